Context: an optimization exercise on an open-source flow, tuned for small area. The choices shown serve that exercise and are no tape-out recipe. In this exercise RTL edits were held to simulation tests only and were not proved equivalent to the original. The runs stand in the order in which they began. Some may have run side by side, so a run need not build on the results above it, and the first need not be the original design. The series may have gaps, and a smaller design here may also do less where the tests do not look. Power is estimated from default activity; no workload was simulated.

==> flow/design.v <==
module cdf5_3 (
input logic clk, resetn, en, dis,
input logic [7:0] in0, in1, in2,
output logic [7:0] out_s, out_d,
output logic result);
	localparam logic ST_IDLE = 1'b0, ST_PROC = 1'b1;
	logic state, next_state;
	logic signed [15:0] x0, x1, x2;
	logic signed [15:0] d_prev;
	logic signed [15:0] s, d;
	always_ff @ (posedge clk or negedge resetn)
	begin
		if (~resetn) state <= ST_IDLE;
		else state <= next_state;
	end
	always_comb
	begin
        next_state = state;
		case (state)
		ST_IDLE:
			if (en) next_state = ST_PROC;
			else next_state = ST_IDLE;
		ST_PROC:
			if (dis) next_state = ST_IDLE;
			else next_state = ST_PROC;
		default:
			next_state = ST_IDLE;
		endcase
	end
	always_ff @ (posedge clk or negedge resetn)
	begin
		if (!resetn)
		begin
			d_prev <= 0;
			result <= 0;
		end
		else	
		case (state)
		ST_IDLE:
			begin				
				result <= 0;
				if (en)
					d_prev <= 0;
			end
		ST_PROC:
			begin				
				result <= 1;
				d_prev <= d;
			end
		endcase
	end
	always_ff @ (posedge clk)
	begin
		if (resetn)
		case (state)
		ST_IDLE:
			if (en)
			begin
				x0 <= in0;
				x1 <= in1;
				x2 <= in2;
			end
		ST_PROC:
			begin
				x0 <= in0;
				x1 <= in1;
				x2 <= in2;
			end
		endcase
	end
	always_ff @ (posedge clk or negedge resetn)
	begin
	if (!resetn)
		begin
			out_s <= 0;
			out_d <= 0;
		end
		else
		begin
			out_s <= s[7:0];
			out_d <= d[7:0];
		end
	end
	always_comb
	begin
		d = x1 - ((x0 + x2) >>> 1);
		s = x0 + ((d + d_prev) >>> 2);
	end
endmodule
module row_to_cdf #(parameter LENGTH = 64)
(
input logic clk, resetn, en,
input logic [LENGTH*8-1:0] in,
output logic [7:0] out0, out1, out2,
output logic result);
	localparam logic ST_IDLE = 1'b0, ST_PROC = 1'b1;
	logic state, next_state;
	logic [7:0] counter;
	always_ff @ (posedge clk or negedge resetn)
	begin
		if (~resetn) state <= ST_IDLE;
		else state <= next_state;
	end
	always_comb
	begin
        next_state = state;
		case (state)
		ST_IDLE:
			if (en) next_state = ST_PROC;
			else next_state = ST_IDLE;
		ST_PROC:
			if (counter == LENGTH - 2) next_state = ST_IDLE;
			else next_state = ST_PROC;
		default:
			next_state = ST_IDLE;
		endcase
	end
	always_ff @ (posedge clk or negedge resetn)
	begin
		if (!resetn)
		begin
			result <= 0;
			counter <= 0;
		end
		else
		case (state)
		ST_IDLE:
			begin				
				if (en)
				begin
					result <= 1;
					counter <= counter + 2;
				end
				else 
				begin
					counter <= 0;
					result <= 0;
				end
			end
		ST_PROC:
			begin
				result <= 1;
				counter <= counter + 2;
			end
	    endcase		
	end
	always_ff @ (posedge clk)
	begin
		if (resetn)
		case (state)
		ST_IDLE:
			if (en)
			begin
				out0 <= in[0*8 +: 8];
				out1 <= in[1*8 +: 8];
				out2 <= in[2*8 +: 8];
			end
		ST_PROC:
			begin
				out0 <= in[counter*8 +: 8];
				out1 <= in[(counter + 1)*8 +: 8];
				if (counter == LENGTH - 2) out2 <= in[(counter + 1)*8 +: 8]; else out2 <= in[(counter + 2)*8 +: 8];
			end
		endcase
	end
endmodule
module coefs_to_row #(parameter LENGTH = 64) (
input logic clk, en, resetn,
input logic [7:0] s, d,
output logic [7:0] out,
output logic result);	
	logic [7:0] counter;
	logic [7:0] d_bank [0:LENGTH/2-1];
	localparam logic [1:0] ST_IDLE = 2'd0, ST_OUT_S = 2'd1, ST_OUT_D = 2'd2;
	logic [1:0] state, next_state;
	always_ff @ (posedge clk or negedge resetn)
	begin
		if (~resetn) state <= ST_IDLE;
		else state <= next_state;
	end
	always_comb
	begin
        next_state = state;
		case (state)
		ST_IDLE:
			if (en) next_state = ST_OUT_S;
			else next_state = ST_IDLE;
		ST_OUT_S:
			if (counter == LENGTH / 2) next_state = ST_OUT_D;
			else next_state = ST_OUT_S;
		ST_OUT_D:
			if (counter == LENGTH / 2) next_state = ST_IDLE;
			else next_state = ST_OUT_D;
		default:
			next_state = ST_IDLE;
		endcase
	end
	always_ff @ (posedge clk or negedge resetn)
	begin
		if (~resetn)
		begin
			counter <= 0;
			result <= 0;
		end
		else
		case (state)
		ST_IDLE:
		begin
			if (en)
			begin
				counter <= 1;
				result <= 1;
			end
			else
			begin
				result <= 0;
				counter <= 0;
			end		
		end
		ST_OUT_S:
			begin		
				if (counter == LENGTH / 2) counter <= 0; else counter <= counter + 1;
				result <= 1;
			end
		ST_OUT_D:
			begin		
				if (counter == LENGTH / 2)
				begin
					counter <= 0;
					result <= 0;
				end
				else 
				begin
					counter <= counter + 1;
					result <= 1;
				end
			end
		endcase		
	end
	always_ff @ (posedge clk)
	begin
		if (resetn)
		case (state)
		ST_IDLE:
			if (en)
			begin
				d_bank[0] <= d;
				out <= s;
			end
		ST_OUT_S:
			begin
				if (counter < LENGTH / 2) d_bank[counter] <= d;
				out <= s;
			end
		ST_OUT_D:
			out <= (counter < LENGTH / 2) ? d_bank[counter] : 8'd0;
		endcase
	end
endmodule
module row_shift_bank #(parameter LENGTH = 64) (
input logic clk, en, resetn,
input logic [7:0] in,
output logic [7:0] out);
	logic [7:0] data[0:LENGTH-1];
	always_ff @ (posedge clk or negedge resetn)
	begin
		if (!resetn)
			for (int i = 0; i < LENGTH; i=i+1)
				data[i] <= 0;
		else
		if (en)
		begin
			for (int i = 1; i < LENGTH; i=i+1)
				data[i] <= data[i-1];
			data[0] <= in;
		end
	end
	always_ff @ (posedge clk)
	begin
		if (resetn && en)
			out <= data[LENGTH-1];
	end
endmodule
module row_processor #(parameter LENGTH = 64) (
input logic clk, resetn, en,
input logic [LENGTH*8-1:0] in,
output logic [7:0] s, d,
output logic result);
	logic [7:0] x0, x1, x2;
	logic tf_en, tf_dis;
	logic df_res;
	logic [9:0] counter;
	localparam logic ST_IDLE = 1'b0, ST_PROC = 1'b1;
	logic state, next_state;
	cdf5_3 transformer(clk, resetn, tf_en, tf_dis, x0, x1, x2, s, d, result);
	row_to_cdf #(.LENGTH(LENGTH)) data_former(clk, resetn, en, in, x0, x1, x2, df_res);
	always_ff @ (posedge clk or negedge resetn)
	begin
		if (~resetn) state <= ST_IDLE;
		else state <= next_state;
	end
	always_comb
	begin
        next_state = state;
		case (state)
		ST_IDLE:
			if (en) next_state = ST_PROC;
			else next_state = ST_IDLE;
		ST_PROC:
			if (counter == LENGTH / 2 + 1) next_state = ST_IDLE;
			else next_state = ST_PROC;
		default:
			next_state = ST_IDLE;
		endcase
	end
	always_ff @ (posedge clk or negedge resetn)
	begin
		if (!resetn)
		begin
			tf_en <= 0;	
			tf_dis <= 0;			
		end
		else
		case (state)
		ST_IDLE:
			begin				
				tf_en <= 0;
				tf_dis <= 0;
				if (en) tf_en <= 1;
			end
		ST_PROC:
			begin
				tf_en <= 0;
				if (counter == LENGTH / 2 - 1) tf_dis <= 1; else tf_dis <= 0;
			end
	    endcase		
	end
	always_ff @ (posedge clk)
	begin
		if (resetn)
		case (state)
		ST_IDLE: counter <= 0;
		ST_PROC: counter <= counter + 1;
		endcase
	end
endmodule
module col_processor #(parameter LENGTH = 64) (
input logic clk, resetn, en,
input logic [7:0] row_0, row_1, row_2,
input logic row_bank_en,
input logic iter_var,
output logic [7:0] s, d,
output logic result);
	logic [7:0] r0_input;
	logic [7:0] bank_out;
	logic tf_en, tf_dis, tf_res;
	logic [8:0] counter;
	localparam logic ST_IDLE = 1'b0, ST_PROC = 1'b1;
	logic state, next_state;
	cdf5_3 transformer(clk, resetn, tf_en, tf_dis, r0_input, row_1, row_2, s, d, tf_res);	
	row_shift_bank #(.LENGTH(LENGTH)) bank(clk, row_bank_en, resetn, row_2, bank_out);
	always_ff @ (posedge clk or negedge resetn)
	begin
		if (~resetn) state <= ST_IDLE;
		else state <= next_state;
	end
	always_comb
	begin
        next_state = state;
		case (state)
		ST_IDLE:
			if (en) next_state = ST_PROC;
			else next_state = ST_IDLE;
		ST_PROC:
			if (counter == LENGTH) next_state = ST_IDLE;
			else next_state = ST_PROC;
		default:
			next_state = ST_IDLE;
		endcase
	end
	always_ff @ (posedge clk or negedge resetn)
	begin
		if (!resetn)
		begin
			counter <= 0;
		end
		else
		case (state)
		ST_IDLE:			
			counter <= 0;
		ST_PROC:
			counter <= counter + 1;		
	    endcase		
	end
	always_comb
	begin
		if (en) tf_en = 1; else tf_en = 0;
		if (counter == LENGTH - 1) tf_dis = 1; else tf_dis = 0;
		if (tf_res == 1) result = 1; else result = 0;
		if (iter_var)
			r0_input = bank_out;
		else
			r0_input = row_0;
	end
endmodule
module block_processor #(parameter LENGTH = 64) (
input logic clk, en, resetn,
input logic [1:0] iter_flag,
input logic [LENGTH*8-1:0] in_row_0, in_row_1, in_row_2,
output logic [7:0] s, d,
output logic result);
	logic [7:0] rp0_s, rp0_d;
	logic [7:0] rp1_s, rp1_d;
	logic [7:0] rp2_s, rp2_d;
	logic rp0_en, rp1_en, rp2_en, rp0_res, rp1_res, rp2_res;
	logic [7:0] cp_in2;
	logic cp_en, cp_res;
	logic cp_rb_en;
	logic iter_var;
	logic cr_en0, cr_en1, cr_en2;
	logic [7:0] cr0_out, cr1_out, cr2_out;
	logic cr_res0, cr_res1, cr_res2;	
	logic [9:0] counter;
	localparam logic [1:0] ST_IDLE = 2'd0, ST_ROW_PROC = 2'd1, ST_COL_PROC = 2'd2;
	logic [1:0] state, next_state;
	row_processor #(.LENGTH(LENGTH)) rp0(clk, resetn, rp0_en, in_row_0, rp0_s, rp0_d, rp0_res);
	row_processor #(.LENGTH(LENGTH)) rp1(clk, resetn, rp1_en, in_row_1, rp1_s, rp1_d, rp1_res);
	row_processor #(.LENGTH(LENGTH)) rp2(clk, resetn, rp2_en, in_row_2, rp2_s, rp2_d, rp2_res);
	coefs_to_row #(.LENGTH(LENGTH)) cr0(clk, cr_en0, resetn, rp0_s, rp0_d, cr0_out, cr_res0);
	coefs_to_row #(.LENGTH(LENGTH)) cr1(clk, cr_en1, resetn, rp1_s, rp1_d, cr1_out, cr_res1);
	coefs_to_row #(.LENGTH(LENGTH)) cr2(clk, cr_en2, resetn, rp2_s, rp2_d, cr2_out, cr_res2);
	col_processor #(.LENGTH(LENGTH)) cp(clk, resetn, cp_en, cr0_out, cr1_out, cp_in2, cr_res1, iter_var, s, d, cp_res);
	always_ff @ (posedge clk or negedge resetn)
	begin
		if (~resetn) state <= ST_IDLE;
		else state <= next_state;
	end
	always_comb
	begin
      next_state = state;
		case (state)
		ST_IDLE:
			if (en) next_state = ST_ROW_PROC;
			else next_state = ST_IDLE;
		ST_ROW_PROC:
			if (rp1_res) next_state = ST_COL_PROC;
			else next_state = ST_ROW_PROC;
		ST_COL_PROC:
			if (counter == LENGTH) next_state = ST_IDLE;
			else next_state = ST_COL_PROC;
		default:
			next_state = ST_IDLE;
		endcase
	end
	always_ff @ (posedge clk or negedge resetn)
	begin
		if (!resetn)
			counter <= 0;
		else
		case (state)
		ST_ROW_PROC:				
				counter <= 0;
		ST_COL_PROC:
				counter <= counter + 1;
		default: ;
	    endcase		
	end
	always_comb
	begin
		if (en && iter_flag == 0) rp0_en = 1; else rp0_en = 0;
		if (en) rp1_en = 1; else rp1_en = 0;
		if (en && iter_flag != 2) rp2_en = 1; else rp2_en = 0;	
		if (state == ST_ROW_PROC && rp0_res) cr_en0 = 1; else cr_en0 = 0;
		if (state == ST_ROW_PROC && rp1_res) cr_en1 = 1; else cr_en1 = 0;
		if (state == ST_ROW_PROC && rp2_res) cr_en2 = 1; else cr_en2 = 0;
		if (state == ST_COL_PROC && counter == 0) 
			cp_en = 1; 
		else 
			cp_en = 0;
		if (iter_flag == 0)
			iter_var = 0; 
		else 
			iter_var = 1;
		if (iter_flag == 2)
			cp_in2 = cr1_out;
		else
			cp_in2 = cr2_out;
		result = cp_res;
	end
endmodule
module input_block #(parameter LENGTH = 64) (
input logic clk, en, resetn,
input logic [1:0] iter_flag,
input logic [7:0] in,
output logic [LENGTH*8-1:0] out_row_0,
output logic [LENGTH*8-1:0] out_row_1,
output logic [LENGTH*8-1:0] out_row_2,
output logic full_flag);	
	logic [9:0] counter;
	logic [1:0] iter;
	logic [7:0] mem [0:(LENGTH*3)-1];
	localparam logic [1:0] ST_IDLE = 2'd0, ST_INPUT = 2'd1, ST_OUTPUT = 2'd2;
	logic [1:0] state, next_state;
	always_ff @ (posedge clk or negedge resetn)
	begin
		if (~resetn) state <= ST_IDLE;
		else state <= next_state;
	end
	always_comb
	begin
        next_state = state;
		case (state)
		ST_IDLE:
			if (en) next_state = ST_INPUT;
			else next_state = ST_IDLE;
		ST_INPUT:
		begin
			if (iter == 0)
				if (counter == (LENGTH*3)-1)
					next_state = ST_OUTPUT;
				else
					next_state = ST_INPUT;
			if (iter == 1)
				if (counter == (LENGTH*2)-1)
					next_state = ST_OUTPUT;
				else
					next_state = ST_INPUT;
			if (iter == 2)
				if (counter == LENGTH-1)
					next_state = ST_OUTPUT;
				else
					next_state = ST_INPUT;
		end
		ST_OUTPUT:
			next_state = ST_IDLE;
		default:
			next_state = ST_IDLE;
		endcase
	end
	always_ff @ (posedge clk or negedge resetn)
	begin
		if (~resetn)
		begin
			counter <= 0;
		end
		else
		case (state)
		ST_IDLE:
			if (en)
				counter <= 1;				
		ST_INPUT:
			counter <= counter + 1;
		default: ;
		endcase
	end
	always_ff @ (posedge clk)
	begin
		if (resetn)
		case (state)
		ST_IDLE:
			if (en)
			begin
				mem[0] <= in;
				iter <= iter_flag;
			end
		ST_INPUT:
			if (counter < LENGTH*3)
				mem[counter] <= in;
		default: ;
		endcase
	end
	assign full_flag = (state == ST_OUTPUT);
	for (genvar i = 0; i < LENGTH; i++)
	begin : g_rows
		assign out_row_0[i*8 +: 8] = mem[i];
		assign out_row_1[i*8 +: 8] = (iter == 0) ? mem[LENGTH + i] : mem[i];
		assign out_row_2[i*8 +: 8] = (iter == 0) ? mem[LENGTH*2 + i] : mem[LENGTH + i];
	end
endmodule
module dwt_module(
input logic clk, en, resetn,
input logic [7:0] in,
output logic [7:0] s, d,
output logic result, rdy);
	localparam LENGTH = 64;
	logic [8:0] result_counter;
	logic [7:0] block_counter;
	logic ip_en, ip_full;
	logic [1:0] iter_flag;
	logic [LENGTH*8-1:0] ip_row_0;
	logic [LENGTH*8-1:0] ip_row_1;
	logic [LENGTH*8-1:0] ip_row_2;
	localparam logic [1:0] ST_IDLE = 2'd0, ST_FIRST_BLOCK = 2'd1, ST_MAIN_BLOCK = 2'd2, ST_LAST_BLOCK = 2'd3;
	logic [1:0] state, next_state;
	input_block #(.LENGTH(LENGTH)) ip(clk, ip_en, resetn, iter_flag, in, ip_row_0, ip_row_1, ip_row_2, ip_full);	
	block_processor #(.LENGTH(LENGTH)) bp(clk, ip_full, resetn, iter_flag, ip_row_0, ip_row_1, ip_row_2, s, d, result);
	always_ff @ (posedge clk or negedge resetn)
	begin
		if (~resetn) state <= ST_IDLE;
		else state <= next_state;
	end
	always_comb
	begin
        next_state = state;
		case (state)
		ST_IDLE:
			if (en) next_state = ST_FIRST_BLOCK;
			else next_state = ST_IDLE;
		ST_FIRST_BLOCK:
			if (block_counter == 1) next_state = ST_MAIN_BLOCK;
			else next_state = ST_FIRST_BLOCK;
		ST_MAIN_BLOCK:
			if (block_counter == LENGTH/2-1) next_state = ST_LAST_BLOCK;
			else next_state = ST_MAIN_BLOCK;
		ST_LAST_BLOCK:
			if (block_counter == LENGTH/2) next_state = ST_IDLE;
			else next_state = ST_LAST_BLOCK;
		default:
			next_state = ST_IDLE;
		endcase
	end
	always_ff @ (posedge clk or negedge resetn)
	begin
		if (!resetn)
		begin
			iter_flag <= 0;
			rdy <= 0;
			ip_en <= 0;
		end
		else
		case (state)
		ST_IDLE:
		begin
			iter_flag <= 0;
			if (en) 
			begin
				ip_en <= 1;				
				rdy <= 0;				
			end
			else 
			begin
				rdy <= 1;
				ip_en <= 0;
			end
		end
		ST_FIRST_BLOCK:
		begin
			ip_en <= 0;
			if (block_counter == 1)	rdy <= 1; else rdy <= 0;
		end
		ST_MAIN_BLOCK:
		begin
			if (block_counter == LENGTH/2-1) iter_flag <= 2; else iter_flag <= 1;
			if (en)
			begin
				ip_en <= 1;
				rdy <= 0;
			end
			else
			begin
				ip_en <= 0;
				if (result_counter == LENGTH) rdy <= 1; else rdy <= 0;
			end
		end
		ST_LAST_BLOCK:
		begin
			iter_flag <= 2;
			if (en)
			begin
				ip_en <= 1;
				rdy <= 0;
			end
			else
			begin
				ip_en <= 0;
				if (result_counter == LENGTH) rdy <= 1; else rdy <= 0;
			end
		end
	    endcase		
	end
	always_ff @ (posedge clk or negedge resetn)
	begin
		if (!resetn)
		begin
			result_counter <= 0;
			block_counter <= 0;
		end
		else
		begin
			if (block_counter == LENGTH/2)
				block_counter <= 0;
			else
			if (result_counter == LENGTH)
			begin
				result_counter <= 0;
				block_counter <= block_counter + 1;
			end
			else
			begin
				if (result) result_counter <= result_counter + 1;
			end
		end
	end
endmodule
==> flow/run.sh <==
#!/bin/bash
# synth_recipe.tcl (not shown) runs the flow's synth.tcl, then flattens the netlist and writes it again
# the make line also repeats each setting of config.mk as NAME=value (left out here)
make -C /OpenROAD-flow-scripts/flow DESIGN_CONFIG=/design/flow/config.mk WORK_HOME=/design/flow/orfs CLKGATE_MAP_FILE= SYNTH_SCRIPT=/design/flow/synth_recipe.tcl finish
==> flow/config.mk <==
export PLATFORM = sky130hd
export DESIGN_NAME = dwt_module
export DESIGN_NICKNAME = dwt_module
export VERILOG_FILES = /design/flow/design.v
export SDC_FILE = /design/flow/constraint.sdc
export NUM_CORES = 4
export LEC_CHECK = 0
export CAP_MARGIN = 20
export CORE_MARGIN = 2
export CORE_UTILIZATION = 40
export PLACE_DENSITY = 0.6
export SLEW_MARGIN = 20
==> flow/constraint.sdc <==
create_clock -name core_clock -period 10.0 [get_ports {clk}]
set_input_delay 2.0000 -clock core_clock [delete_from_list [all_inputs] [get_ports {clk}]]
set_output_delay 2.0000 -clock core_clock [all_outputs]
set_load 0.01 [all_outputs]
==> results of run 1 <==
==> flip-flops by register name (all words and copies together), names as in the netlist, 256 cells and up <==
name             flops
bp.cp.bank.data    512
bp.cr0.d_bank      256
bp.cr1.d_bank      256
bp.cr2.d_bank      256
ip.mem            1536
==> final cells by class <==
cell class,instances,area share
Multi-Input combinational cell,5901,0.3043
Inverter,136,0.003134
Clock buffer,456,0.05847
Tap cell,4972,0.03746
Clock inverter,193,0.01238
Timing Repair Buffer,249,0.01269
Antenna cell,21,0.0003164
Sequential cell,3281,0.5712
==> stage by stage <==
step | area (sq um) | util
2_1_floorplan | 148800 | -
3_3_place_gp | 154100 | 0.4151
3_5_place_dp | 154200 | 0.4152
4_1_cts | 165900 | 0.4469
5_1_grt | 166000 | 0.4471
6_report | 166100 | 0.4472
==> layer usage <==
metal | routed length (um) | part of all wire | track usage | vias up
met5 | 270 | 0.00051 | 0.0006457 | -
met4 | 39090 | 0.074 | 0.1721 | 38
met3 | 56350 | 0.11 | 0.07140 | 1612
met2 | 232700 | 0.44 | 0.4131 | 6344
met1 | 201000 | 0.38 | 0.3579 | 48760
li1 | - | - | - | 38770
==> cell families after synthesis <==
logic type	count (synthesis)	share of synthesized area
DFF	3281	0.6369
muxes	1750	0.1751
xor gates and xnor gates	151	0.008885
and+or+nand+nor	2203	0.06677
adders and majority gates	181	0.01582
AOI/OAI and AO/OA	1616	0.07179
buffers and inverters	791	0.02471
==> power breakdown <==
| part | leakage (nW) | total (mW) | internal (mW) | switching, mW |
|---|---|---|---|---|
| clock network | 5.70 | 13.3 | 7.68 | 5.61 |
| registers | 33.0 | 14.7 | 14.7 | 0.0455 |
| logic | 18.3 | 0.428 | 0.0716 | 0.356 |
==> worst paths after layout <==
path / endpoint / from / cells after the start / slack, ns
worst min-delay path: bp.rp0.transformer.x2[1]$_DFFE_PP_ / bp.rp0.data_former.out2[1]$_DFFE_PP_ / 0 / 0.40
worst max register to register: bp.rp2.transformer.out_s[7]$_DFF_PN0_ / bp.rp2.transformer.x0[1]$_DFFE_PP_ / 24 / 4.63
worst max-delay path: bp.rp2.transformer.out_s[7]$_DFF_PN0_ / bp.rp2.transformer.x0[1]$_DFFE_PP_ / 24 / 4.63
worst min register to register: bp.rp0.transformer.x2[1]$_DFFE_PP_ / bp.rp0.data_former.out2[1]$_DFFE_PP_ / 0 / 0.40
min in group asynchronous: bp.cr2.counter[2]$_DFFE_PN0P_ / resetn / 1 / 0.94
max in group asynchronous: bp.cp.bank.data[38][5]$_DFFE_PN0P_ / resetn / 4 / 6.30
==> critical path, cell delays in order, from the launching register on <==
cell	delay [ns]
sky130_fd_sc_hd__edfxtp_1	0.51
sky130_fd_sc_hd__inv_1	0.10
sky130_fd_sc_hd__fa_1	0.43
sky130_fd_sc_hd__inv_1	0.07
sky130_fd_sc_hd__a21oi_1	0.06
sky130_fd_sc_hd__o21ai_0	0.27
sky130_fd_sc_hd__a21oi_1	0.12
sky130_fd_sc_hd__o21bai_1	0.22
sky130_fd_sc_hd__xnor2_1	0.10
sky130_fd_sc_hd__ha_1	0.32
sky130_fd_sc_hd__o21ai_0	0.09
sky130_fd_sc_hd__a21oi_1	0.26
sky130_fd_sc_hd__o21ai_0	0.16
sky130_fd_sc_hd__nor2b_1	0.18
sky130_fd_sc_hd__xnor2_1	0.23
sky130_fd_sc_hd__ha_1	0.32
sky130_fd_sc_hd__nor4_1	0.09
sky130_fd_sc_hd__a31oi_1	0.14
sky130_fd_sc_hd__nand2_1	0.08
sky130_fd_sc_hd__a211o_1	0.23
sky130_fd_sc_hd__ha_1	0.19
sky130_fd_sc_hd__o41ai_1	0.53
sky130_fd_sc_hd__xnor2_1	0.16
sky130_fd_sc_hd__xnor2_1	0.17
sky130_fd_sc_hd__xnor2_1	0.17
==> cells in the mapped netlist (all sizes together), types with 35 or more instances <==
cell	instances	share of area
edfxtp	2536	0.51
a21oi	438	0.015
o211ai	51	0.0026
o22ai	116	0.0049
o21ai	290	0.0098
xor2	43	0.0025
dfrtp	745	0.13
a22o	35	0.0021
nand3	177	0.0060
xnor2	108	0.0064
inv	128	0.0032
a21o	38	0.0019
nor3	144	0.0048
or3b	56	0.0033
and2	40	0.0017
nand2	881	0.022
buf	345	0.013
mux2	563	0.043
o221ai	59	0.0035
clkbuf	310	0.0078
o21a	39	0.0020
nor2	609	0.015
nand4	35	0.0015
mux2i	560	0.038
a211oi	104	0.0052
a31oi	56	0.0024
nor2b	73	0.0031
mux4	627	0.095
ha	169	0.014
==> run summary, run 1 <==
The flow ran to the end and the layout has no timing, DRC or antenna violations. The number of pins exceeding their max-slew limit in the final report came out at 0. The first TritonRoute pass finished after 9 iterations. The number of clock buffers added by TritonCTS is 353. For this run, the post-layout net count is 10,110. The worst hold slack across all endpoints is 0.3963 ns. The DRC violation count after routing came out at 0. The combined area of the multi-input logic cells came out at 50,540 sq um.

The worst-margin pin slew came out at 1.318 ns. The die is 614.0 um tall. STA classifies the critical path startpoint as a register.

Of all flip-flops after synthesis, the portion carrying an async set or reset was 0.2271. In the layout the commonest cells are 2,536 x sky130_fd_sc_hd__edfxtp_1, 870 x sky130_fd_sc_hd__nand2_1, 714 x sky130_fd_sc_hd__dfrtp_1. The Yosys step of the flow raised 10 warnings. The global-route congestion overflow total is 0. After clock tree synthesis, the clock-pin slew on the worst setup and hold paths is 0.06 ns. The total via count after detailed routing came out at 95,520. The endpoint required time on the critical path came out at 10.82 ns.

The final RePlAce weighted congestion came out at 1.080. In the final layout, flip-flops and latches occupy 94,870 sq um. The filler cell count is 32,560. The critical path is of the reg -> reg type. The tree is rooted in a sky130_fd_sc_hd__clkbuf_16. TritonCTS built the clock tree. The maximum clock frequency came out at 186.3 MHz. The clock insertion delay at the later pin of the skew report is 0.98 ns. The number of global-route vias before repair is 93,300. The clock sink count is 3,281.

The final cell count without fillers came out at 15,210. In the final routed layout, each cell accounts on average for 34.81 um. The synthesized design contains 3,281 register bits. The number of standard-cell rows in the floorplan is 224.

Yosys mapped a number of flops with a built-in enable equal to 2,536. Synthesis produced 9,973 cells. The kind of end point of the critical path is a register. In this run the remaining antenna-violating nets after routing total 0. The cell count after placement came out at 14,540.

The final hold violation count came to 0. The sequential element share of the synthesized area is 0.6369. The ratio of routed vias to standard cells came out at 6.281. The number of antenna violations at the first check in global routing is 46.

The number of buffers added on ports came out at 28. The number of primary I/O pins came out at 29. After synthesis, the netlist uses 91 different library cells. The average cell area after synthesis is 14.92 sq um. The H-tree depth came out at 5. Detailed placement ended at an HPWL of 368.3 mm. The worst setup slack after layout came out at 4.632 ns.

The die covers 377,000 sq um. The total power draw is 28.44 mW. The number of endpoints failing setup at the final stage came out at 0.

The count of maximum capacitance violations is 0. The area of the mapped netlist came out at 148,800 sq um. The power per unit of standard cell area is 171.3 nW/um^2. Counting every net in the synthesized netlist gives 10,170. Compared with the post-synthesis result, the final layout area differs by 11.58%. The most common cell after layout, fill and taps aside is sky130_fd_sc_hd__edfxtp_1. The accumulated negative setup slack is 0 ns. The number of gates resized after CTS was 0. The maximum count of clock buffers along a single path is 4. Setup repair after global routing left no endpoint under its margin. The post-route clock skew is 0.06824 ns. Measured along the x axis, the die boundary spans 614.0 um. The aggregate routed wire length is 529.4 mm. The leakage power is 57.02 nW.

In this run, post-CTS hold repair placed 0 buffers. For this run, the total global-route usage over all layers was measured as 0.2757. Subtracting the final worst setup slack from the clock period gives 5.368 ns. The wire length of the first global-routing pass is 733.7 mm.

The initial utilization of the core area, before any placement, comes to 0.4008. The post-CTS setup buffer count is 0. The path class of the tightest hold or removal check is reg -> reg. The core area came out at 371,400 sq um.

The largest fanout on the critical path came out at 6. The data arrival time of the critical path came out at 6.19 ns. Measured against its own limit, the worst slew margin works out to 0.1212. The share of layout cells above drive strength 1 is 0.2074. VDD sags by at most 0.0002123 V.

The pin count of the biggest net entering global routing came out at 186. The count of routing violations after the opening detailed-route iteration came out at 13,710. The pre-CTS setup slack is 4.390 ns. The most common flop cell mapped by yosys is sky130_fd_sc_hd__edfxtp_1. The final period utilization came out at 0.5368.
==> inputs of run 2 (changes only) <==
==> flow/design.v (replaced) <==
module cdf5_3 (
input logic [7:0] x0, x1, x2,
input logic signed [8:0] d_prev,
output logic [7:0] s,
output logic signed [8:0] d);
	logic [8:0] sum02;
	logic signed [8:0] x1s, hs;
	logic signed [9:0] dd;
	always_comb
	begin
		sum02 = {1'b0, x0} + {1'b0, x2};
		x1s = {1'b0, x1};
		hs = {1'b0, sum02[8:1]};
		d = x1s - hs;
		dd = {d[8], d} + {d_prev[8], d_prev};
		s = x0 + dd[9:2];
	end
endmodule
module coefs_to_row (
input logic clk,
input logic s_en, d_en,
input logic [7:0] s_in, d_in,
output logic [7:0] s_head, d_head);
	row_shift_bank #(.DEPTH(33)) s_chain(clk, s_en, s_in, s_head);
	row_shift_bank #(.DEPTH(31)) d_chain(clk, d_en, d_in, d_head);
endmodule
module row_shift_bank #(parameter DEPTH = 32) (
input logic clk, en,
input logic [7:0] din,
output logic [7:0] head);
	logic [7:0] data [0:DEPTH-1];
	always_ff @ (posedge clk)
	begin
		if (en)
		begin
			for (int i = 1; i < DEPTH; i=i+1)
				data[i] <= data[i-1];
			data[0] <= din;
		end
	end
	assign head = data[DEPTH-1];
endmodule
module dwt_module(
input logic clk, en, resetn,
input logic [7:0] in,
output logic [7:0] s, d,
output logic result, rdy);
	localparam LENGTH = 64;
	logic [6:0] result_counter;
	logic [5:0] block_counter;
	logic ip_en;
	logic [1:0] iter_flag;
	localparam logic [1:0] ST_IDLE = 2'd0, ST_FIRST_BLOCK = 2'd1, ST_MAIN_BLOCK = 2'd2, ST_LAST_BLOCK = 2'd3;
	logic [1:0] state, next_state;
	always_ff @ (posedge clk or negedge resetn)
	begin
		if (~resetn) state <= ST_IDLE;
		else state <= next_state;
	end
	always_comb
	begin
		next_state = state;
		case (state)
		ST_IDLE:
			if (en) next_state = ST_FIRST_BLOCK;
			else next_state = ST_IDLE;
		ST_FIRST_BLOCK:
			if (block_counter == 1) next_state = ST_MAIN_BLOCK;
			else next_state = ST_FIRST_BLOCK;
		ST_MAIN_BLOCK:
			if (block_counter == LENGTH/2-1) next_state = ST_LAST_BLOCK;
			else next_state = ST_MAIN_BLOCK;
		ST_LAST_BLOCK:
			if (block_counter == LENGTH/2) next_state = ST_IDLE;
			else next_state = ST_LAST_BLOCK;
		default:
			next_state = ST_IDLE;
		endcase
	end
	always_ff @ (posedge clk or negedge resetn)
	begin
		if (!resetn)
		begin
			iter_flag <= 0;
			rdy <= 0;
			ip_en <= 0;
		end
		else
		case (state)
		ST_IDLE:
		begin
			iter_flag <= 0;
			if (en)
			begin
				ip_en <= 1;
				rdy <= 0;
			end
			else
			begin
				rdy <= 1;
				ip_en <= 0;
			end
		end
		ST_FIRST_BLOCK:
		begin
			ip_en <= 0;
			if (block_counter == 1) rdy <= 1; else rdy <= 0;
		end
		ST_MAIN_BLOCK:
		begin
			if (block_counter == LENGTH/2-1) iter_flag <= 2; else iter_flag <= 1;
			if (en)
			begin
				ip_en <= 1;
				rdy <= 0;
			end
			else
			begin
				ip_en <= 0;
				if (result_counter == LENGTH) rdy <= 1; else rdy <= 0;
			end
		end
		ST_LAST_BLOCK:
		begin
			iter_flag <= 2;
			if (en)
			begin
				ip_en <= 1;
				rdy <= 0;
			end
			else
			begin
				ip_en <= 0;
				if (result_counter == LENGTH) rdy <= 1; else rdy <= 0;
			end
		end
		endcase
	end
	always_ff @ (posedge clk or negedge resetn)
	begin
		if (!resetn)
		begin
			result_counter <= 0;
			block_counter <= 0;
		end
		else
		begin
			if (block_counter == LENGTH/2)
				block_counter <= 0;
			else
			if (result_counter == LENGTH)
			begin
				result_counter <= 0;
				block_counter <= block_counter + 1;
			end
			else
			begin
				if (result) result_counter <= result_counter + 1;
			end
		end
	end
	localparam logic [1:0] IP_IDLE = 2'd0, IP_INPUT = 2'd1, IP_OUTPUT = 2'd2;
	logic [1:0] ip_state, ip_next;
	logic [7:0] cnt;	 
	logic [1:0] iter;
	always_ff @ (posedge clk or negedge resetn)
	begin
		if (~resetn) ip_state <= IP_IDLE;
		else ip_state <= ip_next;
	end
	always_comb
	begin
		ip_next = ip_state;
		case (ip_state)
		IP_IDLE:
			if (ip_en) ip_next = IP_INPUT;
			else ip_next = IP_IDLE;
		IP_INPUT:
		begin
			if (iter == 0)
				if (cnt == (LENGTH*3)-1) ip_next = IP_OUTPUT; else ip_next = IP_INPUT;
			if (iter == 1)
				if (cnt == (LENGTH*2)-1) ip_next = IP_OUTPUT; else ip_next = IP_INPUT;
			if (iter == 2)
				if (cnt == LENGTH-1) ip_next = IP_OUTPUT; else ip_next = IP_INPUT;
		end
		IP_OUTPUT:
			ip_next = IP_IDLE;
		default:
			ip_next = IP_IDLE;
		endcase
	end
	always_ff @ (posedge clk or negedge resetn)
	begin
		if (~resetn)
			cnt <= 8'hff;
		else
		case (ip_state)
		IP_IDLE:
			if (ip_en) cnt <= 1;
			else if (cnt != 8'hff) cnt <= cnt + 1;
		IP_INPUT:
			cnt <= cnt + 1;
		default:
			cnt <= 0;
		endcase
	end
	always_ff @ (posedge clk)
	begin
		if (resetn && ip_state == IP_IDLE && ip_en)
			iter <= iter_flag;
	end
	logic pv;		 
	logic [5:0] col;
	logic [1:0] row;
	logic even, c63;
	logic [7:0] xe, xo;
	logic signed [8:0] rdp;
	logic sstar;		 
	logic [7:0] rx1, rx2, rs;
	logic signed [8:0] rd;
	logic s_wr, d_wr;
	logic [2:0] tgt, tgt_r, tgt_s;
	assign pv = (ip_state == IP_INPUT) || (ip_state == IP_IDLE && ip_en);
	assign col = (ip_state == IP_INPUT) ? cnt[5:0] : 6'd0;
	assign row = (ip_state == IP_INPUT) ? cnt[7:6] : 2'd0;
	assign even = ~col[0];
	assign c63 = (col == 6'd63);
	assign rx1 = c63 ? in : xo;
	assign rx2 = (c63 || sstar) ? rx1 : in;
	cdf5_3 row_lift(xe, rx1, rx2, rdp, rs, rd);
	assign s_wr = (pv && ((even && col != 0) || c63)) || sstar;
	assign d_wr = pv && even && col != 0;
	always_comb
	begin
		case (row)
		2'd0: tgt = 3'b001;
		2'd1: tgt = 3'b010;
		default: tgt = (iter_flag == 0) ? 3'b100 : 3'b001;
		endcase
	end
	assign tgt_s = sstar ? tgt_r : tgt;
	always_ff @ (posedge clk or negedge resetn)
	begin
		if (~resetn) sstar <= 0;
		else sstar <= pv && c63;
	end
	always_ff @ (posedge clk)
	begin
		if (pv && even) xe <= in;
		if (pv && !even) xo <= in;
		if (pv && col == 0) rdp <= 0;
		else if (pv && (even || c63)) rdp <= rd;
		if (pv && c63) tgt_r <= tgt;
	end
	logic proc_s, proc_d, dsel;
	logic [7:0] u_sh, u_dh, a_sh, a_dh, b_sh, b_dh;
	logic [7:0] hu, ha, hb;
	logic [7:0] up_v, in1_v, in2_v;
	assign proc_s = (ip_state == IP_IDLE) && cnt >= 4 && cnt <= 36;
	assign proc_d = (ip_state == IP_IDLE) && cnt >= 37 && cnt <= 67;
	assign dsel = cnt >= 37;
	assign hu = dsel ? u_dh : u_sh;
	assign ha = dsel ? a_dh : a_sh;
	assign hb = dsel ? b_dh : b_sh;
	assign up_v = (iter_flag == 0) ? hb : hu;
	assign in1_v = (iter == 0) ? ha : hb;
	assign in2_v = (iter_flag == 2) ? in1_v : ((iter == 0) ? ((iter_flag == 0) ? hu : hb) : ha);
	coefs_to_row buf_u(clk, proc_s || (s_wr && tgt_s[2]), proc_d || (d_wr && tgt[2]),
		proc_s ? in2_v : rs, proc_d ? in2_v : rd[7:0], u_sh, u_dh);
	coefs_to_row buf_a(clk, proc_s || (s_wr && tgt_s[1]), proc_d || (d_wr && tgt[1]),
		proc_s ? a_sh : rs, proc_d ? a_dh : rd[7:0], a_sh, a_dh);
	coefs_to_row buf_b(clk, proc_s || (s_wr && tgt_s[0]), proc_d || (d_wr && tgt[0]),
		proc_s ? b_sh : rs, proc_d ? b_dh : rd[7:0], b_sh, b_dh);
	logic signed [8:0] cdp, cdp_r, cd;
	logic [7:0] cs;
	assign cdp = (cnt == 4) ? 9'sd0 : cdp_r;
	cdf5_3 col_lift(up_v, in1_v, in2_v, cdp, cs, cd);
	always_ff @ (posedge clk)
	begin
		cdp_r <= cd;
		s <= cs;
		d <= cd[7:0];
	end
	assign result = (ip_state == IP_IDLE) && cnt >= 5 && cnt <= 68;
endmodule
==> run 2 against run 1 <==
Compared with the run above: still clean on timing, DRC and antenna; utilization is 1.4 points higher; non-clock buffer count is 199 lower; clock-buffer cell count is 257 lower; critical path depth is 1 higher; sequential share of layout area is 22 points higher; maximum frequency is 30% lower; design area is 63% lower; setup slack worse by 2.3 ns; register-to-register slack worse by 2.3 ns; worst hold slack better by 0.0078 ns; critical endpoint is now s[7]$_DFF_P_.
==> run summary, run 2 <==
The storage element area came out at 48,040 sq um (-49%). Yosys instantiated no cell more often than sky130_fd_sc_hd__edfxtp_1. The pin count of the biggest net entering global routing came to 209 (+12%). The path class of the tightest hold or removal check is reg -> reg.

The average detailed-routed wire length per instance came out at 17.76 um (-49%). The data arrival time of the critical path came out at 8.27 ns (+2.08 ns). In the final layout, the registers with the most flip-flops are buf_a.s_chain.data (264), buf_b.s_chain.data (264), buf_u.s_chain.data (264). The area share of and/or/nand/nor cells after synthesis was 0.02780 (-0.03897). The worst min-delay path startpoint is buf_b.d_chain.data[16][2]$_DFFE_PP_.

The total of warnings raised by yosys was 6 (-4). The global-route congestion overflow total was 0 (unchanged). Sorting the synthesized cells by area gives the leading types as sky130_fd_sc_hd__edfxtp_1 88%, sky130_fd_sc_hd__ha_1 1.6%, sky130_fd_sc_hd__dfrtp_1 1.0%. The wire length of the first global-routing pass is 121.9 mm (-83%). The final standard cell utilization of the core came out at 0.4607 (+0.01352). STA classifies the critical path endpoint as a register. The cell sitting at the root of the clock tree is a sky130_fd_sc_hd__clkbuf_16. The number of primary I/O pins came out at 29 (unchanged). The biggest area contributor in the post-synthesis netlist is sky130_fd_sc_hd__edfxtp_1.

After synthesis, the largest family of logic cells by area is simple AND/OR/NAND/NOR gates. The maximum clock frequency was 130.9 MHz (-30%). The worst hold slack across all endpoints came out at 0.4041 ns (+0.007822 ns).

The area of the mapped netlist came out at 53,240 sq um (-64%). The sequential element share of the synthesized area was 0.9023 (+0.2654). The quantity of gates resized following cts is 0 (unchanged).

The ratio of routed vias to standard cells came out at 4.710 (-25%). The worst register-to-register path begins at cnt[6]$_DFFE_PN1P_. The critical path is of the reg -> reg type. The minimum period implied by the final worst setup slack was 7.640 ns (+2.273 ns). The worst hold path cell count came to 0 (unchanged). The count of different cell masters after synthesis is 72 (-21%). The area growth from synthesis to layout is 14.05%. Setup repair after global routing left no endpoint under its margin.

The worst-margin pin slew came out at 1.213 ns (-0.1055 ns). The pre-CTS setup slack is 2.411 ns (-1.978 ns). The number of buffers added on ports is 28 (unchanged). The count of maximum capacitance violations came out at 0 (unchanged).

The overall die area came out at 136,000 sq um (-64%). The number of enable flip-flop cells after synthesis came out at 1,557 (-39%). The count of mapped cells out of synthesis is 2,396 (-76%). The first-pass iteration count of the detailed router was 5 (-4). The worst setup slack after layout is 2.360 ns (-2.273 ns).

The sum of net half-perimeters after detailed placement came out at 44.71 mm (-88%). The combined area of the multi-input logic cells came out at 4956 sq um (-90%). The number of cell instances on the worst register-to-register path was 25 (+4.2%). The total global routing track utilization was 0.1164 (-0.1593).

The final period utilization is 0.7640 (+0.2273). The total via count after detailed routing is 20,950 (-78%). The clock slew at the register clock pins of the worst setup and hold paths came out at 0.06 ns (about the same). The core area is 131,800 sq um (-65%). The number of endpoints failing setup at the final stage is 0 (unchanged). The clock insertion delay at the later pin of the skew report is 0.76 ns (-0.22 ns). The critical path starts at cnt[6]$_DFFE_PN1P_.

The post-route clock skew is 0.02192 ns (-0.04632 ns). The hold-critical path endpoint is buf_b.d_chain.data[17][2]$_DFFE_PP_. STA classifies the critical path startpoint as a register. The number of pins exceeding their max-slew limit in the final report is 0 (unchanged). The count of nets left with antenna violations after detail routing is 0 (unchanged).

The count of routing violations after the opening detailed-route iteration is 1,980 (-86%). The largest fanout on the critical path came out at 25 (+19). The starting density of the core came out at 0.4040 (+0.003150). The most common cell after layout, fill and taps aside is sky130_fd_sc_hd__edfxtp_1.

The clock buffer count from CTS is 157 (-56%). The net count of the mapped netlist is 2,482 (-76%). The endpoint required time on the critical path is 10.63 ns (-0.19 ns). The number of standard-cell rows in the floorplan was 133 (-41%). The slack of the worst reg-to-reg path came to 2.36 ns (-2.27 ns). The aggregate routed wire length came out at 79.02 mm (-85%). The final hold violation count is 0 (unchanged).

The final RePlAce weighted congestion came to 0.8299 (-23%). The most common flop cell mapped by yosys is sky130_fd_sc_hd__edfxtp_1. The layout net count is 2,653 (-74%). The number of antenna violations at the first check in global routing was 3 (-93%). The async set or reset register ratio after synthesis is 0.01860 (-0.2085). The clock sink count was 1,613 (-51%).

The flip-flop and latch count after synthesis came out at 1,613 (-51%). The share of the synthesized area in the top cell type came to 0.8782 (+0.3666). The filler cell count is 10,860 (-67%). The area share of xor/xnor cells in the synthesized design came out at 0.009048 (+0.0001626). The chip height came out at 368.8 um (-40%).

The post-synthesis compound-gate area fraction is 0.02508 (-0.04671). The DRC violation count after routing is 0 (unchanged). The share of layout cells above drive strength 1 is 0.1051 (-0.1023). The average cell area after synthesis came out at 22.22 sq um (+49%). The worst register-to-register path ends at s[7]$_DFF_P_. The width of the chip is 368.8 um (-40%).

The total of hold buffers inserted after clock tree synthesis is 0 (unchanged). The flow ran to the end and the layout has no timing, DRC or antenna violations. The maximum count of clock buffers along a single path is 3 (-1). The worst slew slack as a fraction of its limit was 0.1915 (+0.07030).

TritonCTS built the clock tree. The share of synthesized area spent on multiplexers is 0.01043 (-0.1647). The number of global-route vias before repair was 20,770 (-78%). Ranked by instance count, the synthesized netlist is headed by 1,557 x sky130_fd_sc_hd__edfxtp_1, 142 x sky130_fd_sc_hd__nand2_1, 69 x sky130_fd_sc_hd__ha_1, 64 x sky130_fd_sc_hd__nor2_1, 51 x sky130_fd_sc_hd__a21oi_1. The adder and majority cell fraction of the synthesized area came to 0.01847 (+0.002651).

The H-tree depth came out at 4 (-1). In the layout the commonest cells are 1,557 x sky130_fd_sc_hd__edfxtp_1, 159 x sky130_fd_sc_hd__clkbuf_16, 142 x sky130_fd_sc_hd__nand2_1. The post-CTS setup buffer count came out at 0 (unchanged).
-- run 2: cell count changes in the layout (fill, tap and decap cells not counted), sizes merged, moves of 545 or more --
| cell | change |
|---|---|
| dfrtp | -723 |
| mux2 | -545 |
| mux4 | -627 |
| nor2 | -545 |
| edfxtp | -979 |
| nand2 | -739 |
-- run 2: final cells by class --
cell class                      count  area share
Timing Repair Buffer               50    0.008778
Antenna cell                        1  0.00004121
Multi-Input combinational cell    700     0.08162
Sequential cell                  1613      0.7911
Inverter                           45    0.002782
Clock inverter                     86     0.01121
Tap cell                         1755     0.03616
Clock buffer                      199     0.06833
-- run 2: cell families (layout without fill, tap and decap cells) --
| logic type | count (synthesis) | after routing |
|---|---|---|
| DFF | 1613 | 1613 |
| xor gates and xnor gates | 55 | 55 |
| and+or+nand+nor | 322 | 322 |
| muxes | 52 | 52 |
| adders and majority gates | 75 | 75 |
| buffers and inverters | 83 | 380 |
| AOI/OAI and AO/OA | 196 | 196 |
| other | 0 | 1 |
-- run 2: critical path: stages (launching register included) --
cell,delay [ns]
sky130_fd_sc_hd__dfstp_2,0.65
sky130_fd_sc_hd__or2_0,0.63
sky130_fd_sc_hd__a311o_1,0.20
sky130_fd_sc_hd__buf_4,0.38
sky130_fd_sc_hd__mux2i_1,0.27
sky130_fd_sc_hd__mux2i_1,0.51
sky130_fd_sc_hd__o21ai_0,0.16
sky130_fd_sc_hd__a221oi_1,1.01
sky130_fd_sc_hd__ha_1,0.44
sky130_fd_sc_hd__nor2b_1,0.15
sky130_fd_sc_hd__nor2_1,0.14
sky130_fd_sc_hd__nor2_1,0.07
sky130_fd_sc_hd__a211o_1,0.26
sky130_fd_sc_hd__a311oi_1,0.22
sky130_fd_sc_hd__ha_1,0.32
sky130_fd_sc_hd__a21oi_1,0.16
sky130_fd_sc_hd__o21ai_0,0.12
sky130_fd_sc_hd__xor2_1,0.24
sky130_fd_sc_hd__ha_1,0.30
sky130_fd_sc_hd__o21a_1,0.15
sky130_fd_sc_hd__nor2_1,0.12
sky130_fd_sc_hd__xnor2_1,0.09
sky130_fd_sc_hd__ha_1,0.22
sky130_fd_sc_hd__o41ai_1,0.43
sky130_fd_sc_hd__xnor2_1,0.13
sky130_fd_sc_hd__xnor2_1,0.15
-- run 2: worst max-delay path by stage --
stage | to | cells after the start
global route | s[7]$_DFF_P_ | 27
floorplan | buf_b.s_chain.data[0][0]$_DFFE_PP_ | 6
global placement | buf_u.s_chain.data[0][7]$_DFFE_PP_ | 26
CTS | s[7]$_DFF_P_ | 27
detailed placement | buf_u.s_chain.data[0][7]$_DFFE_PP_ | 24
finish | s[7]$_DFF_P_ | 25
-- run 2: through the flow --
| stage | instance area [sq um] | std cells | setup TNS (ns) |
|---|---|---|---|
| floorplan | 53310 | 2396 | -4054.74 |
| global placement | 55810 | 4161 | 0 |
| detailed placement | 55810 | 4161 | 0 |
| CTS | 60640 | 4446 | 0 |
| global route | 60720 | 4448 | 0 |
| finish | 60720 | 4449 | 0 |
-- run 2: routing by layer --
layer	vias up	share of wire	global-route usage
li1	9720	-	-
met1	10610	0.51	0.1837
met2	472	0.41	0.1530
met3	150	0.055	0.03014
met4	0	0.023	0.04317
met5	-	0	0
Power of run 2 is not shown: default switching activity piles up to over one toggle a cycle in this logic, so the estimate is an artifact.
==> inputs of run 3 (changes only) <==
--- a/flow/config.mk
+++ b/flow/config.mk
@@ -9,4 +9,6 @@
 export CORE_MARGIN = 2
 export CORE_UTILIZATION = 40
+export CTS_BUF_LIST = sky130_fd_sc_hd__clkbuf_8
+export CTS_CLUSTER_SIZE = 30
 export PLACE_DENSITY = 0.6
 export SLEW_MARGIN = 20
==> run 3 against run 2 <==
Compared with the run above: clock-buffer cell count grew 34; sequential share of layout area grew 0.83 points; first-iteration DRC count grew 2.3%; critical path type unchanged.
==> run summary, run 3 <==
The total of warnings raised by yosys came out at 6 (unchanged). The width of the chip is 368.8 um (unchanged). The worst setup path is captured at a register. The DRC violation count after routing was 0 (unchanged). The min-delay analysis places its worst path in the category reg -> reg.

The placed cell area is 55,810 sq um (unchanged). By area, the combinational part of the netlist is dominated by simple AND/OR/NAND/NOR gates. The delay of the slowest critical-path stage came to 0.96 ns (-0.05 ns). The classification of the worst setup path is reg -> reg.

The final period utilization came out at 0.7584 (-0.005645). Among all stages on the critical path, the largest delay is contributed by sky130_fd_sc_hd__a311oi_4. The pre-CTS setup slack is 2.411 ns (unchanged). The worst-margin pin slew is 1.132 ns (-0.08101 ns). The H-tree depth came out at 4 (unchanged). The flip-flop and latch count after synthesis came out at 1,613 (unchanged). The number of standard-cell rows in the floorplan is 133 (unchanged). The area share of and/or/nand/nor cells after synthesis came out at 0.02780 (unchanged). Among all flip-flop cells after synthesis, the most frequent one is sky130_fd_sc_hd__edfxtp_1. The minimum period implied by the final worst setup slack is 7.584 ns (-0.05645 ns). The count of maximum capacitance violations came to 0 (unchanged). Setup repair after global routing left no endpoint under its margin. The final RePlAce weighted congestion came out at 0.8299 (unchanged). The worst setup slack after layout is 2.416 ns (+0.05645 ns).

The worst setup path is launched from a register. The total of hold buffers inserted after clock tree synthesis is 0 (unchanged). The wire length of the first global-routing pass came out at 124.4 mm (+2.1%). The total global routing track utilization is 0.1192 (+0.002796). The finished layout cell area came out at 60,090 sq um (-1.0%). The starting density of the core is 0.4040 (unchanged).

The cell count after placement is 4,161 (unchanged). The post-CTS setup buffer count came to 0 (unchanged). The final cell count without fillers came out at 4,582 (+3.0%). The final standard cell utilization of the core came to 0.4559 (-0.004804). The pin count of the biggest net entering global routing came out at 209 (unchanged). The share of the synthesized area in the top cell type is 0.8782 (unchanged). The count of routing violations after the opening detailed-route iteration came out at 2,026 (+2.3%). The number of antenna violations at the first check in global routing came out at 5 (+2).

The ratio of routed vias to standard cells came out at 4.664 (-0.98%). The number of enable flip-flop cells after synthesis is 1,557 (unchanged). The combined area of the multi-input logic cells came out at 4956 sq um (unchanged). The final hold violation count came to 0 (unchanged). The total via count after detailed routing is 21,370 (+2.0%). The maximum count of clock buffers along a single path came out at 3 (unchanged).

The async set or reset register ratio after synthesis was 0.01860 (unchanged). The filler cell count is 11,020 (+1.4%). The storage element area is 48,040 sq um (unchanged).

The sequential element share of the synthesized area came out at 0.9023 (unchanged). The maximum clock frequency came out at 131.9 MHz (+0.74%). The number of buffers added on ports is 28 (unchanged). The area growth from synthesis to layout is 12.86%.

The largest fanout on the critical path was 18 (-28%). The clock buffer count from CTS came to 233 (+48%). The worst slew slack as a fraction of its limit is 0.2455 (+0.05401). The number of pins exceeding their max-slew limit in the final report is 0 (unchanged). The first-pass iteration count of the detailed router is 5 (unchanged). The share of layout cells above drive strength 1 is 0.1271 (+0.02199).

The share of synthesized area spent on multiplexers is 0.01043 (unchanged). Sorting the synthesized cells by area gives the leading types as sky130_fd_sc_hd__edfxtp_1 88%, sky130_fd_sc_hd__ha_1 1.6%, sky130_fd_sc_hd__dfrtp_1 1.0%. The largest registers in the layout are buf_a.s_chain.data (264), buf_b.s_chain.data (264), buf_u.s_chain.data (264). The average detailed-routed wire length per instance came to 17.67 um (-0.51%). The net count of the mapped netlist came out at 2,482 (unchanged). The clock sink count came out at 1,613 (unchanged). Grouping stages by cell kind, the critical path spends the most delay in compound AO/OA/AOI/OAI gates.

The area share of xor/xnor cells in the synthesized design came to 0.009048 (unchanged). Leaving out fill and tap cells, the most frequent cell in the layout is sky130_fd_sc_hd__edfxtp_1. Clock tree synthesis selected as its root buffer the cell sky130_fd_sc_hd__clkbuf_8. In the layout the commonest cells are 1,557 x sky130_fd_sc_hd__edfxtp_1, 233 x sky130_fd_sc_hd__clkbuf_8, 142 x sky130_fd_sc_hd__nand2_1. The flow ran to the end and the layout has no timing, DRC or antenna violations. The aggregate routed wire length came to 80.97 mm (+2.5%).

The clock slew at the register clock pins of the worst setup and hold paths came out at 0.06 ns (about the same). The clock insertion delay at the later pin of the skew report is 0.89 ns (+0.13 ns). The post-synthesis compound-gate area fraction is 0.02508 (unchanged). TritonCTS built the clock tree. The sum of net half-perimeters after detailed placement is 44.71 mm (unchanged). The number of primary I/O pins is 29 (unchanged). The number of global-route vias before repair came out at 21,490 (+3.5%).

The layout net count is 2,728 (+2.8%). The data arrival time of the critical path came out at 8.36 ns (+0.09 ns). The average cell area after synthesis is 22.22 sq um (unchanged). The library cell appearing most often on the critical path is sky130_fd_sc_hd__xnor2_1.

By instance count, the leading cell after synthesis is sky130_fd_sc_hd__edfxtp_1. The chip height is 368.8 um (unchanged). The quantity of gates resized following cts is 0 (unchanged). The count of mapped cells out of synthesis is 2,396 (unchanged).

The core area came out at 131,800 sq um (unchanged). The largest area contributor in the synthesized netlist is sky130_fd_sc_hd__edfxtp_1. The number of endpoints failing setup at the final stage came out at 0 (unchanged).

The count of nets left with antenna violations after detail routing is 0 (unchanged). The count of different cell masters after synthesis came out at 72 (unchanged). The adder and majority cell fraction of the synthesized area is 0.01847 (unchanged). The area of the mapped netlist is 53,240 sq um (unchanged). After synthesis, the most frequently instantiated cells are 1,557 x sky130_fd_sc_hd__edfxtp_1, 142 x sky130_fd_sc_hd__nand2_1, 69 x sky130_fd_sc_hd__ha_1, 64 x sky130_fd_sc_hd__nor2_1, 51 x sky130_fd_sc_hd__a21oi_1.

The post-route clock skew came to 0.04472 ns (+0.02280 ns). The endpoint required time on the critical path is 10.77 ns (+0.14 ns). The global-route congestion overflow total came out at 0 (unchanged). The overall die area came out at 136,000 sq um (unchanged).

The sum of buffers and inverters on the critical path is 2 (+1).
==> run 3: cell counts after synthesis <==
Identical to the previous run, type by type.
==> run 3: path summary, 6_finish.rpt <==
path	start	endpoint	slack [ns]	cells after the start
worst max register to register	cnt[1]$_DFFE_PN1P_	s[7]$_DFF_P_	2.42	27
min in group asynchronous	resetn	iter_flag[0]$_DFFE_PN0N_	1.20	1
max in group asynchronous	resetn	result_counter[0]$_DFFE_PN0P_	8.29	1
worst min register to register	buf_u.s_chain.data[20][7]$_DFFE_PP_	buf_u.s_chain.data[21][7]$_DFFE_PP_	0.39	0
worst min-delay path	buf_u.s_chain.data[20][7]$_DFFE_PP_	buf_u.s_chain.data[21][7]$_DFFE_PP_	0.39	0
worst max-delay path	cnt[1]$_DFFE_PN1P_	s[7]$_DFF_P_	2.42	27
==> run 3: per-stage QoR <==
stage	TNS (ns)	hold slack (ns)
after global routing	0	0.4036
after floorplan	-4054.74	0.4003
after CTS	0	0.3911
after detailed placement	0	0.4045
final	0	0.3878
after global placement	0	0.4002
==> run 3: kinds of logic (layout without fill, tap and decap cells) <==
logic type,Yosys count,after routing
AO/OA/AOI/OAI,196,196
multiplexers,52,52
AND/OR/NAND/NOR,322,322
buffers and inverters,83,512
XOR/XNOR,55,55
flip-flops,1613,1613
adder cells (fa/ha/maj),75,75
other,0,2
==> run 3: per-layer routing <==
layer,share of wire,wire length [um],global-route usage,vias up
met5,0,0,0,-
met4,0.024,1973,0.04953,0
met3,0.057,4645,0.03299,164
met2,0.41,33080,0.1551,534
met1,0.51,41280,0.1858,10790
li1,-,-,-,9883
==> run 3: area by class of cell <==
class | count | share of cell area
clock inverters | 185 | 0.01682
multi-input cells | 700 | 0.08248
diodes | 2 | 0.00008329
repair buffers | 49 | 0.008475
clock buffers | 233 | 0.05337
inverters | 45 | 0.002811
well taps | 1755 | 0.03654
flip-flops and latches | 1613 | 0.7994
Power of run 3 is left out for the same reason.
==> inputs of run 4 (changes only) <==
--- a/flow/config.mk
+++ b/flow/config.mk
@@ -9,6 +9,5 @@
 export CORE_MARGIN = 2
 export CORE_UTILIZATION = 40
-export CTS_BUF_LIST = sky130_fd_sc_hd__clkbuf_8
-export CTS_CLUSTER_SIZE = 30
+export CTS_BUF_LIST = sky130_fd_sc_hd__clkbuf_4
 export PLACE_DENSITY = 0.6
 export SLEW_MARGIN = 20
==> run 4 against run 3 <==
Compared with the run above: wire length is 1.4% higher; critical path type unchanged; maximum frequency is 0.42% lower; final cell count is 5.5% higher; sequential cell count stayed put; setup slack worse by 0.032 ns; still clean; die area stayed put; register-to-register slack worse by 0.03 ns; via count is 4.4% higher; sequential share of layout area is 0.75 points lower; synthesized cell count stayed put; clock skew is 0.059 ns higher.
==> run summary, run 4 <==
The wire length of the first global-routing pass was 127.5 mm (+2.4%). The clock slew at the register clock pins of the worst setup and hold paths came out at 0.06 ns (about the same). The sequential element share of the synthesized area is 0.9023 (unchanged).

The total of warnings raised by yosys came out at 6 (unchanged). The area share of xor/xnor cells in the synthesized design came out at 0.009048 (unchanged). The net count of the mapped netlist was 2,482 (unchanged). The ratio of routed vias to standard cells is 4.612 (-1.1%).

The count of different cell masters after synthesis is 72 (unchanged). The post-synthesis compound-gate area fraction came out at 0.02508 (unchanged). The number of antenna violations at the first check in global routing is 5 (unchanged). By area, the combinational part of the netlist is dominated by simple AND/OR/NAND/NOR gates. Leaving out fill and tap cells, the most frequent cell in the layout is sky130_fd_sc_hd__edfxtp_1. The worst slew slack as a fraction of its limit came out at 0.1613 (-0.08413). The placed cell area is 55,810 sq um (unchanged). The number of endpoints failing setup at the final stage came out at 0 (unchanged).

In the synthesized netlist the dominant register cell turns out to be sky130_fd_sc_hd__edfxtp_1. The clock insertion delay at the later pin of the skew report is 1.26 ns (+0.37 ns). The average detailed-routed wire length per instance came out at 16.97 um (-4.0%).

The count of mapped cells out of synthesis is 2,396 (unchanged). By area the synthesized netlist is led by sky130_fd_sc_hd__edfxtp_1 88%, sky130_fd_sc_hd__ha_1 1.6%, sky130_fd_sc_hd__dfrtp_1 1.0%. The endpoint required time on the critical path came out at 11.07 ns (+0.30 ns). The number of global-route vias before repair is 22,760 (+5.9%). The area of the mapped netlist came to 53,240 sq um (unchanged). The share of synthesized area spent on multiplexers was 0.01043 (unchanged). The share of layout cells above drive strength 1 came out at 0.2200 (+0.09290). The count of routing violations after the opening detailed-route iteration is 1,930 (-4.7%). The quantity of gates resized following cts came to 0 (unchanged). The chip height was 368.8 um (unchanged). The maximum count of clock buffers along a single path is 4 (+1). The async set or reset register ratio after synthesis is 0.01860 (unchanged). The post-route clock skew is 0.1039 ns (+0.05920 ns). The number of standard-cell rows in the floorplan is 133 (unchanged). The largest registers in the layout are buf_a.s_chain.data (264), buf_b.s_chain.data (264), buf_u.s_chain.data (264). The aggregate routed wire length came out at 82.07 mm (+1.4%). The worst-margin pin slew was 1.258 ns (+0.1262 ns). The maximum clock frequency came out at 131.3 MHz (-0.42%). TritonCTS built the clock tree. The number of pins exceeding their max-slew limit in the final report was 0 (unchanged). The final RePlAce weighted congestion came out at 0.8299 (unchanged). The H-tree depth came out at 5 (+1). The filler cell count is 11,120 (+0.91%).

The library cell with the highest instance count after synthesis is sky130_fd_sc_hd__edfxtp_1. Setup repair after global routing left no endpoint under its margin. The DRC violation count after routing came out at 0 (unchanged). The pin count of the biggest net entering global routing came out at 209 (unchanged).

The number of enable flip-flop cells after synthesis is 1,557 (unchanged). The average cell area after synthesis is 22.22 sq um (unchanged). The library cell appearing most often on the critical path is sky130_fd_sc_hd__ha_1. The core area is 131,800 sq um (unchanged). The starting density of the core is 0.4040 (unchanged).

The number of buffers added on ports came out at 28 (unchanged). The count of nets left with antenna violations after detail routing came out at 0 (unchanged). The synthesized design spends more area on one cell type than any other, namely sky130_fd_sc_hd__edfxtp_1. The delay of the slowest critical-path stage is 1.04 ns (+0.08 ns). The sum of net half-perimeters after detailed placement is 44.71 mm (unchanged). The number of primary I/O pins was 29 (unchanged). The worst setup path is captured at a register. The first-pass iteration count of the detailed router came out at 5 (unchanged).

The clock buffer count from CTS came out at 399 (+71%). The total global routing track utilization came out at 0.1213 (+0.002089). The total via count after detailed routing came out at 22,310 (+4.4%). The path class of the tightest hold or removal check is reg -> reg. Relative to the synthesized area, the layout overhead comes to 13.93%. The count of maximum capacitance violations was 0 (unchanged). The share of the synthesized area in the top cell type came out at 0.8782 (unchanged). The run finished with no timing, DRC or antenna violations. The data arrival time of the critical path came to 8.69 ns (+0.33 ns). STA classifies the critical path startpoint as a register. The layout net count is 2,895 (+6.1%). The final period utilization is 0.7616 (+0.003232). The adder and majority cell fraction of the synthesized area came out at 0.01847 (unchanged). The largest fanout on the critical path is 25 (+7). The clock sink count came out at 1,613 (unchanged). The flip-flop and latch count after synthesis came out at 1,613 (unchanged). The critical path in this run is classified as reg -> reg. The width of the chip came to 368.8 um (unchanged).

Among all stages on the critical path, the largest delay is contributed by sky130_fd_sc_hd__a221oi_1. The minimum period implied by the final worst setup slack came to 7.616 ns (+0.03232 ns). The finished layout cell area was 60,650 sq um (+0.94%). The total of hold buffers inserted after clock tree synthesis is 0 (unchanged). The area share of and/or/nand/nor cells after synthesis came out at 0.02780 (unchanged). The final hold violation count is 0 (unchanged). The post-CTS setup buffer count is 0 (unchanged). By count the netlist is led by 1,557 x sky130_fd_sc_hd__edfxtp_1, 142 x sky130_fd_sc_hd__nand2_1, 69 x sky130_fd_sc_hd__ha_1, 64 x sky130_fd_sc_hd__nor2_1, 51 x sky130_fd_sc_hd__a21oi_1. The library cells used most frequently in the layout, excluding fill and tap cells, are 1,557 x sky130_fd_sc_hd__edfxtp_1, 583 x sky130_fd_sc_hd__clkbuf_4, 142 x sky130_fd_sc_hd__nand2_1. The root buffer cell chosen for the clock tree is sky130_fd_sc_hd__clkbuf_4. The overall die area is 136,000 sq um (unchanged). The global-route congestion overflow total is 0 (unchanged).
==> run 4: cell counts after synthesis <==
Identical to the previous run, type by type.
==> run 4: layer usage <==
metal	share of wire	GRT usage	vias to the layer above
met2	0.41	0.1545	561
met1	0.51	0.1853	11170
met4	0.022	0.05848	0
met3	0.058	0.03865	150
li1	-	-	10430
met5	0	0	-
==> run 4: cell type report <==
class	count	area [sq um]	share of cell area
Clock buffer	583	4377	0.07216
Sequential cell	1613	48040	0.7920
Inverter	45	168.9	0.002785
Multi-Input combinational cell	700	4954	0.08167
Clock inverter	82	382.9	0.006312
Antenna cell	8	20.02	0.0003301
Tap cell	1755	2196	0.03620
Timing Repair Buffer	50	520.5	0.008581
==> run 4: critical path, delay by kind of cell, from the launching register on <==
kind,cells,cell delay (ns)
AND/OR/NAND/NOR,5,1.11
XOR/XNOR,4,0.64
AO/OA/AOI/OAI,9,2.72
multiplexers,2,0.71
flip-flops,1,0.65
adder cells (fa/ha/maj),4,1.29
buffers and inverters,1,0.38
==> run 4: through the flow <==
step	utilization	TNS (ns)	hold WS, ns	std cells	setup slack (ns)
after global routing	0.4602	0	0.3288	4836	1.939
final	0.4602	0	0.3409	4836	2.384
after CTS	0.4595	0	0.3117	4826	2.451
after global placement	0.4234	0	0.4002	4161	2.416
after detailed placement	0.4234	0	0.4045	4161	2.411
after floorplan	-	-4054.74	0.4003	2396	-3.245
==> run 4: worst paths after layout <==
check                      slack (ns)  cells past startpoint                                 from                                   to
max                              2.38                     25                   cnt[6]$_DFFE_PN1P_                         s[7]$_DFF_P_
min                              0.34                      0  buf_a.s_chain.data[19][2]$_DFFE_PP_  buf_a.s_chain.data[20][2]$_DFFE_PP_
max reg2reg                      2.38                     25                   cnt[6]$_DFFE_PN1P_                         s[7]$_DFF_P_
min reg2reg                      0.34                      0  buf_a.s_chain.data[19][2]$_DFFE_PP_  buf_a.s_chain.data[20][2]$_DFFE_PP_
max in group asynchronous        8.61                      1                               resetn        result_counter[3]$_DFFE_PN0P_
min in group asynchronous        0.85                      1                               resetn        result_counter[4]$_DFFE_PN0P_
==> run 4: logic make-up after synthesis <==
group / after synthesis
simple gates: 322
mux: 52
flops: 1613
fa+ha+maj: 75
compound gates: 196
buf+inv: 83
xor+xnor: 55
Power of run 4 is left out for the same reason.
==> inputs of run 5 (changes only) <==
--- a/flow/design.v
+++ b/flow/design.v
@@ -19,8 +19,9 @@
 module coefs_to_row (
 input logic clk,
-input logic s_en, d_en,
+input logic s_en, d_en, link,
 input logic [7:0] s_in, d_in,
-output logic [7:0] s_head, d_head);
-	row_shift_bank #(.DEPTH(33)) s_chain(clk, s_en, s_in, s_head);
+output logic [7:0] head);
+	logic [7:0] d_head;
+	row_shift_bank #(.DEPTH(33)) s_chain(clk, s_en, link ? d_head : s_in, head);
 	row_shift_bank #(.DEPTH(31)) d_chain(clk, d_en, d_in, d_head);
 endmodule
@@ -47,5 +48,5 @@
 output logic result, rdy);
 	localparam LENGTH = 64;
-	logic [6:0] result_counter;
+	logic block_done;	 
 	logic [5:0] block_counter;
 	logic ip_en;
@@ -118,5 +119,5 @@
 			begin
 				ip_en <= 0;
-				if (result_counter == LENGTH) rdy <= 1; else rdy <= 0;
+				rdy <= block_done;
 			end
 		end
@@ -132,5 +133,5 @@
 			begin
 				ip_en <= 0;
-				if (result_counter == LENGTH) rdy <= 1; else rdy <= 0;
+				rdy <= block_done;
 			end
 		end
@@ -141,5 +142,4 @@
 		if (!resetn)
 		begin
-			result_counter <= 0;
 			block_counter <= 0;
 		end
@@ -149,13 +149,6 @@
 				block_counter <= 0;
 			else
-			if (result_counter == LENGTH)
-			begin
-				result_counter <= 0;
+			if (block_done)
 				block_counter <= block_counter + 1;
-			end
-			else
-			begin
-				if (result) result_counter <= result_counter + 1;
-			end
 		end
 	end
@@ -216,10 +209,11 @@
 	logic even, c63;
 	logic [7:0] xe, xo;
-	logic signed [8:0] rdp;
+	logic signed [8:0] dpr;	 
 	logic sstar;		 
 	logic [7:0] rx1, rx2, rs;
 	logic signed [8:0] rd;
 	logic s_wr, d_wr;
-	logic [2:0] tgt, tgt_r, tgt_s;
+	logic [1:0] trow;
+	logic [2:0] tgt;
 	assign pv = (ip_state == IP_INPUT) || (ip_state == IP_IDLE && ip_en);
 	assign col = (ip_state == IP_INPUT) ? cnt[5:0] : 6'd0;
@@ -229,16 +223,15 @@
 	assign rx1 = c63 ? in : xo;
 	assign rx2 = (c63 || sstar) ? rx1 : in;
-	cdf5_3 row_lift(xe, rx1, rx2, rdp, rs, rd);
 	assign s_wr = (pv && ((even && col != 0) || c63)) || sstar;
 	assign d_wr = pv && even && col != 0;
 	always_comb
 	begin
-		case (row)
-		2'd0: tgt = 3'b001;
-		2'd1: tgt = 3'b010;
-		default: tgt = (iter_flag == 0) ? 3'b100 : 3'b001;
-		endcase
-	end
-	assign tgt_s = sstar ? tgt_r : tgt;
+		case (trow)
+		2'd0: tgt = (iter != 0) ? 3'b001 : (iter_flag == 0) ? 3'b100 : 3'b010;
+		2'd1: tgt = (iter == 0) ? 3'b001 : 3'b010;
+		default: tgt = 3'b010;
+		endcase
+	end
+	assign trow = sstar ? cnt[7:6] - 2'd1 : row;
 	always_ff @ (posedge clk or negedge resetn)
 	begin
@@ -250,37 +243,32 @@
 		if (pv && even) xe <= in;
 		if (pv && !even) xo <= in;
-		if (pv && col == 0) rdp <= 0;
-		else if (pv && (even || c63)) rdp <= rd;
-		if (pv && c63) tgt_r <= tgt;
-	end
-	logic proc_s, proc_d, dsel;
-	logic [7:0] u_sh, u_dh, a_sh, a_dh, b_sh, b_dh;
-	logic [7:0] hu, ha, hb;
-	logic [7:0] up_v, in1_v, in2_v;
-	assign proc_s = (ip_state == IP_IDLE) && cnt >= 4 && cnt <= 36;
-	assign proc_d = (ip_state == IP_IDLE) && cnt >= 37 && cnt <= 67;
-	assign dsel = cnt >= 37;
-	assign hu = dsel ? u_dh : u_sh;
-	assign ha = dsel ? a_dh : a_sh;
-	assign hb = dsel ? b_dh : b_sh;
-	assign up_v = (iter_flag == 0) ? hb : hu;
-	assign in1_v = (iter == 0) ? ha : hb;
-	assign in2_v = (iter_flag == 2) ? in1_v : ((iter == 0) ? ((iter_flag == 0) ? hu : hb) : ha);
-	coefs_to_row buf_u(clk, proc_s || (s_wr && tgt_s[2]), proc_d || (d_wr && tgt[2]),
-		proc_s ? in2_v : rs, proc_d ? in2_v : rd[7:0], u_sh, u_dh);
-	coefs_to_row buf_a(clk, proc_s || (s_wr && tgt_s[1]), proc_d || (d_wr && tgt[1]),
-		proc_s ? a_sh : rs, proc_d ? a_dh : rd[7:0], a_sh, a_dh);
-	coefs_to_row buf_b(clk, proc_s || (s_wr && tgt_s[0]), proc_d || (d_wr && tgt[0]),
-		proc_s ? b_sh : rs, proc_d ? b_dh : rd[7:0], b_sh, b_dh);
-	logic signed [8:0] cdp, cdp_r, cd;
-	logic [7:0] cs;
-	assign cdp = (cnt == 4) ? 9'sd0 : cdp_r;
-	cdf5_3 col_lift(up_v, in1_v, in2_v, cdp, cs, cd);
-	always_ff @ (posedge clk)
-	begin
-		cdp_r <= cd;
-		s <= cs;
-		d <= cd[7:0];
+	end
+	logic proc;
+	logic [7:0] hu, hx, hy;
+	logic [7:0] up_v, in1_v, in2_v, u_src;
+	assign proc = (ip_state == IP_IDLE) && cnt >= 4 && cnt <= 67;
+	assign up_v = (iter == 2 && iter_flag == 0) ? hx : hu;
+	assign in1_v = hx;
+	assign in2_v = (iter == 2) ? ((iter_flag == 2) ? hx : hu) : hy;
+	assign u_src = (iter == 2) ? hu : hy;
+	coefs_to_row buf_u(clk, proc || (s_wr && tgt[2]), proc || (d_wr && tgt[2]), proc,
+		rs, proc ? u_src : rd[7:0], hu);
+	coefs_to_row buf_y(clk, proc || (s_wr && tgt[1]), proc || (d_wr && tgt[1]), proc,
+		rs, rd[7:0], hy);
+	coefs_to_row buf_x(clk, proc || (s_wr && tgt[0]), proc || (d_wr && tgt[0]), proc,
+		rs, rd[7:0], hx);
+	logic [7:0] lx0, lx1, lx2;
+	assign lx0 = proc ? up_v : xe;
+	assign lx1 = proc ? in1_v : rx1;
+	assign lx2 = proc ? in2_v : rx2;
+	cdf5_3 lift(lx0, lx1, lx2, dpr, rs, rd);
+	always_ff @ (posedge clk)
+	begin
+		if ((pv && col == 0) || (ip_state == IP_IDLE && cnt == 3)) dpr <= 0;
+		else if ((pv && (even || c63)) || proc) dpr <= rd;
+		s <= rs;
+		d <= rd[7:0];
 	end
 	assign result = (ip_state == IP_IDLE) && cnt >= 5 && cnt <= 68;
-endmodule
+	assign block_done = (ip_state == IP_IDLE) && cnt == 69;
+endmodule
--- a/flow/config.mk
+++ b/flow/config.mk
@@ -9,5 +9,7 @@
 export CORE_MARGIN = 2
 export CORE_UTILIZATION = 40
-export CTS_BUF_LIST = sky130_fd_sc_hd__clkbuf_4
+export CTS_BUF_LIST = sky130_fd_sc_hd__clkbuf_16
+export CTS_CLUSTER_DIAMETER = 150
+export CTS_CLUSTER_SIZE = 25
 export PLACE_DENSITY = 0.6
 export SLEW_MARGIN = 20
==> run 5 against run 4 <==
Compared with the run above: clock skew shrank 0.068 ns; first-iteration DRC count grew 14%; still clean on timing, DRC and antenna; critical path type unchanged; worst hold slack gained 0.057 ns; wire length shrank 15%; maximum frequency shrank 0.61%; register-to-register slack lost 0.05 ns.
==> run summary, run 5 <==
The tree is rooted in a sky130_fd_sc_hd__clkbuf_16. The share of layout cells above drive strength 1 is 0.05856 (-0.1614). The clock insertion delay at the later pin of the skew report came out at 0.67 ns (-0.59 ns). The endpoint required time on the critical path came out at 10.37 ns (-0.70 ns). TritonCTS built the clock tree.

The area of the mapped netlist is 51,040 sq um (-4.1%). By count the netlist is led by 1,554 x sky130_fd_sc_hd__edfxtp_1, 81 x sky130_fd_sc_hd__nand2_1, 59 x sky130_fd_sc_hd__nor2_1, 54 x sky130_fd_sc_hd__o21ai_0, 42 x sky130_fd_sc_hd__ha_1. The aggregate routed wire length is 70.09 mm (-15%). The largest fanout on the critical path came to 35 (+40%). The delay of the slowest critical-path stage came to 0.82 ns (-0.22 ns). The flip-flop and latch count after synthesis is 1,602 (-0.68%). The count of different cell masters after synthesis is 57 (-21%).

The library cell with the highest instance count after synthesis is sky130_fd_sc_hd__edfxtp_1. The first-pass iteration count of the detailed router came out at 5 (unchanged). The largest individual stage delay along the critical path comes from the cell sky130_fd_sc_hd__a31o_2. The net count of the mapped netlist is 2,167 (-13%).

The overall die area is 130,500 sq um (-4.1%). The chip height was 361.2 um (-2.1%). The quantity of gates resized following cts is 0 (unchanged). The path class of the lowest-slack min-delay path is reg -> reg. The layout net count came to 2,267 (-22%).

The width of the chip came to 361.2 um (-2.1%). The final hold violation count is 0 (unchanged). The worst-margin pin slew is 1.141 ns (-0.1170 ns). The number of primary I/O pins came out at 29 (unchanged). The total of hold buffers inserted after clock tree synthesis came out at 0 (unchanged). The average cell area after synthesis is 24.18 sq um (+8.8%). The worst slew slack as a fraction of its limit came out at 0.2393 (+0.07799).

The final standard cell utilization of the core is 0.4390 (-0.02120). STA classifies the critical path startpoint as a register. The top cell types in the final layout, fill and taps aside, are 1,554 x sky130_fd_sc_hd__edfxtp_1, 81 x sky130_fd_sc_hd__nand2_1, 74 x sky130_fd_sc_hd__clkbuf_16. The post-route clock skew came to 0.03555 ns (-0.06837 ns). The core area was 127,000 sq um (-3.6%). The clock slew at the register clock pins of the worst setup and hold paths was 0.10 ns (+0.04 ns).

The H-tree depth came out at 3 (-2). The setup path with the least slack is of type reg -> reg. The count of mapped cells out of synthesis came out at 2,111 (-12%). In the final layout, the registers with the most flip-flops are buf_u.s_chain.data (264), buf_x.s_chain.data (264), buf_y.s_chain.data (264). The most used flip-flop cell after synthesis is sky130_fd_sc_hd__edfxtp_1. The number of buffers added on ports came to 28 (unchanged).

The count of maximum capacitance violations came out at 0 (unchanged). The number of standard-cell rows in the floorplan was 131 (-1.5%). The starting density of the core came out at 0.4018 (-0.002192). Leaving out fill and tap cells, the most frequent cell in the layout is sky130_fd_sc_hd__edfxtp_1. The clock sink count came to 1,602 (-0.68%). The combined area of the multi-input logic cells is 3198 sq um (-35%).

The count of nets left with antenna violations after detail routing is 0 (unchanged). The sum of buffers and inverters on the critical path came out at 1 (unchanged). The largest area contributor in the synthesized netlist is sky130_fd_sc_hd__edfxtp_1. The number of pins exceeding their max-slew limit in the final report is 0 (unchanged). The kind of cell with the highest combined delay along the critical path is compound AO/OA/AOI/OAI gates. The accumulated negative setup slack came out at 0 ns (unchanged).

The run finished with no timing, DRC or antenna violations. The final period utilization is 0.7663 (+0.004667). The final RePlAce weighted congestion is 0.8312 (+0.16%).

The number of enable flip-flop cells after synthesis came out at 1,554 (-0.19%). By area the synthesized netlist is led by sky130_fd_sc_hd__edfxtp_1 91%, sky130_fd_sc_hd__ha_1 1.0%, sky130_fd_sc_hd__dfxtp_1 0.98%. The filler cell count is 10,450 (-6.0%).

Setup repair after global routing left no endpoint under its margin. The ratio of routed vias to standard cells was 4.717 (+2.3%). The pin count of the biggest net entering global routing came out at 208 (-0.48%). The area growth from synthesis to layout came out at 9.272%. The wire length of the first global-routing pass is 108.3 mm (-15%). The worst setup path is captured at a register. The pre-CTS setup slack is 2.056 ns (-0.3554 ns).

The sequential element share of the synthesized area was 0.9356 (+0.03339). The clock buffer count from CTS is 74 (-81%). The data arrival time of the critical path is 8.04 ns (-0.65 ns). The maximum clock frequency is 130.5 MHz (-0.61%). The number of global-route vias before repair was 18,290 (-20%). The sum of net half-perimeters after detailed placement is 37.88 mm (-15%).

The maximum count of clock buffers along a single path was 3 (-1). The total via count after detailed routing came out at 18,480 (-17%). The post-CTS setup buffer count is 0 (unchanged).

The DRC violation count after routing was 0 (unchanged). The total of warnings raised by yosys came out at 6 (unchanged). The global-route congestion overflow total was 0 (unchanged). The count of routing violations after the opening detailed-route iteration came out at 2,197 (+14%). The number of antenna violations at the first check in global routing came out at 6 (+1). The number of endpoints failing setup at the final stage came out at 0 (unchanged).

The storage element area is 47,750 sq um (-0.59%). The total global routing track utilization was 0.1061 (-0.01518). The worst setup slack after layout came out at 2.337 ns (-0.04667 ns).

The async set or reset register ratio after synthesis came out at 0.01436 (-0.004242). The share of the synthesized area in the top cell type is 0.9144 (+0.03617). The average detailed-routed wire length per instance is 17.89 um (+5.4%). The minimum period implied by the final worst setup slack is 7.663 ns (+0.04667 ns).
-- run 5: cell count changes after synthesis, sizes merged, moves of 9 or more --
cell and delta:
a21oi -20, and3 -9, buf -17, ha -27, inv -22, mux2 -17
nand2 -61, nand3 -12, nor2b -17, nor3 -10, o21a -9, o21ai +10
xnor2 -17
-- run 5: area by class of cell --
class	count	area share
tap	1662	0.03729
clock inverter	45	0.005026
clock buffer	74	0.03321
antenna	1	0.00004487
inverter	23	0.001548
timing repair buffer	46	0.009289
multi-input combinational	464	0.05735
sequential	1602	0.8563
-- run 5: path summary, 6_finish.rpt --
kind	from	end	slack, ns	depth (start not counted)
max in group asynchronous	resetn	cnt[2]$_DFFE_PN1P_	7.99	2
hold / removal	buf_u.s_chain.data[9][5]$_DFFE_PP_	buf_u.s_chain.data[10][5]$_DFFE_PP_	0.40	0
setup / recovery	cnt[7]$_DFFE_PN1P_	buf_u.s_chain.data[0][7]$_DFFE_PP_	2.34	29
hold reg to reg	buf_u.s_chain.data[9][5]$_DFFE_PP_	buf_u.s_chain.data[10][5]$_DFFE_PP_	0.40	0
setup reg to reg	cnt[7]$_DFFE_PN1P_	buf_u.s_chain.data[0][7]$_DFFE_PP_	2.34	29
min in group asynchronous	resetn	sstar$_DFF_PN0_	1.71	2
-- run 5: cell families after synthesis --
logic type | share of synthesized area
adder cells (fa/ha/maj) | 0.01147
AND/OR/NAND/NOR | 0.01782
flip-flops | 0.9356
multiplexers | 0.007870
AO/OA/AOI/OAI | 0.01868
buffers and inverters | 0.003359
XOR/XNOR | 0.005148
-- run 5: worst reg2reg max path: cells and delay by family (launching register included) --
kind | cells | cell delay [ns]
adders and majority gates | 5 | 1.64
and+or+nand+nor | 4 | 0.43
xor gates and xnor gates | 5 | 1.20
buffers and inverters | 1 | 0.11
DFF | 1 | 0.62
AOI/OAI and AO/OA | 14 | 3.38
-- run 5: per-stage QoR --
stage | hold WS (ns) | area, sq um | std cells
finish | 0.3983 | 55770 | 3917
global route | 0.3923 | 55760 | 3916
CTS | 0.3831 | 55710 | 3914
detailed placement | 0.4045 | 53580 | 3795
global placement | 0.4004 | 53570 | 3795
floorplan | 0.4003 | 51040 | 2111
-- run 5: metal layers --
| layer | global-route usage | wire length, um |
|---|---|---|
| met1 | 0.1686 | 36000 |
| met2 | 0.1485 | 29590 |
| met3 | 0.01778 | 2966 |
| met4 | 0.03380 | 1505 |
| met5 | 0 | 13 |
Power of run 5 is left out for the same reason.
==> inputs of run 6 (changes only) <==
--- a/flow/config.mk
+++ b/flow/config.mk
@@ -8,8 +8,8 @@
 export CAP_MARGIN = 20
 export CORE_MARGIN = 2
-export CORE_UTILIZATION = 40
+export CORE_UTILIZATION = 65
 export CTS_BUF_LIST = sky130_fd_sc_hd__clkbuf_16
-export CTS_CLUSTER_DIAMETER = 150
+export CTS_CLUSTER_DIAMETER = 120
 export CTS_CLUSTER_SIZE = 25
-export PLACE_DENSITY = 0.6
+export PLACE_DENSITY = 0.8
 export SLEW_MARGIN = 20
==> run 6 against run 5 <==
Compared with the run above: design area is 1.3% lower; worst hold slack gained 0.012 ns; setup slack lost 0.10 ns; critical endpoint is now buf_y.s_chain.data[0][7]$_DFFE_PP_; via count hardly changed; critical path depth fell by 2; final cell count decreased by 16%; still clean on timing, DRC and antenna; register-to-register slack worse by 0.10 ns; wire length grew 11%; die area decreased by 38%; sequential cell count did not move; clock skew decreased by 0.010 ns; utilization rose by 27 points.
==> run summary, run 6 <==
The post-route clock skew came to 0.02511 ns (-0.01044 ns). The path class of the lowest-slack min-delay path is reg -> reg. The wire length of the first global-routing pass came out at 114.4 mm (+5.6%). The count of different cell masters after synthesis is 57 (unchanged). The count of nets left with antenna violations after detail routing is 0 (unchanged).

The layout net count is 2,269 (+0.088%). The cell sitting at the root of the clock tree is a sky130_fd_sc_hd__clkbuf_16. The DRC violation count after routing is 0 (unchanged).

The filler cell count came to 4,434 (-58%). The critical path starts at cnt[7]$_DFFE_PN1P_. The flip-flop and latch count after synthesis is 1,602 (unchanged). The sequential element share of the synthesized area came out at 0.9356 (unchanged). The worst slew slack as a fraction of its limit is 0.2318 (-0.007509). The minimum period implied by the final worst setup slack came to 7.765 ns (+0.1023 ns). The worst hold path cell count came out at 0 (unchanged). The most common flop cell mapped by yosys is sky130_fd_sc_hd__edfxtp_1. The maximum clock frequency is 128.8 MHz (-1.3%). The pin count of the biggest net entering global routing came to 233 (+12%).

The sum of net half-perimeters after detailed placement was 39.45 mm (+4.2%). The total global routing track utilization is 0.1919 (+0.08584). The average cell area after synthesis is 24.18 sq um (unchanged).

The global-route congestion overflow total came out at 0 (unchanged). The aggregate routed wire length is 77.57 mm (+11%). The number of primary I/O pins was 29 (unchanged). The count of maximum capacitance violations is 0 (unchanged). The clock insertion delay at the later pin of the skew report is 0.65 ns (-0.02 ns). The end of the worst register-to-register path is buf_y.s_chain.data[0][7]$_DFFE_PP_. The startpoint class of the critical path is a register. The quantity of gates resized following cts is 0 (unchanged).

The core area is 77,590 sq um (-39%). The worst-margin pin slew is 1.152 ns (+0.01126 ns). The largest fanout on the critical path came out at 35 (unchanged).

The TritonCTS clock tree is done. The number of buffers added on ports was 28 (unchanged). The number of enable flip-flop cells after synthesis came out at 1,554 (unchanged). The worst hold path terminates at buf_x.s_chain.data[24][6]$_DFFE_PP_. The library cell used most frequently in the layout, excluding fill and tap cells, is sky130_fd_sc_hd__edfxtp_1. The number of pins exceeding their max-slew limit in the final report came out at 0 (unchanged). The final standard cell utilization of the core came out at 0.7091 (+0.2701). Setup repair after global routing left no endpoint under its margin. The library cells used most frequently in the layout, excluding fill and tap cells, are 1,554 x sky130_fd_sc_hd__edfxtp_1, 81 x sky130_fd_sc_hd__nand2_1, 76 x sky130_fd_sc_hd__clkbuf_16. The kind of end point of the critical path is a register.

The average detailed-routed wire length per instance is 23.52 um (+31%). The count of routing violations after the opening detailed-route iteration is 1,844 (-16%). The async set or reset register ratio after synthesis came out at 0.01436 (unchanged). The number of standard-cell rows in the floorplan was 102 (-22%). From synthesis to final layout, the design area changed by 7.809%.

The clock sink count came out at 1,602 (unchanged). The H-tree depth came out at 3 (unchanged). The area of the mapped netlist is 51,040 sq um (unchanged).

The number of antenna violations at the first check in global routing is 11 (+5). The overall die area is 80,770 sq um (-38%). The worst setup path is of the reg -> reg kind. Of all cell types, the one taking the most synthesized area is sky130_fd_sc_hd__edfxtp_1. The largest registers in the layout are buf_u.s_chain.data (264), buf_x.s_chain.data (264), buf_y.s_chain.data (264). The width of the chip came out at 284.2 um (-21%). The clock buffer count from CTS is 74 (unchanged). The accumulated negative setup slack is 0 ns (unchanged). The share of the synthesized area in the top cell type is 0.9144 (unchanged). The net count of the mapped netlist came to 2,167 (unchanged).

The final period utilization came out at 0.7765 (+0.01023). Ranked by instance count, the synthesized netlist is headed by 1,554 x sky130_fd_sc_hd__edfxtp_1, 81 x sky130_fd_sc_hd__nand2_1, 59 x sky130_fd_sc_hd__nor2_1, 54 x sky130_fd_sc_hd__o21ai_0, 42 x sky130_fd_sc_hd__ha_1. The number of global-route vias before repair was 18,480 (+1.0%). The first-pass iteration count of the detailed router came out at 5 (unchanged). The total via count after detailed routing came out at 18,480 (+0.032%). The total of warnings raised by yosys is 6 (unchanged). The number of cell instances on the worst register-to-register path is 27 (-6.9%).

The most common cell in the synthesized netlist is sky130_fd_sc_hd__edfxtp_1. The total of hold buffers inserted after clock tree synthesis is 0 (unchanged). The post-CTS setup buffer count is 0 (unchanged). The clock slew at the register clock pins of the worst setup and hold paths is 0.09 ns (about the same). The ratio of routed vias to standard cells is 5.604 (+19%). The starting density of the core is 0.6577 (+0.2560).

The slack of the worst reg-to-reg path came out at 2.23 ns (-0.10 ns). By area the synthesized netlist is led by sky130_fd_sc_hd__edfxtp_1 91%, sky130_fd_sc_hd__ha_1 1.0%, sky130_fd_sc_hd__dfxtp_1 0.98%. The flow ran to the end and the layout has no timing, DRC or antenna violations. The count of mapped cells out of synthesis came out at 2,111 (unchanged). The endpoint required time on the critical path is 10.35 ns (-0.02 ns). The data arrival time of the critical path was 8.11 ns (+0.07 ns).

The final cell count without fillers is 3,298 (-16%). The final RePlAce weighted congestion came out at 0.8281 (-0.37%). The share of layout cells above drive strength 1 came to 0.05895 (+0.0003913). The maximum count of clock buffers along a single path came to 3 (unchanged).

The worst min-delay path startpoint is buf_x.s_chain.data[23][6]$_DFFE_PP_. The startpoint of the most critical register-to-register path is cnt[7]$_DFFE_PN1P_. The number of endpoints failing setup at the final stage is 0 (unchanged). The final hold violation count came out at 0 (unchanged). The chip height was 284.2 um (-21%).

The cell count after placement is 3,175 (-16%).
run 6: layout make-up:
type / instances / area [sq um] / area share
inverter: 23 / 86.33 / 0.001569
clock buffer: 76 / 1902 / 0.03457
multi-input combinational: 464 / 3202 / 0.05819
tap: 1040 / 1301 / 0.02365
timing repair buffer: 48 / 529.3 / 0.009619
antenna: 2 / 5.005 / 0.00009096
sequential: 1602 / 47750 / 0.8679
clock inverter: 43 / 244.0 / 0.004434
run 6: kinds of logic after synthesis:
group	count (synthesis)	share of synthesized area
buffers and inverters	45	0.003359
multiplexers	40	0.007870
AND/OR/NAND/NOR	199	0.01782
flip-flops	1602	0.9356
AO/OA/AOI/OAI	150	0.01868
XOR/XNOR	30	0.005148
adder cells (fa/ha/maj)	45	0.01147
run 6: worst max-delay path by stage:
stage                                    endpoint
4_1_cts        buf_u.s_chain.data[0][7]$_DFFE_PP_
5_1_grt        buf_u.s_chain.data[0][7]$_DFFE_PP_
2_1_floorplan  buf_u.s_chain.data[0][0]$_DFFE_PP_
3_3_place_gp   buf_u.s_chain.data[0][7]$_DFFE_PP_
6_report       buf_y.s_chain.data[0][7]$_DFFE_PP_
3_5_place_dp   buf_u.s_chain.data[0][7]$_DFFE_PP_
run 6: stage by stage:
step | setup slack [ns] | hold WS (ns) | area (sq um)
6_report | 2.235 | 0.4099 | 55020
5_1_grt | 1.559 | 0.4121 | 55020
4_1_cts | 2.221 | 0.4121 | 54960
3_5_place_dp | 2.090 | 0.4045 | 52810
3_3_place_gp | 2.008 | 0.4003 | 52810
2_1_floorplan | -4.165 | 0.4003 | 51040
run 6: critical path: stages (launching register included):
cell,delay (ns)
sky130_fd_sc_hd__dfstp_2,0.62
sky130_fd_sc_hd__inv_1,0.11
sky130_fd_sc_hd__ha_1,0.28
sky130_fd_sc_hd__nand2_1,0.09
sky130_fd_sc_hd__a221o_1,0.21
sky130_fd_sc_hd__a31o_2,0.80
sky130_fd_sc_hd__o21ai_0,0.55
sky130_fd_sc_hd__fa_1,0.58
sky130_fd_sc_hd__a21o_1,0.18
sky130_fd_sc_hd__a21oi_1,0.23
sky130_fd_sc_hd__xnor2_1,0.10
sky130_fd_sc_hd__ha_1,0.32
sky130_fd_sc_hd__a21boi_0,0.24
sky130_fd_sc_hd__o21ai_0,0.14
sky130_fd_sc_hd__nor2b_1,0.16
sky130_fd_sc_hd__xnor2_1,0.52
sky130_fd_sc_hd__ha_1,0.37
sky130_fd_sc_hd__a221oi_1,0.41
sky130_fd_sc_hd__o21bai_1,0.11
sky130_fd_sc_hd__a21oi_1,0.18
sky130_fd_sc_hd__xnor2_1,0.14
sky130_fd_sc_hd__ha_1,0.27
sky130_fd_sc_hd__o21a_1,0.12
sky130_fd_sc_hd__nor2_1,0.09
sky130_fd_sc_hd__a21oi_1,0.06
sky130_fd_sc_hd__xnor2_1,0.16
sky130_fd_sc_hd__xnor2_1,0.33
sky130_fd_sc_hd__a21oi_1,0.12
run 6: per-layer routing:
metal / global-route usage / up-vias / wire length, um
met5: 0 / - / 0
met4: 0.04816 / 0 / 1447
met3: 0.03491 / 85 / 4240
met2: 0.3079 / 384 / 38040
met1: 0.2811 / 9555 / 33840
li1: - / 8458 / -
Power of run 6 is left out for the same reason.
==> inputs of run 7 (changes only) <==
--- a/flow/config.mk
+++ b/flow/config.mk
@@ -8,8 +8,8 @@
 export CAP_MARGIN = 20
 export CORE_MARGIN = 2
-export CORE_UTILIZATION = 65
+export CORE_UTILIZATION = 40
 export CTS_BUF_LIST = sky130_fd_sc_hd__clkbuf_16
-export CTS_CLUSTER_DIAMETER = 120
-export CTS_CLUSTER_SIZE = 25
-export PLACE_DENSITY = 0.8
+export CTS_CLUSTER_DIAMETER = 200
+export CTS_CLUSTER_SIZE = 27
+export PLACE_DENSITY = 0.6
 export SLEW_MARGIN = 20
==> run 7 against run 6 <==
Compared with the run above: global-route usage shrank 8.6 points; critical path type unchanged; register-to-register slack improved by 0.07 ns; die area up 62%; design area rose by 1.2%; worst hold slack worse by 0.0023 ns; still clean; setup slack better by 0.071 ns; first-iteration DRC count increased by 17%; clock skew increased by 0.0068 ns; sequential cell count stayed put; maximum frequency is 0.93% higher.
==> run summary, run 7 <==
The total global routing track utilization came out at 0.1060 (-0.08598). The quantity of gates resized following cts is 0 (unchanged). The worst hold path cell count is 0 (unchanged). The clock insertion delay at the later pin of the skew report is 0.67 ns (+0.02 ns). The worst hold path belongs to the class reg -> reg. The share of the synthesized area in the top cell type came out at 0.9144 (unchanged). The worst slew slack as a fraction of its limit is 0.2467 (+0.01492). The worst setup slack after layout was 2.306 ns (+0.07125 ns).

The ratio of routed vias to standard cells is 4.714 (-16%). The finished layout cell area came out at 55,670 sq um (+1.2%). The number of buffers added on ports came to 28 (unchanged). The minimum period implied by the final worst setup slack is 7.694 ns (-0.07125 ns). The final period utilization came out at 0.7694 (-0.007125). The width of the chip is 361.2 um (+27%). The pin count of the biggest net entering global routing came to 208 (-11%).

The number of global-route vias before repair came to 18,200 (-1.5%). In this run the critical register-to-register path is launched from cnt[7]$_DFFE_PN1P_. The data arrival time of the critical path is 8.05 ns (-0.06 ns).

The endpoint required time on the critical path is 10.36 ns (about the same). TritonCTS built the clock tree. The overall die area was 130,500 sq um (+62%). The number of endpoints failing setup at the final stage came out at 0 (unchanged).

The final RePlAce weighted congestion is 0.8312 (+0.37%). The count of different cell masters after synthesis is 57 (unchanged). The first-pass iteration count of the detailed router is 5 (unchanged). The classification of the worst setup path is reg -> reg. The H-tree depth came to 3 (unchanged).

The worst min-delay path startpoint is buf_x.s_chain.data[2][5]$_DFFE_PP_. For hold timing, the worst endpoint is buf_x.s_chain.data[3][5]$_DFFE_PP_. The core area is 127,000 sq um (+64%).

By area the synthesized netlist is led by sky130_fd_sc_hd__edfxtp_1 91%, sky130_fd_sc_hd__ha_1 1.0%, sky130_fd_sc_hd__dfxtp_1 0.98%. The post-CTS setup buffer count came out at 0 (unchanged). For this run, the leading register cell type out of synthesis is sky130_fd_sc_hd__edfxtp_1. The largest area contributor in the synthesized netlist is sky130_fd_sc_hd__edfxtp_1. The maximum clock frequency came out at 130.0 MHz (+0.93%). The total via count after detailed routing came to 18,430 (-0.30%). The number of primary I/O pins came out at 29 (unchanged). The layout net count came out at 2,262 (-0.31%). The total of hold buffers inserted after clock tree synthesis came out at 0 (unchanged). Setup repair after global routing left no endpoint under its margin. The endpoint identified for the worst register-to-register timing path is buf_u.s_chain.data[0][7]$_DFFE_PP_.

The count of routing violations after the opening detailed-route iteration is 2,160 (+17%). The number of cell instances on the worst register-to-register path is 29 (+7.4%). The clock sink count is 1,602 (unchanged). The largest fanout on the critical path is 35 (unchanged). The filler cell count is 10,480 (+140%). The placed cell area was 53,580 sq um (+1.4%). The DRC violation count after routing is 0 (unchanged). The count of maximum capacitance violations is 0 (unchanged). The chip height came to 361.2 um (+27%). Grouping stages by cell kind, the critical path spends the most delay in compound AO/OA/AOI/OAI gates.

The worst setup path is captured at a register. The slack of the worst reg-to-reg path is 2.31 ns (+0.07 ns). For this design, the slowest cell found on the critical path is sky130_fd_sc_hd__a31o_2. The sum of net half-perimeters after detailed placement is 37.88 mm (-4.0%). The worst-margin pin slew came out at 1.124 ns (-0.02850 ns). The net count of the mapped netlist is 2,167 (unchanged).

The final hold violation count came to 0 (unchanged). The sequential element share of the synthesized area came out at 0.9356 (unchanged). The largest registers in the layout are buf_u.s_chain.data (264), buf_x.s_chain.data (264), buf_y.s_chain.data (264). The flow ran to the end and the layout has no timing, DRC or antenna violations.

The number of enable flip-flop cells after synthesis was 1,554 (unchanged). The starting density of the core came out at 0.4018 (-0.2560). The number of pins exceeding their max-slew limit in the final report came out at 0 (unchanged).

The clock buffer count from CTS is 69 (-6.8%). In the synthesized netlist, the cells that appear most often are 1,554 x sky130_fd_sc_hd__edfxtp_1, 81 x sky130_fd_sc_hd__nand2_1, 59 x sky130_fd_sc_hd__nor2_1, 54 x sky130_fd_sc_hd__o21ai_0, 42 x sky130_fd_sc_hd__ha_1. STA classifies the critical path startpoint as a register. The share of layout cells above drive strength 1 came out at 0.05652 (-0.002434). The number of antenna violations at the first check in global routing came out at 4 (-7). The aggregate routed wire length is 70.15 mm (-9.6%). The sum of buffers and inverters on the critical path came to 1 (unchanged).

The async set or reset register ratio after synthesis came out at 0.01436 (unchanged). The average cell area after synthesis is 24.18 sq um (unchanged). The wire length of the first global-routing pass was 107.9 mm (-5.7%). The cell sitting at the root of the clock tree is a sky130_fd_sc_hd__clkbuf_16. In the layout the commonest cells are 1,554 x sky130_fd_sc_hd__edfxtp_1, 81 x sky130_fd_sc_hd__nand2_1, 73 x sky130_fd_sc_hd__clkbuf_16. The count of mapped cells out of synthesis is 2,111 (unchanged). The global-route congestion overflow total is 0 (unchanged).

The number of standard-cell rows in the floorplan came to 131 (+28%). Relative to the synthesized area, the layout overhead comes to 9.083%. The flip-flop and latch count after synthesis is 1,602 (unchanged). The average detailed-routed wire length per instance came to 17.95 um (-24%). Among all cell types in the netlist, the one instantiated most often is sky130_fd_sc_hd__edfxtp_1. The maximum count of clock buffers along a single path is 3 (unchanged).

The area of the mapped netlist came out at 51,040 sq um (unchanged). The total of warnings raised by yosys came to 6 (unchanged). The count of nets left with antenna violations after detail routing came out at 0 (unchanged). The post-route clock skew came out at 0.03195 ns (+0.006838 ns).

The delay of the slowest critical-path stage came to 0.82 ns (+0.02 ns). Leaving out fill and tap cells, the most frequent cell in the layout is sky130_fd_sc_hd__edfxtp_1. The count of inserted antenna diode cells is 0 (-2). The pre-CTS setup slack came to 2.056 ns (-0.03435 ns). The clock slew at the register clock pins of the worst setup and hold paths is 0.10 ns (about the same).
==> run 7: cell count changes in the layout (fill, tap and decap cells not counted), moves of 2 or more <==
cell	previous run	this run
sky130_fd_sc_hd__clkinv_8	2	0
sky130_fd_sc_hd__diode_2	2	0
sky130_fd_sc_hd__clkbuf_16	76	73
sky130_fd_sc_hd__inv_1	61	57
sky130_fd_sc_hd__clkinv_16	2	0
==> run 7: layout make-up <==
| cell class | count | area, sq um | area share |
|---|---|---|---|
| clock buffer | 73 | 1827 | 0.03281 |
| sequential | 1602 | 47750 | 0.8577 |
| inverter | 23 | 86.33 | 0.001551 |
| timing repair buffer | 46 | 518.0 | 0.009305 |
| tap | 1662 | 2079 | 0.03735 |
| clock inverter | 39 | 211.5 | 0.003798 |
| multi-input combinational | 464 | 3198 | 0.05745 |
==> run 7: cell families after synthesis <==
family,after synthesis,synth area share
muxes,40,0.007870
buffers and inverters,45,0.003359
xor gates and xnor gates,30,0.005148
adders and majority gates,45,0.01147
and+or+nand+nor,199,0.01782
AOI/OAI and AO/OA,150,0.01868
DFF,1602,0.9356
==> run 7: worst max-delay path by stage <==
stage	startpoint	endpoint	slack, ns	cells past startpoint
after global placement	in[1]	buf_y.s_chain.data[0][7]$_DFFE_PP_	2.13	26
after detailed placement	in[1]	buf_u.s_chain.data[0][7]$_DFFE_PP_	2.06	26
after global routing	cnt[7]$_DFFE_PN1P_	buf_y.s_chain.data[0][7]$_DFFE_PP_	1.80	27
final	cnt[7]$_DFFE_PN1P_	buf_u.s_chain.data[0][7]$_DFFE_PP_	2.31	29
after floorplan	cnt[2]$_DFFE_PN1P_	buf_u.s_chain.data[0][0]$_DFFE_PP_	-4.17	6
after CTS	cnt[7]$_DFFE_PN1P_	buf_u.s_chain.data[0][7]$_DFFE_PP_	2.36	27
==> run 7: per-stage QoR <==
step / std cells / TNS (ns) / util / hold WS (ns)
floorplan: 2111 / -5629.19 / - / 0.4003
global placement: 3795 / 0 / 0.4217 / 0.4004
detailed placement: 3795 / 0 / 0.4218 / 0.4045
CTS: 3907 / 0 / 0.4378 / 0.4065
global route: 3909 / 0 / 0.4383 / 0.4186
finish: 3909 / 0 / 0.4383 / 0.4076
==> run 7: metal layers <==
layer  part of all wire  wire length [um]  global-route usage
met1               0.51             35890              0.1669
met2               0.42             29800              0.1496
met3              0.042              2953             0.01897
met4              0.021              1494             0.03265
met5            0.00017                12                   0
Power of run 7 is left out for the same reason.
==> inputs of run 8 (changes only) <==
--- a/flow/config.mk
+++ b/flow/config.mk
@@ -11,5 +11,5 @@
 export CTS_BUF_LIST = sky130_fd_sc_hd__clkbuf_16
 export CTS_CLUSTER_DIAMETER = 200
-export CTS_CLUSTER_SIZE = 27
+export CTS_CLUSTER_SIZE = 30
 export PLACE_DENSITY = 0.6
 export SLEW_MARGIN = 20
==> run 8 against run 7 <==
Compared with the run above: utilization down 0.26 points; critical path type unchanged; critical path depth unchanged; first-iteration DRC count up 3.1%; wire length down 0.37%; synthesized cell count unchanged; via count down 0.58%; final cell count down 0.10%; setup slack worse by 0.024 ns; register-to-register slack worse by 0.02 ns; worst hold slack worse by 0.0083 ns; design area down 0.58%; non-clock buffer count unchanged.
==> run summary, run 8 <==
The number of antenna violations at the first check in global routing is 4 (unchanged). The clock slew at the register clock pins of the worst setup and hold paths came out at 0.11 ns (about the same). The number of cell instances on the worst register-to-register path is 29 (unchanged). The average detailed-routed wire length per instance is 17.90 um (-0.27%). The ratio of routed vias to standard cells was 4.691 (-0.48%). The cell count after placement came out at 3,795 (unchanged). The final RePlAce weighted congestion came out at 0.8312 (unchanged). The delay of the slowest critical-path stage is 0.81 ns (about the same). The count of maximum capacitance violations is 0 (unchanged). The share of the synthesized area in the top cell type came to 0.9144 (unchanged).

The final period utilization is 0.7718 (+0.002447). The count of routing violations after the opening detailed-route iteration is 2,226 (+3.1%). The worst hold path cell count is 0 (unchanged).

Counting instances in the post-synthesis netlist gives the leading cell types as 1,554 x sky130_fd_sc_hd__edfxtp_1, 81 x sky130_fd_sc_hd__nand2_1, 59 x sky130_fd_sc_hd__nor2_1, 54 x sky130_fd_sc_hd__o21ai_0, 42 x sky130_fd_sc_hd__ha_1. The slack of the worst reg-to-reg path is 2.28 ns (-0.02 ns). The final cell count without fillers came out at 3,905 (-0.10%). The worst-margin pin slew is 1.119 ns (-0.005079 ns). The maximum clock frequency is 129.6 MHz (-0.32%).

The starting density of the core came out at 0.4018 (unchanged). The layout net count is 2,252 (-0.44%). The share of layout cells above drive strength 1 is 0.05040 (-0.006118).

The clock buffer count from CTS came out at 59 (-14%). The global-route congestion overflow total came to 0 (unchanged). The overall die area came out at 130,500 sq um (unchanged). In this run the critical register-to-register path is launched from cnt[7]$_DFFE_PN1P_. The total of warnings raised by yosys is 6 (unchanged). The final standard cell utilization of the core is 0.4357 (-0.002552).

The number of enable flip-flop cells after synthesis was 1,554 (unchanged). The flip-flop and latch count after synthesis came out at 1,602 (unchanged). In the synthesized netlist the dominant register cell turns out to be sky130_fd_sc_hd__edfxtp_1. The number of global-route vias before repair came to 18,100 (-0.56%). The worst hold slack across all endpoints came to 0.3993 ns (-0.008324 ns). The count of mapped cells out of synthesis came out at 2,111 (unchanged). The largest fanout on the critical path is 35 (unchanged).

The count of different cell masters after synthesis is 57 (unchanged). The chip height is 361.2 um (unchanged). The min-delay analysis places its worst path in the category reg -> reg.

Setup repair after global routing left no endpoint under its margin. The total via count after detailed routing is 18,320 (-0.58%). The final hold violation count came out at 0 (unchanged). The maximum count of clock buffers along a single path came out at 3 (unchanged). The worst hold path begins at buf_x.d_chain.data[24][0]$_DFFE_PP_.

The total of hold buffers inserted after clock tree synthesis came out at 0 (unchanged). The largest total area in the synthesized netlist belongs to sky130_fd_sc_hd__edfxtp_1. The sum of net half-perimeters after detailed placement is 37.88 mm (unchanged). The post-route clock skew came out at 0.05071 ns (+0.01876 ns).

The run finished with no timing, DRC or antenna violations. The worst setup path is launched from a register. The slowest stage of the critical path belongs to the cell sky130_fd_sc_hd__a31o_2. From synthesis to final layout, the design area changed by 8.448%. The clock sink count came out at 1,602 (unchanged).

STA classifies the critical path endpoint as a register. The total global routing track utilization came out at 0.1050 (-0.0009374). After synthesis, the cell types taking the most area are sky130_fd_sc_hd__edfxtp_1 91%, sky130_fd_sc_hd__ha_1 1.0%, sky130_fd_sc_hd__dfxtp_1 0.98%. The number of endpoints failing setup at the final stage is 0 (unchanged). The number of pins exceeding their max-slew limit in the final report is 0 (unchanged).

The average cell area after synthesis came out at 24.18 sq um (unchanged). The wire length of the first global-routing pass is 107.5 mm (-0.33%). The first-pass iteration count of the detailed router came out at 5 (unchanged). Leaving out fill and tap cells, the most frequent cells in the layout are 1,554 x sky130_fd_sc_hd__edfxtp_1, 81 x sky130_fd_sc_hd__nand2_1, 66 x sky130_fd_sc_hd__inv_1.

The DRC violation count after routing came out at 0 (unchanged). The post-CTS setup buffer count came out at 0 (unchanged). The width of the chip is 361.2 um (unchanged). The number of primary I/O pins came out at 29 (unchanged). The pin count of the biggest net entering global routing is 208 (unchanged).

The number of standard-cell rows in the floorplan came to 131 (unchanged). The H-tree depth is 2 (-1). CTS placed an instance of sky130_fd_sc_hd__clkbuf_16 at the clock tree root.

The minimum period implied by the final worst setup slack was 7.718 ns (+0.02447 ns). The core area came out at 127,000 sq um (unchanged). The most common cell in the synthesized netlist is sky130_fd_sc_hd__edfxtp_1. The worst hold path terminates at buf_x.d_chain.data[25][0]$_DFFE_PP_. The library cell used most frequently in the layout, excluding fill and tap cells, is sky130_fd_sc_hd__edfxtp_1. The clock insertion delay at the later pin of the skew report is 0.73 ns (+0.06 ns). The async set or reset register ratio after synthesis is 0.01436 (unchanged). The area of the mapped netlist is 51,040 sq um (unchanged).

The data arrival time of the critical path is 8.14 ns (+0.09 ns). The setup path with the least slack is of type reg -> reg. The aggregate routed wire length came to 69.89 mm (-0.37%).

TritonCTS built the clock tree. The quantity of gates resized following cts came to 0 (unchanged). The worst register-to-register path ends at buf_u.s_chain.data[0][7]$_DFFE_PP_. The endpoint required time on the critical path is 10.42 ns (+0.06 ns). The sequential element share of the synthesized area is 0.9356 (unchanged). The filler cell count was 10,510 (+0.26%). The worst slew slack as a fraction of its limit is 0.2542 (+0.007468). The net count of the mapped netlist is 2,167 (unchanged). The count of nets left with antenna violations after detail routing came to 0 (unchanged). Tracing the worst setup path back leads to its startpoint at cnt[7]$_DFFE_PN1P_. The number of buffers added on ports is 28 (unchanged). The largest registers in the layout are buf_u.s_chain.data (264), buf_x.s_chain.data (264), buf_y.s_chain.data (264).
[run 8: changes by cell type in the layout (fill, tap and decap cells not counted)]
cell and change:
sky130_fd_sc_hd__clkinv_4 +1, sky130_fd_sc_hd__inv_1 +9, sky130_fd_sc_hd__inv_12 -1, sky130_fd_sc_hd__diode_2 +1
sky130_fd_sc_hd__inv_16 +1, sky130_fd_sc_hd__bufinv_16 -1, sky130_fd_sc_hd__clkinv_8 +1, sky130_fd_sc_hd__inv_6 -1
sky130_fd_sc_hd__clkbuf_16 -14
[run 8: area by class of cell]
| type | instances | area, sq um | share of cell area |
|---|---|---|---|
| Antenna cell | 1 | 2.502 | 0.00004521 |
| Clock buffer | 59 | 1476 | 0.02668 |
| Clock inverter | 48 | 235.2 | 0.004250 |
| Inverter | 23 | 86.33 | 0.001560 |
| Multi-Input combinational cell | 464 | 3198 | 0.05778 |
| Sequential cell | 1602 | 47750 | 0.8628 |
| Tap cell | 1662 | 2079 | 0.03757 |
| Timing Repair Buffer | 46 | 518.0 | 0.009359 |
[run 8: how the worst max path moves through the flow]
stage / slack, ns / end / cells past startpoint
2_1_floorplan: -4.17 / buf_u.s_chain.data[0][0]$_DFFE_PP_ / 6
3_3_place_gp: 2.13 / buf_y.s_chain.data[0][7]$_DFFE_PP_ / 26
3_5_place_dp: 2.06 / buf_u.s_chain.data[0][7]$_DFFE_PP_ / 26
4_1_cts: 2.34 / buf_u.s_chain.data[0][7]$_DFFE_PP_ / 27
5_1_grt: 1.79 / buf_y.s_chain.data[0][7]$_DFFE_PP_ / 27
6_report: 2.28 / buf_u.s_chain.data[0][7]$_DFFE_PP_ / 29
[run 8: through the flow]
step           setup TNS [ns]  instance area [sq um]  setup WS [ns]
3_3_place_gp                0                  53570          2.132
5_1_grt                     0                  55340          1.790
6_report                    0                  55350          2.282
4_1_cts                     0                  55290          2.344
3_5_place_dp                0                  53580          2.056
2_1_floorplan        -5629.19                  51040         -4.165
[run 8: logic make-up after synthesis]
logic type | synth area share
XOR/XNOR | 0.005148
buffers and inverters | 0.003359
flip-flops | 0.9356
multiplexers | 0.007870
adder cells (fa/ha/maj) | 0.01147
AO/OA/AOI/OAI | 0.01868
AND/OR/NAND/NOR | 0.01782
[run 8: worst max-delay path, delay by kind of cell (launching register included)]
kind                     cells  cell delay (ns)
adder cells (fa/ha/maj)      5             1.63
flip-flops                   1             0.63
AO/OA/AOI/OAI               14             3.33
AND/OR/NAND/NOR              4             0.43
buffers and inverters        1             0.11
XOR/XNOR                     5             1.25
[run 8: layer usage]
layer / track usage / part of all wire / vias up / wire (um)
met1: 0.1671 / 0.52 / 9581 / 36170
met2: 0.1489 / 0.42 / 234 / 29620
met5: 0 / 0.00019 / - / 13
li1: - / - / 8406 / -
met3: 0.01793 / 0.036 / 97 / 2526
met4: 0.02830 / 0.022 / 2 / 1558
Power of run 8 is left out for the same reason.

## re-timing with driven ports
Ports are ideal in the flow. The routed layouts listed here were re-timed in OpenROAD. Step 1: set_driving_cell puts a clkbuf_16 on clk and a buf_2 on each other input, an assumption about the parent block. Step 2 adds t to the input delays and takes it off the output delays; t is the mean of the earliest and latest rising clock arrival at the registers after step 1. Input paths then give back, and output paths get back, about the clock's delay inside the block. Slacks: ideal ports / drivers / drivers and shift; pairs: ideal ports / drivers.
| run | shift t [ns] | slack for setup (ns) | latest minus earliest clock arrival (ns) |
|---|---|---|---|
| run 1 | 1.057 | 4.632 / 4.632 / 4.204 | 0.071 / 0.070 |
| run 2 | 0.819 | 2.360 / 2.360 / 2.360 | 0.029 / 0.028 |
| run 3 | 0.937 | 2.416 / 2.416 / 2.416 | 0.048 / 0.048 |
| run 4 | 1.268 | 2.384 / 2.384 / 2.377 | 0.122 / 0.122 |
| run 5 | 0.724 | 2.337 / 2.337 / 2.010 | 0.042 / 0.041 |
| run 6 | 0.697 | 2.235 / 2.235 / 2.013 | 0.031 / 0.031 |
| run 7 | 0.726 | 2.306 / 2.306 / 1.962 | 0.033 / 0.034 |
| run 8 | 0.774 | 2.282 / 2.282 / 1.941 | 0.052 / 0.052 |
After both steps every run listed still meets setup and hold. For run 1, which loses most, drivers alone change the setup slack by 0.000 ns; drivers and shift together by -0.428 ns.
